This design comes from an exercise in tuning for small area and a short achievable clock period on the open sky130 flow, not from production work.
Function was checked by simulation only, so behaviour that the tests miss may differ from the original.
The runs stand in the order in which they began. Some may have run side by side, so a run need not build on the results above it, and the first need not be the original design.
Some runs may be left out. An edit can pass the tests and still lose a function that they never use.
Power is estimated from default activity; no workload was simulated.

`flow/config.mk`:
```
export PLATFORM = sky130hd
export DESIGN_NAME = islemci
export DESIGN_NICKNAME = islemci
export VERILOG_FILES = /design/flow/design.v
export SDC_FILE = /design/flow/constraint.sdc
export NUM_CORES = 4
export LEC_CHECK = 0
export CAP_MARGIN = 20
export CORE_MARGIN = 2
export CORE_UTILIZATION = 40
export SLEW_MARGIN = 20
```
`flow/constraint.sdc`:
```
create_clock -name core_clock -period 25.0 [get_ports {saat}]
set_input_delay 5.0000 -clock core_clock [delete_from_list [all_inputs] [get_ports {saat}]]
set_output_delay 5.0000 -clock core_clock [all_outputs]
set_load 0.01 [all_outputs]
```
`flow/design.v`:
```
`timescale 1ns / 1ps
module islemci(
    input saat,
    input reset,
    input [31:0] buyruk,
    output reg [31:0] program_sayaci,
    output [1023:0] yazmaclar
);
    reg [31:0] yazmaclar_r [31:0];
    genvar i;
    generate 
        for (i = 0; i < 32; i = i + 1) begin
            assign yazmaclar[i*32 +: 32] = yazmaclar_r[i];
        end
    endgenerate
    wire [31:0] buyruk_w;
    assign buyruk_w = {buyruk[7:0], buyruk[15:8], buyruk[23:16], buyruk[31:24]};
    wire [6:0] opcode;
    wire [2:0] funct3;
    wire [6:0] funct7;
    assign opcode = buyruk_w[6:0];
    assign funct3 = buyruk_w[14:12];
    assign funct7 = buyruk_w[31:25];
    wire [4:0] rd_adres;
    wire [4:0] rs1_adres;
    wire [4:0] rs2_adres;
    assign rd_adres = buyruk_w[11:7];
    assign rs1_adres = buyruk_w[19:15];
    assign rs2_adres = buyruk_w[24:20];
    integer j;
    always @(posedge saat) begin
        if(reset) begin   
            program_sayaci <= 32'h00000000;
            for (j=0; j < 32; j = j+1) begin
                yazmaclar_r[j] <= 32'h00000000;
            end
        end
        else begin
            if(opcode == 7'b1110111 && funct3 == 3'b000 && funct7 == 7'b0000000) begin
                yazmaclar_r[rd_adres] <= yazmaclar_r[rs1_adres] * yazmaclar_r[rs1_adres] +
                                         yazmaclar_r[rs2_adres] * yazmaclar_r[rs2_adres];
                program_sayaci <= program_sayaci + 4;
            end
            else if(opcode == 7'b1110111 && funct3 == 3'b001 && funct7 == 7'b1000010) begin
                yazmaclar_r[rd_adres] <= yazmaclar_r[rs1_adres] * yazmaclar_r[rs2_adres] -
                                         yazmaclar_r[rs1_adres];
                program_sayaci <= program_sayaci + 4;
            end
            else if(opcode == 7'b1110111 && funct3 == 3'b100) begin
                yazmaclar_r[rd_adres] <= yazmaclar_r[rs1_adres] ^ {{20{buyruk_w[31]}}, buyruk_w[31:20]};
                program_sayaci <= program_sayaci + 4;
            end
            else if(opcode == 7'b1110111 && funct3 == 3'b101) begin
                yazmaclar_r[rd_adres] <= {{20{1'b0}}, buyruk_w[31:20]};
                program_sayaci <= program_sayaci + 4;
            end
            else if(opcode == 7'b1110111 && funct3 == 3'b010 && buyruk_w[30:20] == 11'b10101010101) begin
                yazmaclar_r[rd_adres] <= bitsay(buyruk_w[31], yazmaclar_r[rs1_adres]);
                program_sayaci <= program_sayaci + 4;
            end
            else if(opcode == 7'b1111111 && funct3 == 3'b111) begin
                case(buyruk_w[31:30])
                    2'b00: begin
                        program_sayaci <= program_sayaci + 4;
                    end
                    2'b01: begin
                        if(yazmaclar_r[rs1_adres] == yazmaclar_r[rs2_adres])
                            program_sayaci <= {{21{buyruk_w[7]}}, buyruk_w[7], buyruk_w[29:25], buyruk_w[11:8], 1'b0};
                        else
                            program_sayaci <= program_sayaci + 4;
                    end
                    2'b10: begin
                        if($signed(yazmaclar_r[rs1_adres]) < $signed(yazmaclar_r[rs2_adres]))
                            program_sayaci <= {{21{buyruk_w[7]}}, buyruk_w[7], buyruk_w[29:25], buyruk_w[11:8], 1'b0};
                        else
                            program_sayaci <= program_sayaci + 4;
                    end
                    2'b11: begin
                        if($signed(yazmaclar_r[rs1_adres]) >= $signed(yazmaclar_r[rs2_adres]))
                            program_sayaci <= {{21{buyruk_w[7]}}, buyruk_w[7], buyruk_w[29:25], buyruk_w[11:8], 1'b0};
                        else
                            program_sayaci <= program_sayaci + 4;
                    end
                endcase
            end
            else if(opcode == 7'b1111111) begin
                yazmaclar_r[rd_adres] <= program_sayaci + 4;
                program_sayaci <= {{10{buyruk_w[31]}}, buyruk_w[31], buyruk_w[19:12], buyruk_w[20], buyruk_w[30:21], 1'b0, 1'b0};
            end
        end
        yazmaclar_r[0] <= 0;
    end
    function [31:0] bitsay;
        input s1;
        input [31:0] deger;
        integer k;
        reg [31:0] bir_sayisi;
        begin
            bir_sayisi = 0;
            for(k = 0; k < 32; k = k+1) begin
                if(deger[k])begin
                    bir_sayisi = bir_sayisi + 1;
                end
            end
            if (s1)
                bitsay = bir_sayisi;
            else
                bitsay = 32 - bir_sayisi;
        end
    endfunction
endmodule
```
`flow/run.sh`:
```
#!/bin/bash
# synth_recipe.tcl (not shown) runs the flow's synth.tcl, then flattens the netlist and writes it again
# the make line also repeats each setting of config.mk as NAME=value (left out here)
make -C /OpenROAD-flow-scripts/flow DESIGN_CONFIG=/design/flow/config.mk WORK_HOME=/design/flow/orfs CLKGATE_MAP_FILE= SYNTH_SCRIPT=/design/flow/synth_recipe.tcl finish
```
==> results of run 1 <==
final cells by class:
type	instances	area [sq um]	share of cell area, %
clock buffer	136	2850	2.27
clock inverter	59	593	0.473
tap	3496	4370	3.49
timing repair buffer	1487	14300	11.4
antenna	26	65.1	0.0519
multi-input combinational	6337	66400	53.0
inverter	1521	5720	4.56
sequential	1055	31000	24.8
how the worst min path moves through the flow:
| stage | cells after the start | endpoint | from | slack, ns |
|---|---|---|---|---|
| after floorplan | 2 | program_sayaci[1]$_SDFFE_PP0P_ | program_sayaci[1]$_SDFFE_PP0P_ | 0.51 |
| after global placement | 2 | program_sayaci[31]$_SDFFE_PP0N_ | program_sayaci[31]$_SDFFE_PP0N_ | 0.52 |
| after detailed placement | 2 | program_sayaci[31]$_SDFFE_PP0N_ | program_sayaci[31]$_SDFFE_PP0N_ | 0.54 |
| after CTS | 2 | program_sayaci[3]$_SDFFE_PP0N_ | program_sayaci[3]$_SDFFE_PP0N_ | 0.55 |
| after global routing | 2 | program_sayaci[3]$_SDFFE_PP0N_ | program_sayaci[3]$_SDFFE_PP0N_ | 0.59 |
| final | 2 | program_sayaci[31]$_SDFFE_PP0N_ | program_sayaci[31]$_SDFFE_PP0N_ | 0.55 |
stage by stage:
stage	hold WS, ns	instances	setup TNS, ns
2_1_floorplan	0.507	9539	-1116.61
3_3_place_gp	0.519	13900	0
3_5_place_dp	0.538	13900	0
4_1_cts	0.554	14100	0
5_1_grt	0.587	14100	0
6_report	0.552	14100	0
sequential cells by signal, indices dropped and copies added (netlist names):
name            count
yazmaclar_r      1024
program_sayaci     31
synth_stat cells, drive strengths merged (7+ instances only):
master	count	area, sq um
a22oi	39	293
ha	466	5830
a211o	9	78.8
a211oi	34	265
nand3b	10	78.8
and3	29	181
or2	16	100
buf	252	1290
o21ai	131	659
nor3b	12	95.1
or3	14	92.6
fa	1235	24700
and2	26	164
a21o	25	188
o22ai	28	195
nor2	1570	5900
and4	12	105
clkbuf	375	1410
a21oi	211	1060
o31ai	9	67.6
o21a	7	52.6
o211ai	19	143
a21boi	19	146
nand2	830	3120
edfxtp	992	29800
xnor2	279	2590
nor4	14	87.6
a221oi	14	190
o21bai	27	203
xor2	66	661
o221ai	8	70.1
nor2b	29	181
nand4	33	206
xnor3	16	364
a31oi	22	153
dfxtp	63	1260
nand2b	18	113
mux2	44	499
a2111oi	13	120
mux2i	150	1550
clkinv	12	50.1
nor3	70	380
inv	1509	5660
nand3	87	435
mux4	578	13000
worst reg2reg max path: cells and delay by family, from the launching register on:
kind / cells / cell delay [ns]
xor gates and xnor gates: 2 / 0.24
and+or+nand+nor: 32 / 3.73
buffers and inverters: 9 / 0.93
DFF: 1 / 0.67
adders and majority gates: 28 / 7.08
muxes: 10 / 3.03
AOI/OAI and AO/OA: 27 / 4.23
metal layers:
layer	wire length (um)	track usage, %
met2	221000	56.7
met5	186	0.0731
met3	77400	15.1
met4	50500	29.6
met1	178000	47.7
cells by family (layout without fill, tap and decap cells):
family,after synthesis,after routing
compound gates,677,677
xor+xnor,364,364
fa+ha+maj,1701,1701
buf+inv,2148,3203
flops,1055,1055
mux,772,772
other cells,1,59
simple gates,2789,2790
==> metrics.md, run 1 <==
| Metric | Value |
|---|---|
| Vias per cell | 6.18 |
| Die height | 516 um |
| Mapped Area | 0.105 sq mm |
| Setup violators final | 0 |
| Critical Path RT | 25.49 ns |
| Drt first pass iters | 8 |
| Yosys warnings | 1 |
| Critical path's top delay family | adder cells |
| CP max-delay cell | nor2_2 |
| Critical setup path kind | primary input to register |
| Slew HR | 14.5% |
| CP startpoint | buyruk[23] |
| Total gr overflow | 0 |
| I/O pins | 1090 |
| Critical Path AT | 24.51 ns |
| Post-synth EDFFs | 992 |
| Startpoint Class | primary input |
| Final Critical Period | 24.03 ns |
| Final Hold Viols | 0 |
| Yosys reg bits | 1055 |
| Worst r2r src | yazmaclar_r[3][1]$_SDFFCE_PN0P_ |
| Overall Global Routing Usage | 39.4% |
| FILL cells | 23500 |
| Clock Path Buffers | 3 |
| Skew final | 0.0807 ns |
| # rows | 187 |
| Root Driver | clkbuf_16 |
| Final HPWL DP | 390000 um |
| Synth Instances | 9507 |
| H-tree lvl count | 3 |
| Worst Slack Setup Final | 0.975 ns |
| Port Buffers | 1088 |
| Max_cap viols | 0 |
| CTS tree | built |
| Post-synthesis sequential area ratio | 29.7% |
| Drc violations | 0 |
| Avg Cell Area, Syn | 11.0 sq um |
| Critical path destination | yazmaclar_r[7][24]$_SDFFCE_PN0P_ |
| Initial antenna violation count | 41 |
| Postcts setup bufs | 0 |
| Worst-Margin Slew | 1.28 ns |
| Tcrit/Tclk final | 96.1% |
| Reg2Reg Depth | 108 |
| Distinct cells, synth | 121 |
| Register-to-Register Setup Slack | 4.77 ns |
| Fin nets | 12200 |
| Initial Util | 40.3% |
| Critical-path maximum fanout | 20 |
| Worst-skew pair later-pin latency | 0.78 ns |
| CTS clk-pin slew, worst paths | 0.07 ns |
| Hold buffers post-CTS | 0 |
| Share of cells above drive strength 1 | 13.8% |
| Chip width | 516 um |
| First-pass GRT wire length | 719000 um |
| WP buf/inv | 10 |
| Delay of the slowest critical-path stage | 0.65 ns |
| WL final | 528000 um |
| Crit-path most repeated cell | ha_1 |
| Worst hold path type | register to register |
| Simple-gate portion of the synthesized area | 10.9% |
| Synth async-reset ratio | 0% |
| RSZ-0062 raised after global routing | false |
| Post-Place Cell Area | 0.122 sq mm |
| Core area | 0.260 sq mm |
| Top FF cell, synth | edfxtp_1 |
| Vias in the first global route | 88400 |
| Crit. End Element | register |
| Most common cell after layout, fill and taps aside | nor2_1 |
| Main combinational cell family by area after synthesis | adder cells |
| Peak Freq | 0.0416 GHz |
| ANT nets after route | 0 |
| Final Max Tran Viols | 0 |
| Layout area overhead | 19.7% |
| Post-Synth Adder-Cell Area | 29.2% |
| Inserted Clock Buffers | 104 |
| Worst reg2reg path endpoint | yazmaclar_r[7][24]$_SDFFCE_PN0P_ |
| Compound-Gate Fraction of Synth Area | 4.31% |
| GP Congestion | 1.02 |
| Design area | 0.125 sq mm |
| Die ar. | 0.266 sq mm |
| Sink Count | 1055 |
| Status | finished clean |
| XOR/XNOR share of the synthesized area | 3.52% |
| Post-CTS resize count | 0 |
| Vias | 87200 |
| Multiplexer area fraction after synthesis | 14.4% |
| Pre-CTS WS | 0.280 ns |
| Final core utilization | 48.2% |
| Most frequent cells in the layout | nor2_1, inv_1, fa_1 |
| Largest net degree at the start of global routing | 81 |
| Starting DRC count in detailed routing | 12600 |
| Critical path depth in cells | 109 |
| WL/cell | 37.4 um |
Power of run 1 is left out: the tool's default activity adds up to more than one toggle a clock period on the data nets, which glitch-free logic cannot reach.
==> inputs of run 2 (changes only) <==
==> flow/design.v (replaced) <==
`timescale 1ns / 1ps
module islemci(
    input saat,
    input reset,
    input [31:0] buyruk,
    output [31:0] program_sayaci,
    output [1023:0] yazmaclar
);
    wire [31:0] w = {buyruk[7:0], buyruk[15:8], buyruk[23:16], buyruk[31:24]};
    wire [6:0] opcode = w[6:0];
    wire [4:0] rd = w[11:7];
    wire [2:0] f3 = w[14:12];
    wire [4:0] rs1 = w[19:15];
    wire [4:0] rs2 = w[24:20];
    wire [6:0] f7 = w[31:25];
    wire op77 = opcode == 7'b1110111;
    wire op7f = opcode == 7'b1111111;
    wire kt = op77 && f3 == 3'b000 && f7 == 7'b0000000;
    wire cc = op77 && f3 == 3'b001 && f7 == 7'b1000010;
    wire sf = op77 && f3 == 3'b100;
    wire ta = op77 && f3 == 3'b101;
    wire bs = op77 && f3 == 3'b010 && w[30:20] == 11'b10101010101;
    wire br = op7f && f3 == 3'b111;
    wire jl = op7f && f3 != 3'b111;
    wire wr = kt | cc | sf | ta | bs | jl;
    wire valid = wr | br;
    wire [31:0] x [0:31];
    assign x[0] = 32'd0;
    genvar gi;
    generate
        for (gi = 0; gi < 32; gi = gi + 1) begin : g_out
            assign yazmaclar[gi*32 +: 32] = x[gi];
        end
    endgenerate
    reg [31:1] pc;
    assign program_sayaci = {pc, 1'b0};
    reg [31:0] A, B;
    integer ri;
    always @* begin
        A = 32'd0;
        B = 32'd0;
        for (ri = 1; ri < 32; ri = ri + 1) begin
            A = A | (x[ri] & {32{rs1 == ri}});
            B = B | (x[ri] & {32{rs2 == ri}});
        end
    end
    wire [31:0] U = kt ? A : {1'b0, B[31:1]};
    wire [31:0] V = kt ? B : {1'b0, A[31:1]};
    wire mp1 = (A[0] & (B[0] | kt));
    wire mp2 = (B[0] & kt);
    wire mp3 = (~A[0] & ~kt);
    wire mp4 = ~kt;
    wire mp5 = (A[0] & B[1] & ~kt);
    wire mp6 = (A[1] & B[0] & ~kt);
    wire mp7 = (~A[1] & ~kt);
    wire mp8 = (A[0] & U[1]);
    wire mp9 = (A[1] & (B[1] | kt));
    wire mp10 = (B[1] & kt);
    wire mp11 = (B[0] & V[1]);
    wire mp12 = (~A[2] & ~kt);
    wire mp13 = (A[0] & U[2]);
    wire mp14 = (A[1] & B[2] & ~kt);
    wire mp15 = (A[2] & B[1] & ~kt);
    wire mp16 = (B[0] & V[2]);
    wire mp17 = (~A[3] & ~kt);
    wire mp18 = (A[0] & U[3]);
    wire mp19 = (A[1] & U[2]);
    wire mp20 = (A[2] & (B[2] | kt));
    wire mp21 = (B[2] & kt);
    wire mp22 = (B[1] & V[2]);
    wire mp23 = (B[0] & V[3]);
    wire mp24 = (~A[4] & ~kt);
    wire mp25 = (A[0] & U[4]);
    wire mp26 = (A[1] & U[3]);
    wire mp27 = (A[2] & B[3] & ~kt);
    wire mp28 = (A[3] & B[2] & ~kt);
    wire mp29 = (B[1] & V[3]);
    wire mp30 = (B[0] & V[4]);
    wire mp31 = (~A[5] & ~kt);
    wire mp32 = (A[0] & U[5]);
    wire mp33 = (A[1] & U[4]);
    wire mp34 = (A[2] & U[3]);
    wire mp35 = (A[3] & (B[3] | kt));
    wire mp36 = (B[3] & kt);
    wire mp37 = (B[2] & V[3]);
    wire mp38 = (B[1] & V[4]);
    wire mp39 = (B[0] & V[5]);
    wire mp40 = (~A[6] & ~kt);
    wire mp41 = (A[0] & U[6]);
    wire mp42 = (A[1] & U[5]);
    wire mp43 = (A[2] & U[4]);
    wire mp44 = (A[3] & B[4] & ~kt);
    wire mp45 = (A[4] & B[3] & ~kt);
    wire mp46 = (B[2] & V[4]);
    wire mp47 = (B[1] & V[5]);
    wire mp48 = (B[0] & V[6]);
    wire mp49 = (~A[7] & ~kt);
    wire mp50 = (A[0] & U[7]);
    wire mp51 = (A[1] & U[6]);
    wire mp52 = (A[2] & U[5]);
    wire mp53 = (A[3] & U[4]);
    wire mp54 = (A[4] & (B[4] | kt));
    wire mp55 = (B[4] & kt);
    wire mp56 = (B[3] & V[4]);
    wire mp57 = (B[2] & V[5]);
    wire mp58 = (B[1] & V[6]);
    wire mp59 = (B[0] & V[7]);
    wire mp60 = (~A[8] & ~kt);
    wire mp61 = (A[0] & U[8]);
    wire mp62 = (A[1] & U[7]);
    wire mp63 = (A[2] & U[6]);
    wire mp64 = (A[3] & U[5]);
    wire mp65 = (A[4] & B[5] & ~kt);
    wire mp66 = (A[5] & B[4] & ~kt);
    wire mp67 = (B[3] & V[5]);
    wire mp68 = (B[2] & V[6]);
    wire mp69 = (B[1] & V[7]);
    wire mp70 = (B[0] & V[8]);
    wire mp71 = (~A[9] & ~kt);
    wire mp72 = (A[0] & U[9]);
    wire mp73 = (A[1] & U[8]);
    wire mp74 = (A[2] & U[7]);
    wire mp75 = (A[3] & U[6]);
    wire mp76 = (A[4] & U[5]);
    wire mp77 = (A[5] & (B[5] | kt));
    wire mp78 = (B[5] & kt);
    wire mp79 = (B[4] & V[5]);
    wire mp80 = (B[3] & V[6]);
    wire mp81 = (B[2] & V[7]);
    wire mp82 = (B[1] & V[8]);
    wire mp83 = (B[0] & V[9]);
    wire mp84 = (~A[10] & ~kt);
    wire mp85 = (A[0] & U[10]);
    wire mp86 = (A[1] & U[9]);
    wire mp87 = (A[2] & U[8]);
    wire mp88 = (A[3] & U[7]);
    wire mp89 = (A[4] & U[6]);
    wire mp90 = (A[5] & B[6] & ~kt);
    wire mp91 = (A[6] & B[5] & ~kt);
    wire mp92 = (B[4] & V[6]);
    wire mp93 = (B[3] & V[7]);
    wire mp94 = (B[2] & V[8]);
    wire mp95 = (B[1] & V[9]);
    wire mp96 = (B[0] & V[10]);
    wire mp97 = (~A[11] & ~kt);
    wire mp98 = (A[0] & U[11]);
    wire mp99 = (A[1] & U[10]);
    wire mp100 = (A[2] & U[9]);
    wire mp101 = (A[3] & U[8]);
    wire mp102 = (A[4] & U[7]);
    wire mp103 = (A[5] & U[6]);
    wire mp104 = (A[6] & (B[6] | kt));
    wire mp105 = (B[6] & kt);
    wire mp106 = (B[5] & V[6]);
    wire mp107 = (B[4] & V[7]);
    wire mp108 = (B[3] & V[8]);
    wire mp109 = (B[2] & V[9]);
    wire mp110 = (B[1] & V[10]);
    wire mp111 = (B[0] & V[11]);
    wire mp112 = (~A[12] & ~kt);
    wire mp113 = (A[0] & U[12]);
    wire mp114 = (A[1] & U[11]);
    wire mp115 = (A[2] & U[10]);
    wire mp116 = (A[3] & U[9]);
    wire mp117 = (A[4] & U[8]);
    wire mp118 = (A[5] & U[7]);
    wire mp119 = (A[6] & B[7] & ~kt);
    wire mp120 = (A[7] & B[6] & ~kt);
    wire mp121 = (B[5] & V[7]);
    wire mp122 = (B[4] & V[8]);
    wire mp123 = (B[3] & V[9]);
    wire mp124 = (B[2] & V[10]);
    wire mp125 = (B[1] & V[11]);
    wire mp126 = (B[0] & V[12]);
    wire mp127 = (~A[13] & ~kt);
    wire mp128 = (A[0] & U[13]);
    wire mp129 = (A[1] & U[12]);
    wire mp130 = (A[2] & U[11]);
    wire mp131 = (A[3] & U[10]);
    wire mp132 = (A[4] & U[9]);
    wire mp133 = (A[5] & U[8]);
    wire mp134 = (A[6] & U[7]);
    wire mp135 = (A[7] & (B[7] | kt));
    wire mp136 = (B[7] & kt);
    wire mp137 = (B[6] & V[7]);
    wire mp138 = (B[5] & V[8]);
    wire mp139 = (B[4] & V[9]);
    wire mp140 = (B[3] & V[10]);
    wire mp141 = (B[2] & V[11]);
    wire mp142 = (B[1] & V[12]);
    wire mp143 = (B[0] & V[13]);
    wire mp144 = (~A[14] & ~kt);
    wire mp145 = (A[0] & U[14]);
    wire mp146 = (A[1] & U[13]);
    wire mp147 = (A[2] & U[12]);
    wire mp148 = (A[3] & U[11]);
    wire mp149 = (A[4] & U[10]);
    wire mp150 = (A[5] & U[9]);
    wire mp151 = (A[6] & U[8]);
    wire mp152 = (A[7] & B[8] & ~kt);
    wire mp153 = (A[8] & B[7] & ~kt);
    wire mp154 = (B[6] & V[8]);
    wire mp155 = (B[5] & V[9]);
    wire mp156 = (B[4] & V[10]);
    wire mp157 = (B[3] & V[11]);
    wire mp158 = (B[2] & V[12]);
    wire mp159 = (B[1] & V[13]);
    wire mp160 = (B[0] & V[14]);
    wire mp161 = (~A[15] & ~kt);
    wire mp162 = (A[0] & U[15]);
    wire mp163 = (A[1] & U[14]);
    wire mp164 = (A[2] & U[13]);
    wire mp165 = (A[3] & U[12]);
    wire mp166 = (A[4] & U[11]);
    wire mp167 = (A[5] & U[10]);
    wire mp168 = (A[6] & U[9]);
    wire mp169 = (A[7] & U[8]);
    wire mp170 = (A[8] & (B[8] | kt));
    wire mp171 = (B[8] & kt);
    wire mp172 = (B[7] & V[8]);
    wire mp173 = (B[6] & V[9]);
    wire mp174 = (B[5] & V[10]);
    wire mp175 = (B[4] & V[11]);
    wire mp176 = (B[3] & V[12]);
    wire mp177 = (B[2] & V[13]);
    wire mp178 = (B[1] & V[14]);
    wire mp179 = (B[0] & V[15]);
    wire mp180 = (~A[16] & ~kt);
    wire mp181 = (A[0] & U[16]);
    wire mp182 = (A[1] & U[15]);
    wire mp183 = (A[2] & U[14]);
    wire mp184 = (A[3] & U[13]);
    wire mp185 = (A[4] & U[12]);
    wire mp186 = (A[5] & U[11]);
    wire mp187 = (A[6] & U[10]);
    wire mp188 = (A[7] & U[9]);
    wire mp189 = (A[8] & B[9] & ~kt);
    wire mp190 = (A[9] & B[8] & ~kt);
    wire mp191 = (B[7] & V[9]);
    wire mp192 = (B[6] & V[10]);
    wire mp193 = (B[5] & V[11]);
    wire mp194 = (B[4] & V[12]);
    wire mp195 = (B[3] & V[13]);
    wire mp196 = (B[2] & V[14]);
    wire mp197 = (B[1] & V[15]);
    wire mp198 = (B[0] & V[16]);
    wire mp199 = (~A[17] & ~kt);
    wire mp200 = (A[0] & U[17]);
    wire mp201 = (A[1] & U[16]);
    wire mp202 = (A[2] & U[15]);
    wire mp203 = (A[3] & U[14]);
    wire mp204 = (A[4] & U[13]);
    wire mp205 = (A[5] & U[12]);
    wire mp206 = (A[6] & U[11]);
    wire mp207 = (A[7] & U[10]);
    wire mp208 = (A[8] & U[9]);
    wire mp209 = (A[9] & (B[9] | kt));
    wire mp210 = (B[9] & kt);
    wire mp211 = (B[8] & V[9]);
    wire mp212 = (B[7] & V[10]);
    wire mp213 = (B[6] & V[11]);
    wire mp214 = (B[5] & V[12]);
    wire mp215 = (B[4] & V[13]);
    wire mp216 = (B[3] & V[14]);
    wire mp217 = (B[2] & V[15]);
    wire mp218 = (B[1] & V[16]);
    wire mp219 = (B[0] & V[17]);
    wire mp220 = (~A[18] & ~kt);
    wire mp221 = (A[0] & U[18]);
    wire mp222 = (A[1] & U[17]);
    wire mp223 = (A[2] & U[16]);
    wire mp224 = (A[3] & U[15]);
    wire mp225 = (A[4] & U[14]);
    wire mp226 = (A[5] & U[13]);
    wire mp227 = (A[6] & U[12]);
    wire mp228 = (A[7] & U[11]);
    wire mp229 = (A[8] & U[10]);
    wire mp230 = (A[9] & B[10] & ~kt);
    wire mp231 = (A[10] & B[9] & ~kt);
    wire mp232 = (B[8] & V[10]);
    wire mp233 = (B[7] & V[11]);
    wire mp234 = (B[6] & V[12]);
    wire mp235 = (B[5] & V[13]);
    wire mp236 = (B[4] & V[14]);
    wire mp237 = (B[3] & V[15]);
    wire mp238 = (B[2] & V[16]);
    wire mp239 = (B[1] & V[17]);
    wire mp240 = (B[0] & V[18]);
    wire mp241 = (~A[19] & ~kt);
    wire mp242 = (A[0] & U[19]);
    wire mp243 = (A[1] & U[18]);
    wire mp244 = (A[2] & U[17]);
    wire mp245 = (A[3] & U[16]);
    wire mp246 = (A[4] & U[15]);
    wire mp247 = (A[5] & U[14]);
    wire mp248 = (A[6] & U[13]);
    wire mp249 = (A[7] & U[12]);
    wire mp250 = (A[8] & U[11]);
    wire mp251 = (A[9] & U[10]);
    wire mp252 = (A[10] & (B[10] | kt));
    wire mp253 = (B[10] & kt);
    wire mp254 = (B[9] & V[10]);
    wire mp255 = (B[8] & V[11]);
    wire mp256 = (B[7] & V[12]);
    wire mp257 = (B[6] & V[13]);
    wire mp258 = (B[5] & V[14]);
    wire mp259 = (B[4] & V[15]);
    wire mp260 = (B[3] & V[16]);
    wire mp261 = (B[2] & V[17]);
    wire mp262 = (B[1] & V[18]);
    wire mp263 = (B[0] & V[19]);
    wire mp264 = (~A[20] & ~kt);
    wire mp265 = (A[0] & U[20]);
    wire mp266 = (A[1] & U[19]);
    wire mp267 = (A[2] & U[18]);
    wire mp268 = (A[3] & U[17]);
    wire mp269 = (A[4] & U[16]);
    wire mp270 = (A[5] & U[15]);
    wire mp271 = (A[6] & U[14]);
    wire mp272 = (A[7] & U[13]);
    wire mp273 = (A[8] & U[12]);
    wire mp274 = (A[9] & U[11]);
    wire mp275 = (A[10] & B[11] & ~kt);
    wire mp276 = (A[11] & B[10] & ~kt);
    wire mp277 = (B[9] & V[11]);
    wire mp278 = (B[8] & V[12]);
    wire mp279 = (B[7] & V[13]);
    wire mp280 = (B[6] & V[14]);
    wire mp281 = (B[5] & V[15]);
    wire mp282 = (B[4] & V[16]);
    wire mp283 = (B[3] & V[17]);
    wire mp284 = (B[2] & V[18]);
    wire mp285 = (B[1] & V[19]);
    wire mp286 = (B[0] & V[20]);
    wire mp287 = (~A[21] & ~kt);
    wire mp288 = (A[0] & U[21]);
    wire mp289 = (A[1] & U[20]);
    wire mp290 = (A[2] & U[19]);
    wire mp291 = (A[3] & U[18]);
    wire mp292 = (A[4] & U[17]);
    wire mp293 = (A[5] & U[16]);
    wire mp294 = (A[6] & U[15]);
    wire mp295 = (A[7] & U[14]);
    wire mp296 = (A[8] & U[13]);
    wire mp297 = (A[9] & U[12]);
    wire mp298 = (A[10] & U[11]);
    wire mp299 = (A[11] & (B[11] | kt));
    wire mp300 = (B[11] & kt);
    wire mp301 = (B[10] & V[11]);
    wire mp302 = (B[9] & V[12]);
    wire mp303 = (B[8] & V[13]);
    wire mp304 = (B[7] & V[14]);
    wire mp305 = (B[6] & V[15]);
    wire mp306 = (B[5] & V[16]);
    wire mp307 = (B[4] & V[17]);
    wire mp308 = (B[3] & V[18]);
    wire mp309 = (B[2] & V[19]);
    wire mp310 = (B[1] & V[20]);
    wire mp311 = (B[0] & V[21]);
    wire mp312 = (~A[22] & ~kt);
    wire mp313 = (A[0] & U[22]);
    wire mp314 = (A[1] & U[21]);
    wire mp315 = (A[2] & U[20]);
    wire mp316 = (A[3] & U[19]);
    wire mp317 = (A[4] & U[18]);
    wire mp318 = (A[5] & U[17]);
    wire mp319 = (A[6] & U[16]);
    wire mp320 = (A[7] & U[15]);
    wire mp321 = (A[8] & U[14]);
    wire mp322 = (A[9] & U[13]);
    wire mp323 = (A[10] & U[12]);
    wire mp324 = (A[11] & B[12] & ~kt);
    wire mp325 = (A[12] & B[11] & ~kt);
    wire mp326 = (B[10] & V[12]);
    wire mp327 = (B[9] & V[13]);
    wire mp328 = (B[8] & V[14]);
    wire mp329 = (B[7] & V[15]);
    wire mp330 = (B[6] & V[16]);
    wire mp331 = (B[5] & V[17]);
    wire mp332 = (B[4] & V[18]);
    wire mp333 = (B[3] & V[19]);
    wire mp334 = (B[2] & V[20]);
    wire mp335 = (B[1] & V[21]);
    wire mp336 = (B[0] & V[22]);
    wire mp337 = (~A[23] & ~kt);
    wire mp338 = (A[0] & U[23]);
    wire mp339 = (A[1] & U[22]);
    wire mp340 = (A[2] & U[21]);
    wire mp341 = (A[3] & U[20]);
    wire mp342 = (A[4] & U[19]);
    wire mp343 = (A[5] & U[18]);
    wire mp344 = (A[6] & U[17]);
    wire mp345 = (A[7] & U[16]);
    wire mp346 = (A[8] & U[15]);
    wire mp347 = (A[9] & U[14]);
    wire mp348 = (A[10] & U[13]);
    wire mp349 = (A[11] & U[12]);
    wire mp350 = (A[12] & (B[12] | kt));
    wire mp351 = (B[12] & kt);
    wire mp352 = (B[11] & V[12]);
    wire mp353 = (B[10] & V[13]);
    wire mp354 = (B[9] & V[14]);
    wire mp355 = (B[8] & V[15]);
    wire mp356 = (B[7] & V[16]);
    wire mp357 = (B[6] & V[17]);
    wire mp358 = (B[5] & V[18]);
    wire mp359 = (B[4] & V[19]);
    wire mp360 = (B[3] & V[20]);
    wire mp361 = (B[2] & V[21]);
    wire mp362 = (B[1] & V[22]);
    wire mp363 = (B[0] & V[23]);
    wire mp364 = (~A[24] & ~kt);
    wire mp365 = (A[0] & U[24]);
    wire mp366 = (A[1] & U[23]);
    wire mp367 = (A[2] & U[22]);
    wire mp368 = (A[3] & U[21]);
    wire mp369 = (A[4] & U[20]);
    wire mp370 = (A[5] & U[19]);
    wire mp371 = (A[6] & U[18]);
    wire mp372 = (A[7] & U[17]);
    wire mp373 = (A[8] & U[16]);
    wire mp374 = (A[9] & U[15]);
    wire mp375 = (A[10] & U[14]);
    wire mp376 = (A[11] & U[13]);
    wire mp377 = (A[12] & B[13] & ~kt);
    wire mp378 = (A[13] & B[12] & ~kt);
    wire mp379 = (B[11] & V[13]);
    wire mp380 = (B[10] & V[14]);
    wire mp381 = (B[9] & V[15]);
    wire mp382 = (B[8] & V[16]);
    wire mp383 = (B[7] & V[17]);
    wire mp384 = (B[6] & V[18]);
    wire mp385 = (B[5] & V[19]);
    wire mp386 = (B[4] & V[20]);
    wire mp387 = (B[3] & V[21]);
    wire mp388 = (B[2] & V[22]);
    wire mp389 = (B[1] & V[23]);
    wire mp390 = (B[0] & V[24]);
    wire mp391 = (~A[25] & ~kt);
    wire mp392 = (A[0] & U[25]);
    wire mp393 = (A[1] & U[24]);
    wire mp394 = (A[2] & U[23]);
    wire mp395 = (A[3] & U[22]);
    wire mp396 = (A[4] & U[21]);
    wire mp397 = (A[5] & U[20]);
    wire mp398 = (A[6] & U[19]);
    wire mp399 = (A[7] & U[18]);
    wire mp400 = (A[8] & U[17]);
    wire mp401 = (A[9] & U[16]);
    wire mp402 = (A[10] & U[15]);
    wire mp403 = (A[11] & U[14]);
    wire mp404 = (A[12] & U[13]);
    wire mp405 = (A[13] & (B[13] | kt));
    wire mp406 = (B[13] & kt);
    wire mp407 = (B[12] & V[13]);
    wire mp408 = (B[11] & V[14]);
    wire mp409 = (B[10] & V[15]);
    wire mp410 = (B[9] & V[16]);
    wire mp411 = (B[8] & V[17]);
    wire mp412 = (B[7] & V[18]);
    wire mp413 = (B[6] & V[19]);
    wire mp414 = (B[5] & V[20]);
    wire mp415 = (B[4] & V[21]);
    wire mp416 = (B[3] & V[22]);
    wire mp417 = (B[2] & V[23]);
    wire mp418 = (B[1] & V[24]);
    wire mp419 = (B[0] & V[25]);
    wire mp420 = (~A[26] & ~kt);
    wire mp421 = (A[0] & U[26]);
    wire mp422 = (A[1] & U[25]);
    wire mp423 = (A[2] & U[24]);
    wire mp424 = (A[3] & U[23]);
    wire mp425 = (A[4] & U[22]);
    wire mp426 = (A[5] & U[21]);
    wire mp427 = (A[6] & U[20]);
    wire mp428 = (A[7] & U[19]);
    wire mp429 = (A[8] & U[18]);
    wire mp430 = (A[9] & U[17]);
    wire mp431 = (A[10] & U[16]);
    wire mp432 = (A[11] & U[15]);
    wire mp433 = (A[12] & U[14]);
    wire mp434 = (A[13] & B[14] & ~kt);
    wire mp435 = (A[14] & B[13] & ~kt);
    wire mp436 = (B[12] & V[14]);
    wire mp437 = (B[11] & V[15]);
    wire mp438 = (B[10] & V[16]);
    wire mp439 = (B[9] & V[17]);
    wire mp440 = (B[8] & V[18]);
    wire mp441 = (B[7] & V[19]);
    wire mp442 = (B[6] & V[20]);
    wire mp443 = (B[5] & V[21]);
    wire mp444 = (B[4] & V[22]);
    wire mp445 = (B[3] & V[23]);
    wire mp446 = (B[2] & V[24]);
    wire mp447 = (B[1] & V[25]);
    wire mp448 = (B[0] & V[26]);
    wire mp449 = (~A[27] & ~kt);
    wire mp450 = (A[0] & U[27]);
    wire mp451 = (A[1] & U[26]);
    wire mp452 = (A[2] & U[25]);
    wire mp453 = (A[3] & U[24]);
    wire mp454 = (A[4] & U[23]);
    wire mp455 = (A[5] & U[22]);
    wire mp456 = (A[6] & U[21]);
    wire mp457 = (A[7] & U[20]);
    wire mp458 = (A[8] & U[19]);
    wire mp459 = (A[9] & U[18]);
    wire mp460 = (A[10] & U[17]);
    wire mp461 = (A[11] & U[16]);
    wire mp462 = (A[12] & U[15]);
    wire mp463 = (A[13] & U[14]);
    wire mp464 = (A[14] & (B[14] | kt));
    wire mp465 = (B[14] & kt);
    wire mp466 = (B[13] & V[14]);
    wire mp467 = (B[12] & V[15]);
    wire mp468 = (B[11] & V[16]);
    wire mp469 = (B[10] & V[17]);
    wire mp470 = (B[9] & V[18]);
    wire mp471 = (B[8] & V[19]);
    wire mp472 = (B[7] & V[20]);
    wire mp473 = (B[6] & V[21]);
    wire mp474 = (B[5] & V[22]);
    wire mp475 = (B[4] & V[23]);
    wire mp476 = (B[3] & V[24]);
    wire mp477 = (B[2] & V[25]);
    wire mp478 = (B[1] & V[26]);
    wire mp479 = (B[0] & V[27]);
    wire mp480 = (~A[28] & ~kt);
    wire mp481 = (A[0] & U[28]);
    wire mp482 = (A[1] & U[27]);
    wire mp483 = (A[2] & U[26]);
    wire mp484 = (A[3] & U[25]);
    wire mp485 = (A[4] & U[24]);
    wire mp486 = (A[5] & U[23]);
    wire mp487 = (A[6] & U[22]);
    wire mp488 = (A[7] & U[21]);
    wire mp489 = (A[8] & U[20]);
    wire mp490 = (A[9] & U[19]);
    wire mp491 = (A[10] & U[18]);
    wire mp492 = (A[11] & U[17]);
    wire mp493 = (A[12] & U[16]);
    wire mp494 = (A[13] & U[15]);
    wire mp495 = (A[14] & B[15] & ~kt);
    wire mp496 = (A[15] & B[14] & ~kt);
    wire mp497 = (B[13] & V[15]);
    wire mp498 = (B[12] & V[16]);
    wire mp499 = (B[11] & V[17]);
    wire mp500 = (B[10] & V[18]);
    wire mp501 = (B[9] & V[19]);
    wire mp502 = (B[8] & V[20]);
    wire mp503 = (B[7] & V[21]);
    wire mp504 = (B[6] & V[22]);
    wire mp505 = (B[5] & V[23]);
    wire mp506 = (B[4] & V[24]);
    wire mp507 = (B[3] & V[25]);
    wire mp508 = (B[2] & V[26]);
    wire mp509 = (B[1] & V[27]);
    wire mp510 = (B[0] & V[28]);
    wire mp511 = (~A[29] & ~kt);
    wire mp512 = (A[0] & U[29]);
    wire mp513 = (A[1] & U[28]);
    wire mp514 = (A[2] & U[27]);
    wire mp515 = (A[3] & U[26]);
    wire mp516 = (A[4] & U[25]);
    wire mp517 = (A[5] & U[24]);
    wire mp518 = (A[6] & U[23]);
    wire mp519 = (A[7] & U[22]);
    wire mp520 = (A[8] & U[21]);
    wire mp521 = (A[9] & U[20]);
    wire mp522 = (A[10] & U[19]);
    wire mp523 = (A[11] & U[18]);
    wire mp524 = (A[12] & U[17]);
    wire mp525 = (A[13] & U[16]);
    wire mp526 = (A[14] & U[15]);
    wire mp527 = (A[15] & (B[15] | kt));
    wire mp528 = (B[15] & kt);
    wire mp529 = (B[14] & V[15]);
    wire mp530 = (B[13] & V[16]);
    wire mp531 = (B[12] & V[17]);
    wire mp532 = (B[11] & V[18]);
    wire mp533 = (B[10] & V[19]);
    wire mp534 = (B[9] & V[20]);
    wire mp535 = (B[8] & V[21]);
    wire mp536 = (B[7] & V[22]);
    wire mp537 = (B[6] & V[23]);
    wire mp538 = (B[5] & V[24]);
    wire mp539 = (B[4] & V[25]);
    wire mp540 = (B[3] & V[26]);
    wire mp541 = (B[2] & V[27]);
    wire mp542 = (B[1] & V[28]);
    wire mp543 = (B[0] & V[29]);
    wire mp544 = (~A[30] & ~kt);
    wire mp545 = (A[0] & U[30]);
    wire mp546 = (A[1] & U[29]);
    wire mp547 = (A[2] & U[28]);
    wire mp548 = (A[3] & U[27]);
    wire mp549 = (A[4] & U[26]);
    wire mp550 = (A[5] & U[25]);
    wire mp551 = (A[6] & U[24]);
    wire mp552 = (A[7] & U[23]);
    wire mp553 = (A[8] & U[22]);
    wire mp554 = (A[9] & U[21]);
    wire mp555 = (A[10] & U[20]);
    wire mp556 = (A[11] & U[19]);
    wire mp557 = (A[12] & U[18]);
    wire mp558 = (A[13] & U[17]);
    wire mp559 = (A[14] & U[16]);
    wire mp560 = (A[15] & B[16] & ~kt);
    wire mp561 = (A[16] & B[15] & ~kt);
    wire mp562 = (B[14] & V[16]);
    wire mp563 = (B[13] & V[17]);
    wire mp564 = (B[12] & V[18]);
    wire mp565 = (B[11] & V[19]);
    wire mp566 = (B[10] & V[20]);
    wire mp567 = (B[9] & V[21]);
    wire mp568 = (B[8] & V[22]);
    wire mp569 = (B[7] & V[23]);
    wire mp570 = (B[6] & V[24]);
    wire mp571 = (B[5] & V[25]);
    wire mp572 = (B[4] & V[26]);
    wire mp573 = (B[3] & V[27]);
    wire mp574 = (B[2] & V[28]);
    wire mp575 = (B[1] & V[29]);
    wire mp576 = (B[0] & V[30]);
    wire mp577 = (~A[31] & ~kt);
    wire ms578;
    wire mc579;
    wire ms580;
    wire mc581;
    wire ms582;
    wire mc583;
    wire ms584;
    wire mc585;
    wire ms586;
    wire mc587;
    wire ms588;
    wire mc589;
    wire ms590;
    wire mc591;
    wire ms592;
    wire mc593;
    wire ms594;
    wire mc595;
    wire ms596;
    wire mc597;
    wire ms598;
    wire mc599;
    wire ms600;
    wire ms601;
    wire ms602;
    wire ms603;
    wire ms604;
    wire ms605;
    wire mc606;
    wire ms607;
    wire mc608;
    wire ms609;
    wire mc610;
    wire ms611;
    wire mc612;
    wire ms613;
    wire mc614;
    wire ms615;
    wire mc616;
    wire ms617;
    wire mc618;
    wire ms619;
    wire mc620;
    wire ms621;
    wire mc622;
    wire ms623;
    wire mc624;
    wire ms625;
    wire mc626;
    wire ms627;
    wire mc628;
    wire ms629;
    wire mc630;
    wire ms631;
    wire mc632;
    wire ms633;
    wire mc634;
    wire ms635;
    wire mc636;
    wire ms637;
    wire mc638;
    wire ms639;
    wire mc640;
    wire ms641;
    wire mc642;
    wire ms643;
    wire mc644;
    wire ms645;
    wire mc646;
    wire ms647;
    wire mc648;
    wire ms649;
    wire mc650;
    wire ms651;
    wire mc652;
    wire ms653;
    wire mc654;
    wire ms655;
    wire mc656;
    wire ms657;
    wire mc658;
    wire ms659;
    wire mc660;
    wire ms661;
    wire mc662;
    wire ms663;
    wire mc664;
    wire ms665;
    wire mc666;
    wire ms667;
    wire mc668;
    wire ms669;
    wire mc670;
    wire ms671;
    wire mc672;
    wire ms673;
    wire mc674;
    wire ms675;
    wire mc676;
    wire ms677;
    wire mc678;
    wire ms679;
    wire mc680;
    wire ms681;
    wire mc682;
    wire ms683;
    wire mc684;
    wire ms685;
    wire mc686;
    wire ms687;
    wire mc688;
    wire ms689;
    wire mc690;
    wire ms691;
    wire mc692;
    wire ms693;
    wire mc694;
    wire ms695;
    wire mc696;
    wire ms697;
    wire mc698;
    wire ms699;
    wire mc700;
    wire ms701;
    wire mc702;
    wire ms703;
    wire mc704;
    wire ms705;
    wire mc706;
    wire ms707;
    wire mc708;
    wire ms709;
    wire mc710;
    wire ms711;
    wire mc712;
    wire ms713;
    wire mc714;
    wire ms715;
    wire mc716;
    wire ms717;
    wire mc718;
    wire ms719;
    wire mc720;
    wire ms721;
    wire mc722;
    wire ms723;
    wire mc724;
    wire ms725;
    wire mc726;
    wire ms727;
    wire mc728;
    wire ms729;
    wire mc730;
    wire ms731;
    wire mc732;
    wire ms733;
    wire mc734;
    wire ms735;
    wire mc736;
    wire ms737;
    wire mc738;
    wire ms739;
    wire mc740;
    wire ms741;
    wire mc742;
    wire ms743;
    wire mc744;
    wire ms745;
    wire mc746;
    wire ms747;
    wire mc748;
    wire ms749;
    wire mc750;
    wire ms751;
    wire mc752;
    wire ms753;
    wire mc754;
    wire ms755;
    wire mc756;
    wire ms757;
    wire mc758;
    wire ms759;
    wire mc760;
    wire ms761;
    wire mc762;
    wire ms763;
    wire mc764;
    wire ms765;
    wire mc766;
    wire ms767;
    wire ms768;
    wire ms769;
    wire ms770;
    wire ms771;
    wire ms772;
    wire ms773;
    wire ms774;
    wire ms775;
    wire ms776;
    wire mc777;
    wire ms778;
    wire mc779;
    wire ms780;
    wire mc781;
    wire ms782;
    wire mc783;
    wire ms784;
    wire mc785;
    wire ms786;
    wire mc787;
    wire ms788;
    wire mc789;
    wire ms790;
    wire mc791;
    wire ms792;
    wire mc793;
    wire ms794;
    wire mc795;
    wire ms796;
    wire mc797;
    wire ms798;
    wire mc799;
    wire ms800;
    wire mc801;
    wire ms802;
    wire mc803;
    wire ms804;
    wire mc805;
    wire ms806;
    wire mc807;
    wire ms808;
    wire mc809;
    wire ms810;
    wire mc811;
    wire ms812;
    wire mc813;
    wire ms814;
    wire mc815;
    wire ms816;
    wire mc817;
    wire ms818;
    wire mc819;
    wire ms820;
    wire mc821;
    wire ms822;
    wire mc823;
    wire ms824;
    wire mc825;
    wire ms826;
    wire mc827;
    wire ms828;
    wire mc829;
    wire ms830;
    wire mc831;
    wire ms832;
    wire mc833;
    wire ms834;
    wire mc835;
    wire ms836;
    wire mc837;
    wire ms838;
    wire mc839;
    wire ms840;
    wire mc841;
    wire ms842;
    wire mc843;
    wire ms844;
    wire mc845;
    wire ms846;
    wire mc847;
    wire ms848;
    wire mc849;
    wire ms850;
    wire mc851;
    wire ms852;
    wire mc853;
    wire ms854;
    wire mc855;
    wire ms856;
    wire mc857;
    wire ms858;
    wire mc859;
    wire ms860;
    wire mc861;
    wire ms862;
    wire mc863;
    wire ms864;
    wire mc865;
    wire ms866;
    wire mc867;
    wire ms868;
    wire mc869;
    wire ms870;
    wire mc871;
    wire ms872;
    wire mc873;
    wire ms874;
    wire mc875;
    wire ms876;
    wire mc877;
    wire ms878;
    wire mc879;
    wire ms880;
    wire mc881;
    wire ms882;
    wire mc883;
    wire ms884;
    wire mc885;
    wire ms886;
    wire mc887;
    wire ms888;
    wire mc889;
    wire ms890;
    wire mc891;
    wire ms892;
    wire mc893;
    wire ms894;
    wire mc895;
    wire ms896;
    wire mc897;
    wire ms898;
    wire mc899;
    wire ms900;
    wire mc901;
    wire ms902;
    wire mc903;
    wire ms904;
    wire mc905;
    wire ms906;
    wire mc907;
    wire ms908;
    wire mc909;
    wire ms910;
    wire mc911;
    wire ms912;
    wire mc913;
    wire ms914;
    wire mc915;
    wire ms916;
    wire mc917;
    wire ms918;
    wire mc919;
    wire ms920;
    wire mc921;
    wire ms922;
    wire mc923;
    wire ms924;
    wire mc925;
    wire ms926;
    wire mc927;
    wire ms928;
    wire mc929;
    wire ms930;
    wire mc931;
    wire ms932;
    wire mc933;
    wire ms934;
    wire mc935;
    wire ms936;
    wire mc937;
    wire ms938;
    wire mc939;
    wire ms940;
    wire mc941;
    wire ms942;
    wire mc943;
    wire ms944;
    wire mc945;
    wire ms946;
    wire mc947;
    wire ms948;
    wire mc949;
    wire ms950;
    wire mc951;
    wire ms952;
    wire mc953;
    wire ms954;
    wire mc955;
    wire ms956;
    wire mc957;
    wire ms958;
    wire mc959;
    wire ms960;
    wire mc961;
    wire ms962;
    wire mc963;
    wire ms964;
    wire mc965;
    wire ms966;
    wire mc967;
    wire ms968;
    wire mc969;
    wire ms970;
    wire mc971;
    wire ms972;
    wire mc973;
    wire ms974;
    wire ms975;
    wire ms976;
    wire ms977;
    wire ms978;
    wire ms979;
    wire ms980;
    wire mc981;
    wire ms982;
    wire mc983;
    wire ms984;
    wire mc985;
    wire ms986;
    wire mc987;
    wire ms988;
    wire mc989;
    wire ms990;
    wire mc991;
    wire ms992;
    wire mc993;
    wire ms994;
    wire mc995;
    wire ms996;
    wire mc997;
    wire ms998;
    wire mc999;
    wire ms1000;
    wire mc1001;
    wire ms1002;
    wire mc1003;
    wire ms1004;
    wire mc1005;
    wire ms1006;
    wire mc1007;
    wire ms1008;
    wire mc1009;
    wire ms1010;
    wire mc1011;
    wire ms1012;
    wire mc1013;
    wire ms1014;
    wire mc1015;
    wire ms1016;
    wire mc1017;
    wire ms1018;
    wire mc1019;
    wire ms1020;
    wire mc1021;
    wire ms1022;
    wire mc1023;
    wire ms1024;
    wire mc1025;
    wire ms1026;
    wire mc1027;
    wire ms1028;
    wire mc1029;
    wire ms1030;
    wire mc1031;
    wire ms1032;
    wire mc1033;
    wire ms1034;
    wire mc1035;
    wire ms1036;
    wire mc1037;
    wire ms1038;
    wire mc1039;
    wire ms1040;
    wire mc1041;
    wire ms1042;
    wire mc1043;
    wire ms1044;
    wire mc1045;
    wire ms1046;
    wire mc1047;
    wire ms1048;
    wire mc1049;
    wire ms1050;
    wire mc1051;
    wire ms1052;
    wire mc1053;
    wire ms1054;
    wire mc1055;
    wire ms1056;
    wire mc1057;
    wire ms1058;
    wire mc1059;
    wire ms1060;
    wire mc1061;
    wire ms1062;
    wire mc1063;
    wire ms1064;
    wire mc1065;
    wire ms1066;
    wire mc1067;
    wire ms1068;
    wire mc1069;
    wire ms1070;
    wire mc1071;
    wire ms1072;
    wire mc1073;
    wire ms1074;
    wire mc1075;
    wire ms1076;
    wire mc1077;
    wire ms1078;
    wire mc1079;
    wire ms1080;
    wire mc1081;
    wire ms1082;
    wire mc1083;
    wire ms1084;
    wire mc1085;
    wire ms1086;
    wire mc1087;
    wire ms1088;
    wire mc1089;
    wire ms1090;
    wire mc1091;
    wire ms1092;
    wire mc1093;
    wire ms1094;
    wire mc1095;
    wire ms1096;
    wire mc1097;
    wire ms1098;
    wire mc1099;
    wire ms1100;
    wire mc1101;
    wire ms1102;
    wire mc1103;
    wire ms1104;
    wire mc1105;
    wire ms1106;
    wire mc1107;
    wire ms1108;
    wire mc1109;
    wire ms1110;
    wire mc1111;
    wire ms1112;
    wire mc1113;
    wire ms1114;
    wire mc1115;
    wire ms1116;
    wire mc1117;
    wire ms1118;
    wire mc1119;
    wire ms1120;
    wire mc1121;
    wire ms1122;
    wire mc1123;
    wire ms1124;
    wire mc1125;
    wire ms1126;
    wire mc1127;
    wire ms1128;
    wire mc1129;
    wire ms1130;
    wire mc1131;
    wire ms1132;
    wire mc1133;
    wire ms1134;
    wire mc1135;
    wire ms1136;
    wire mc1137;
    wire ms1138;
    wire mc1139;
    wire ms1140;
    wire mc1141;
    wire ms1142;
    wire mc1143;
    wire ms1144;
    wire mc1145;
    wire ms1146;
    wire mc1147;
    wire ms1148;
    wire mc1149;
    wire ms1150;
    wire mc1151;
    wire ms1152;
    wire ms1153;
    wire ms1154;
    wire ms1155;
    wire ms1156;
    wire mc1157;
    wire ms1158;
    wire mc1159;
    wire ms1160;
    wire mc1161;
    wire ms1162;
    wire mc1163;
    wire ms1164;
    wire mc1165;
    wire ms1166;
    wire mc1167;
    wire ms1168;
    wire mc1169;
    wire ms1170;
    wire mc1171;
    wire ms1172;
    wire mc1173;
    wire ms1174;
    wire mc1175;
    wire ms1176;
    wire mc1177;
    wire ms1178;
    wire mc1179;
    wire ms1180;
    wire mc1181;
    wire ms1182;
    wire mc1183;
    wire ms1184;
    wire mc1185;
    wire ms1186;
    wire mc1187;
    wire ms1188;
    wire mc1189;
    wire ms1190;
    wire mc1191;
    wire ms1192;
    wire mc1193;
    wire ms1194;
    wire mc1195;
    wire ms1196;
    wire mc1197;
    wire ms1198;
    wire mc1199;
    wire ms1200;
    wire mc1201;
    wire ms1202;
    wire mc1203;
    wire ms1204;
    wire mc1205;
    wire ms1206;
    wire mc1207;
    wire ms1208;
    wire mc1209;
    wire ms1210;
    wire mc1211;
    wire ms1212;
    wire mc1213;
    wire ms1214;
    wire mc1215;
    wire ms1216;
    wire mc1217;
    wire ms1218;
    wire mc1219;
    wire ms1220;
    wire mc1221;
    wire ms1222;
    wire mc1223;
    wire ms1224;
    wire mc1225;
    wire ms1226;
    wire mc1227;
    wire ms1228;
    wire mc1229;
    wire ms1230;
    wire mc1231;
    wire ms1232;
    wire mc1233;
    wire ms1234;
    wire mc1235;
    wire ms1236;
    wire mc1237;
    wire ms1238;
    wire mc1239;
    wire ms1240;
    wire mc1241;
    wire ms1242;
    wire mc1243;
    wire ms1244;
    wire mc1245;
    wire ms1246;
    wire mc1247;
    wire ms1248;
    wire mc1249;
    wire ms1250;
    wire mc1251;
    wire ms1252;
    wire mc1253;
    wire ms1254;
    wire mc1255;
    wire ms1256;
    wire mc1257;
    wire ms1258;
    wire mc1259;
    wire ms1260;
    wire mc1261;
    wire ms1262;
    wire mc1263;
    wire ms1264;
    wire mc1265;
    wire ms1266;
    wire mc1267;
    wire ms1268;
    wire mc1269;
    wire ms1270;
    wire mc1271;
    wire ms1272;
    wire mc1273;
    wire ms1274;
    wire mc1275;
    wire ms1276;
    wire mc1277;
    wire ms1278;
    wire mc1279;
    wire ms1280;
    wire mc1281;
    wire ms1282;
    wire mc1283;
    wire ms1284;
    wire mc1285;
    wire ms1286;
    wire mc1287;
    wire ms1288;
    wire mc1289;
    wire ms1290;
    wire mc1291;
    wire ms1292;
    wire mc1293;
    wire ms1294;
    wire mc1295;
    wire ms1296;
    wire mc1297;
    wire ms1298;
    wire mc1299;
    wire ms1300;
    wire mc1301;
    wire ms1302;
    wire mc1303;
    wire ms1304;
    wire mc1305;
    wire ms1306;
    wire mc1307;
    wire ms1308;
    wire ms1309;
    wire ms1310;
    wire ms1311;
    wire mc1312;
    wire ms1313;
    wire mc1314;
    wire ms1315;
    wire mc1316;
    wire ms1317;
    wire mc1318;
    wire ms1319;
    wire mc1320;
    wire ms1321;
    wire mc1322;
    wire ms1323;
    wire mc1324;
    wire ms1325;
    wire mc1326;
    wire ms1327;
    wire mc1328;
    wire ms1329;
    wire mc1330;
    wire ms1331;
    wire mc1332;
    wire ms1333;
    wire mc1334;
    wire ms1335;
    wire mc1336;
    wire ms1337;
    wire mc1338;
    wire ms1339;
    wire mc1340;
    wire ms1341;
    wire mc1342;
    wire ms1343;
    wire mc1344;
    wire ms1345;
    wire mc1346;
    wire ms1347;
    wire mc1348;
    wire ms1349;
    wire mc1350;
    wire ms1351;
    wire mc1352;
    wire ms1353;
    wire mc1354;
    wire ms1355;
    wire mc1356;
    wire ms1357;
    wire mc1358;
    wire ms1359;
    wire mc1360;
    wire ms1361;
    wire mc1362;
    wire ms1363;
    wire mc1364;
    wire ms1365;
    wire mc1366;
    wire ms1367;
    wire mc1368;
    wire ms1369;
    wire mc1370;
    wire ms1371;
    wire mc1372;
    wire ms1373;
    wire mc1374;
    wire ms1375;
    wire mc1376;
    wire ms1377;
    wire mc1378;
    wire ms1379;
    wire mc1380;
    wire ms1381;
    wire mc1382;
    wire ms1383;
    wire mc1384;
    wire ms1385;
    wire mc1386;
    wire ms1387;
    wire mc1388;
    wire ms1389;
    wire mc1390;
    wire ms1391;
    wire mc1392;
    wire ms1393;
    wire mc1394;
    wire ms1395;
    wire mc1396;
    wire ms1397;
    wire mc1398;
    wire ms1399;
    wire mc1400;
    wire ms1401;
    wire mc1402;
    wire ms1403;
    wire mc1404;
    wire ms1405;
    wire mc1406;
    wire ms1407;
    wire mc1408;
    wire ms1409;
    wire mc1410;
    wire ms1411;
    wire mc1412;
    wire ms1413;
    wire mc1414;
    wire ms1415;
    wire mc1416;
    wire ms1417;
    wire mc1418;
    wire ms1419;
    wire mc1420;
    wire ms1421;
    wire mc1422;
    wire ms1423;
    wire ms1424;
    wire ms1425;
    wire mc1426;
    wire ms1427;
    wire mc1428;
    wire ms1429;
    wire mc1430;
    wire ms1431;
    wire mc1432;
    wire ms1433;
    wire mc1434;
    wire ms1435;
    wire mc1436;
    wire ms1437;
    wire mc1438;
    wire ms1439;
    wire mc1440;
    wire ms1441;
    wire mc1442;
    wire ms1443;
    wire mc1444;
    wire ms1445;
    wire mc1446;
    wire ms1447;
    wire mc1448;
    wire ms1449;
    wire mc1450;
    wire ms1451;
    wire mc1452;
    wire ms1453;
    wire mc1454;
    wire ms1455;
    wire mc1456;
    wire ms1457;
    wire mc1458;
    wire ms1459;
    wire mc1460;
    wire ms1461;
    wire mc1462;
    wire ms1463;
    wire mc1464;
    wire ms1465;
    wire mc1466;
    wire ms1467;
    wire mc1468;
    wire ms1469;
    wire mc1470;
    wire ms1471;
    wire mc1472;
    wire ms1473;
    wire mc1474;
    wire ms1475;
    wire mc1476;
    wire ms1477;
    wire mc1478;
    wire ms1479;
    wire mc1480;
    wire ms1481;
    wire mc1482;
    wire ms1483;
    wire mc1484;
    wire ms1485;
    wire mc1486;
    wire ms1487;
    wire ms1488;
    wire mc1489;
    wire ms1490;
    wire mc1491;
    wire ms1492;
    wire mc1493;
    wire ms1494;
    wire mc1495;
    wire ms1496;
    wire mc1497;
    wire ms1498;
    wire mc1499;
    wire ms1500;
    wire mc1501;
    wire ms1502;
    wire mc1503;
    wire ms1504;
    wire mc1505;
    wire ms1506;
    wire mc1507;
    wire ms1508;
    wire mc1509;
    wire ms1510;
    wire mc1511;
    wire ms1512;
    wire mc1513;
    wire ms1514;
    wire mc1515;
    wire ms1516;
    wire mc1517;
    wire ms1518;
    wire mc1519;
    wire ms1520;
    wire mc1521;
    wire ms1522;
    wire mc1523;
    wire ms1524;
    wire mc1525;
    wire ms1526;
    wire mc1527;
    wire ms1528;
    wire mc1529;
    wire ms1530;
    wire mc1531;
    wire ms1532;
    wire mc1533;
    wire ms1534;
    wire mc1535;
    wire ms1536;
    wire mc1537;
    wire ms1538;
    wire mc1539;
    wire ms1540;
    wire mc1541;
    wire ms1542;
    wire mc1543;
    wire ms1544;
    wire mc1545;
    wire ms1546;
    wire mc1547;
    wire ms1548;
    wire mc1549;
    wire ms1550;
    wire ps1551;
    wire pc1552;
    wire ps1553;
    wire pc1554;
    wire ps1555;
    wire pc1556;
    wire ps1557;
    wire pc1558;
    wire ps1559;
    wire pc1560;
    wire ps1561;
    wire pc1562;
    wire ps1563;
    wire pc1564;
    wire ps1565;
    wire pc1566;
    wire ps1567;
    wire pc1568;
    wire ps1569;
    wire pc1570;
    wire ps1571;
    wire pc1572;
    wire ps1573;
    wire pc1574;
    wire ps1575;
    wire pc1576;
    wire ps1577;
    wire pc1578;
    wire ps1579;
    wire pc1580;
    wire ps1581;
    wire pc1582;
    wire ps1583;
    wire pc1584;
    wire ps1585;
    wire pc1586;
    wire ps1587;
    wire pc1588;
    wire ps1589;
    wire pc1590;
    wire ps1591;
    wire pc1592;
    wire ps1593;
    wire pc1594;
    wire ps1595;
    wire pc1596;
    wire ps1597;
    wire pc1598;
    wire ps1599;
    wire pc1600;
    wire ps1601;
    wire pc1602;
    wire ps1603;
    wire pc1604;
    wire ps1605;
    wire pc1606;
    wire ps1607;
    wire pc1608;
    wire ps1609;
    wire pc1610;
    wire ps1611;
    wire pc1612;
    assign {mc579,ms578} = mp392 + mp393;
    assign {mc581,ms580} = mp421 + mp422 + mp423;
    assign {mc583,ms582} = mp450 + mp451 + mp452;
    assign {mc585,ms584} = mp453 + mp454 + mp455;
    assign {mc587,ms586} = mp481 + mp482 + mp483;
    assign {mc589,ms588} = mp484 + mp485 + mp486;
    assign {mc591,ms590} = mp487 + mp488;
    assign {mc593,ms592} = mp512 + mp513 + mp514;
    assign {mc595,ms594} = mp515 + mp516 + mp517;
    assign {mc597,ms596} = mp518 + mp519 + mp520;
    assign {mc599,ms598} = mp521 + mp522 + mp523;
    assign ms600 = mp545 ^ mp546 ^ mp547;
    assign ms601 = mp548 ^ mp549 ^ mp550;
    assign ms602 = mp551 ^ mp552 ^ mp553;
    assign ms603 = mp554 ^ mp555 ^ mp556;
    assign ms604 = mp557 ^ mp558;
    assign {mc606,ms605} = mp200 + mp201 + mp202;
    assign {mc608,ms607} = mp221 + mp222 + mp223;
    assign {mc610,ms609} = mp224 + mp225;
    assign {mc612,ms611} = mp242 + mp243 + mp244;
    assign {mc614,ms613} = mp245 + mp246 + mp247;
    assign {mc616,ms615} = mp248 + mp249 + mp250;
    assign {mc618,ms617} = mp265 + mp266 + mp267;
    assign {mc620,ms619} = mp268 + mp269 + mp270;
    assign {mc622,ms621} = mp271 + mp272 + mp273;
    assign {mc624,ms623} = mp274 + mp275;
    assign {mc626,ms625} = mp288 + mp289 + mp290;
    assign {mc628,ms627} = mp291 + mp292 + mp293;
    assign {mc630,ms629} = mp294 + mp295 + mp296;
    assign {mc632,ms631} = mp297 + mp298 + mp299;
    assign {mc634,ms633} = mp300 + mp301 + mp302;
    assign {mc636,ms635} = mp313 + mp314 + mp315;
    assign {mc638,ms637} = mp316 + mp317 + mp318;
    assign {mc640,ms639} = mp319 + mp320 + mp321;
    assign {mc642,ms641} = mp322 + mp323 + mp324;
    assign {mc644,ms643} = mp325 + mp326 + mp327;
    assign {mc646,ms645} = mp328 + mp329;
    assign {mc648,ms647} = mp338 + mp339 + mp340;
    assign {mc650,ms649} = mp341 + mp342 + mp343;
    assign {mc652,ms651} = mp344 + mp345 + mp346;
    assign {mc654,ms653} = mp347 + mp348 + mp349;
    assign {mc656,ms655} = mp350 + mp351 + mp352;
    assign {mc658,ms657} = mp353 + mp354 + mp355;
    assign {mc660,ms659} = mp356 + mp357 + mp358;
    assign {mc662,ms661} = mp365 + mp366 + mp367;
    assign {mc664,ms663} = mp368 + mp369 + mp370;
    assign {mc666,ms665} = mp371 + mp372 + mp373;
    assign {mc668,ms667} = mp374 + mp375 + mp376;
    assign {mc670,ms669} = mp377 + mp378 + mp379;
    assign {mc672,ms671} = mp380 + mp381 + mp382;
    assign {mc674,ms673} = mp383 + mp384 + mp385;
    assign {mc676,ms675} = mp386 + mp387;
    assign {mc678,ms677} = mp394 + mp395 + mp396;
    assign {mc680,ms679} = mp397 + mp398 + mp399;
    assign {mc682,ms681} = mp400 + mp401 + mp402;
    assign {mc684,ms683} = mp403 + mp404 + mp405;
    assign {mc686,ms685} = mp406 + mp407 + mp408;
    assign {mc688,ms687} = mp409 + mp410 + mp411;
    assign {mc690,ms689} = mp412 + mp413 + mp414;
    assign {mc692,ms691} = mp415 + mp416 + mp417;
    assign {mc694,ms693} = mp418 + mp419;
    assign {mc696,ms695} = mp424 + mp425 + mp426;
    assign {mc698,ms697} = mp427 + mp428 + mp429;
    assign {mc700,ms699} = mp430 + mp431 + mp432;
    assign {mc702,ms701} = mp433 + mp434 + mp435;
    assign {mc704,ms703} = mp436 + mp437 + mp438;
    assign {mc706,ms705} = mp439 + mp440 + mp441;
    assign {mc708,ms707} = mp442 + mp443 + mp444;
    assign {mc710,ms709} = mp445 + mp446 + mp447;
    assign {mc712,ms711} = mp448 + mp449 + mc579;
    assign {mc714,ms713} = mp456 + mp457 + mp458;
    assign {mc716,ms715} = mp459 + mp460 + mp461;
    assign {mc718,ms717} = mp462 + mp463 + mp464;
    assign {mc720,ms719} = mp465 + mp466 + mp467;
    assign {mc722,ms721} = mp468 + mp469 + mp470;
    assign {mc724,ms723} = mp471 + mp472 + mp473;
    assign {mc726,ms725} = mp474 + mp475 + mp476;
    assign {mc728,ms727} = mp477 + mp478 + mp479;
    assign {mc730,ms729} = mp480 + mc581 + ms582;
    assign {mc732,ms731} = mp489 + mp490 + mp491;
    assign {mc734,ms733} = mp492 + mp493 + mp494;
    assign {mc736,ms735} = mp495 + mp496 + mp497;
    assign {mc738,ms737} = mp498 + mp499 + mp500;
    assign {mc740,ms739} = mp501 + mp502 + mp503;
    assign {mc742,ms741} = mp504 + mp505 + mp506;
    assign {mc744,ms743} = mp507 + mp508 + mp509;
    assign {mc746,ms745} = mp510 + mp511 + mc583;
    assign {mc748,ms747} = mc585 + ms586 + ms588;
    assign {mc750,ms749} = mp524 + mp525 + mp526;
    assign {mc752,ms751} = mp527 + mp528 + mp529;
    assign {mc754,ms753} = mp530 + mp531 + mp532;
    assign {mc756,ms755} = mp533 + mp534 + mp535;
    assign {mc758,ms757} = mp536 + mp537 + mp538;
    assign {mc760,ms759} = mp539 + mp540 + mp541;
    assign {mc762,ms761} = mp542 + mp543 + mp544;
    assign {mc764,ms763} = mc587 + mc589 + mc591;
    assign {mc766,ms765} = ms592 + ms594 + ms596;
    assign ms767 = mp559 ^ mp560 ^ mp561;
    assign ms768 = mp562 ^ mp563 ^ mp564;
    assign ms769 = mp565 ^ mp566 ^ mp567;
    assign ms770 = mp568 ^ mp569 ^ mp570;
    assign ms771 = mp571 ^ mp572 ^ mp573;
    assign ms772 = mp574 ^ mp575 ^ mp576;
    assign ms773 = mp577 ^ mc593 ^ mc595;
    assign ms774 = mc597 ^ mc599 ^ ms600;
    assign ms775 = ms601 ^ ms602 ^ ms603;
    assign {mc777,ms776} = mp98 + mp99 + mp100;
    assign {mc779,ms778} = mp113 + mp114 + mp115;
    assign {mc781,ms780} = mp116 + mp117;
    assign {mc783,ms782} = mp128 + mp129 + mp130;
    assign {mc785,ms784} = mp131 + mp132 + mp133;
    assign {mc787,ms786} = mp134 + mp135 + mp136;
    assign {mc789,ms788} = mp145 + mp146 + mp147;
    assign {mc791,ms790} = mp148 + mp149 + mp150;
    assign {mc793,ms792} = mp151 + mp152 + mp153;
    assign {mc795,ms794} = mp154 + mp155;
    assign {mc797,ms796} = mp162 + mp163 + mp164;
    assign {mc799,ms798} = mp165 + mp166 + mp167;
    assign {mc801,ms800} = mp168 + mp169 + mp170;
    assign {mc803,ms802} = mp171 + mp172 + mp173;
    assign {mc805,ms804} = mp174 + mp175 + mp176;
    assign {mc807,ms806} = mp181 + mp182 + mp183;
    assign {mc809,ms808} = mp184 + mp185 + mp186;
    assign {mc811,ms810} = mp187 + mp188 + mp189;
    assign {mc813,ms812} = mp190 + mp191 + mp192;
    assign {mc815,ms814} = mp193 + mp194 + mp195;
    assign {mc817,ms816} = mp196 + mp197;
    assign {mc819,ms818} = mp203 + mp204 + mp205;
    assign {mc821,ms820} = mp206 + mp207 + mp208;
    assign {mc823,ms822} = mp209 + mp210 + mp211;
    assign {mc825,ms824} = mp212 + mp213 + mp214;
    assign {mc827,ms826} = mp215 + mp216 + mp217;
    assign {mc829,ms828} = mp218 + mp219 + mp220;
    assign {mc831,ms830} = mp226 + mp227 + mp228;
    assign {mc833,ms832} = mp229 + mp230 + mp231;
    assign {mc835,ms834} = mp232 + mp233 + mp234;
    assign {mc837,ms836} = mp235 + mp236 + mp237;
    assign {mc839,ms838} = mp238 + mp239 + mp240;
    assign {mc841,ms840} = mp241 + mc606 + ms607;
    assign {mc843,ms842} = mp251 + mp252 + mp253;
    assign {mc845,ms844} = mp254 + mp255 + mp256;
    assign {mc847,ms846} = mp257 + mp258 + mp259;
    assign {mc849,ms848} = mp260 + mp261 + mp262;
    assign {mc851,ms850} = mp263 + mp264 + mc608;
    assign {mc853,ms852} = mc610 + ms611 + ms613;
    assign {mc855,ms854} = mp276 + mp277 + mp278;
    assign {mc857,ms856} = mp279 + mp280 + mp281;
    assign {mc859,ms858} = mp282 + mp283 + mp284;
    assign {mc861,ms860} = mp285 + mp286 + mp287;
    assign {mc863,ms862} = mc612 + mc614 + mc616;
    assign {mc865,ms864} = ms617 + ms619 + ms621;
    assign {mc867,ms866} = mp303 + mp304 + mp305;
    assign {mc869,ms868} = mp306 + mp307 + mp308;
    assign {mc871,ms870} = mp309 + mp310 + mp311;
    assign {mc873,ms872} = mp312 + mc618 + mc620;
    assign {mc875,ms874} = mc622 + mc624 + ms625;
    assign {mc877,ms876} = ms627 + ms629 + ms631;
    assign {mc879,ms878} = mp330 + mp331 + mp332;
    assign {mc881,ms880} = mp333 + mp334 + mp335;
    assign {mc883,ms882} = mp336 + mp337 + mc626;
    assign {mc885,ms884} = mc628 + mc630 + mc632;
    assign {mc887,ms886} = mc634 + ms635 + ms637;
    assign {mc889,ms888} = ms639 + ms641 + ms643;
    assign {mc891,ms890} = mp359 + mp360 + mp361;
    assign {mc893,ms892} = mp362 + mp363 + mp364;
    assign {mc895,ms894} = mc636 + mc638 + mc640;
    assign {mc897,ms896} = mc642 + mc644 + mc646;
    assign {mc899,ms898} = ms647 + ms649 + ms651;
    assign {mc901,ms900} = ms653 + ms655 + ms657;
    assign {mc903,ms902} = mp388 + mp389 + mp390;
    assign {mc905,ms904} = mp391 + mc648 + mc650;
    assign {mc907,ms906} = mc652 + mc654 + mc656;
    assign {mc909,ms908} = mc658 + mc660 + ms661;
    assign {mc911,ms910} = ms663 + ms665 + ms667;
    assign {mc913,ms912} = ms669 + ms671 + ms673;
    assign {mc915,ms914} = mp420 + ms578 + mc662;
    assign {mc917,ms916} = mc664 + mc666 + mc668;
    assign {mc919,ms918} = mc670 + mc672 + mc674;
    assign {mc921,ms920} = mc676 + ms677 + ms679;
    assign {mc923,ms922} = ms681 + ms683 + ms685;
    assign {mc925,ms924} = ms687 + ms689 + ms691;
    assign {mc927,ms926} = ms580 + mc678 + mc680;
    assign {mc929,ms928} = mc682 + mc684 + mc686;
    assign {mc931,ms930} = mc688 + mc690 + mc692;
    assign {mc933,ms932} = mc694 + ms695 + ms697;
    assign {mc935,ms934} = ms699 + ms701 + ms703;
    assign {mc937,ms936} = ms705 + ms707 + ms709;
    assign {mc939,ms938} = ms584 + mc696 + mc698;
    assign {mc941,ms940} = mc700 + mc702 + mc704;
    assign {mc943,ms942} = mc706 + mc708 + mc710;
    assign {mc945,ms944} = mc712 + ms713 + ms715;
    assign {mc947,ms946} = ms717 + ms719 + ms721;
    assign {mc949,ms948} = ms723 + ms725 + ms727;
    assign {mc951,ms950} = ms590 + mc714 + mc716;
    assign {mc953,ms952} = mc718 + mc720 + mc722;
    assign {mc955,ms954} = mc724 + mc726 + mc728;
    assign {mc957,ms956} = mc730 + ms731 + ms733;
    assign {mc959,ms958} = ms735 + ms737 + ms739;
    assign {mc961,ms960} = ms741 + ms743 + ms745;
    assign {mc963,ms962} = ms598 + mc732 + mc734;
    assign {mc965,ms964} = mc736 + mc738 + mc740;
    assign {mc967,ms966} = mc742 + mc744 + mc746;
    assign {mc969,ms968} = mc748 + ms749 + ms751;
    assign {mc971,ms970} = ms753 + ms755 + ms757;
    assign {mc973,ms972} = ms759 + ms761 + ms763;
    assign ms974 = ms604 ^ mc750 ^ mc752;
    assign ms975 = mc754 ^ mc756 ^ mc758;
    assign ms976 = mc760 ^ mc762 ^ mc764;
    assign ms977 = mc766 ^ ms767 ^ ms768;
    assign ms978 = ms769 ^ ms770 ^ ms771;
    assign ms979 = ms772 ^ ms773 ^ ms774;
    assign {mc981,ms980} = mp50 + mp51 + mp52;
    assign {mc983,ms982} = mp61 + mp62 + mp63;
    assign {mc985,ms984} = mp64 + mp65;
    assign {mc987,ms986} = mp72 + mp73 + mp74;
    assign {mc989,ms988} = mp75 + mp76 + mp77;
    assign {mc991,ms990} = mp78 + mp79 + mp80;
    assign {mc993,ms992} = mp85 + mp86 + mp87;
    assign {mc995,ms994} = mp88 + mp89 + mp90;
    assign {mc997,ms996} = mp91 + mp92 + mp93;
    assign {mc999,ms998} = mp94 + mp95;
    assign {mc1001,ms1000} = mp101 + mp102 + mp103;
    assign {mc1003,ms1002} = mp104 + mp105 + mp106;
    assign {mc1005,ms1004} = mp107 + mp108 + mp109;
    assign {mc1007,ms1006} = mp110 + mp111 + mp112;
    assign {mc1009,ms1008} = mp118 + mp119 + mp120;
    assign {mc1011,ms1010} = mp121 + mp122 + mp123;
    assign {mc1013,ms1012} = mp124 + mp125 + mp126;
    assign {mc1015,ms1014} = mp127 + mc777 + ms778;
    assign {mc1017,ms1016} = mp137 + mp138 + mp139;
    assign {mc1019,ms1018} = mp140 + mp141 + mp142;
    assign {mc1021,ms1020} = mp143 + mp144 + mc779;
    assign {mc1023,ms1022} = mc781 + ms782 + ms784;
    assign {mc1025,ms1024} = mp156 + mp157 + mp158;
    assign {mc1027,ms1026} = mp159 + mp160 + mp161;
    assign {mc1029,ms1028} = mc783 + mc785 + mc787;
    assign {mc1031,ms1030} = ms788 + ms790 + ms792;
    assign {mc1033,ms1032} = mp177 + mp178 + mp179;
    assign {mc1035,ms1034} = mp180 + mc789 + mc791;
    assign {mc1037,ms1036} = mc793 + mc795 + ms796;
    assign {mc1039,ms1038} = ms798 + ms800 + ms802;
    assign {mc1041,ms1040} = mp198 + mp199 + mc797;
    assign {mc1043,ms1042} = mc799 + mc801 + mc803;
    assign {mc1045,ms1044} = mc805 + ms806 + ms808;
    assign {mc1047,ms1046} = ms810 + ms812 + ms814;
    assign {mc1049,ms1048} = ms605 + mc807 + mc809;
    assign {mc1051,ms1050} = mc811 + mc813 + mc815;
    assign {mc1053,ms1052} = mc817 + ms818 + ms820;
    assign {mc1055,ms1054} = ms822 + ms824 + ms826;
    assign {mc1057,ms1056} = ms609 + mc819 + mc821;
    assign {mc1059,ms1058} = mc823 + mc825 + mc827;
    assign {mc1061,ms1060} = mc829 + ms830 + ms832;
    assign {mc1063,ms1062} = ms834 + ms836 + ms838;
    assign {mc1065,ms1064} = ms615 + mc831 + mc833;
    assign {mc1067,ms1066} = mc835 + mc837 + mc839;
    assign {mc1069,ms1068} = mc841 + ms842 + ms844;
    assign {mc1071,ms1070} = ms846 + ms848 + ms850;
    assign {mc1073,ms1072} = ms623 + mc843 + mc845;
    assign {mc1075,ms1074} = mc847 + mc849 + mc851;
    assign {mc1077,ms1076} = mc853 + ms854 + ms856;
    assign {mc1079,ms1078} = ms858 + ms860 + ms862;
    assign {mc1081,ms1080} = ms633 + mc855 + mc857;
    assign {mc1083,ms1082} = mc859 + mc861 + mc863;
    assign {mc1085,ms1084} = mc865 + ms866 + ms868;
    assign {mc1087,ms1086} = ms870 + ms872 + ms874;
    assign {mc1089,ms1088} = ms645 + mc867 + mc869;
    assign {mc1091,ms1090} = mc871 + mc873 + mc875;
    assign {mc1093,ms1092} = mc877 + ms878 + ms880;
    assign {mc1095,ms1094} = ms882 + ms884 + ms886;
    assign {mc1097,ms1096} = ms659 + mc879 + mc881;
    assign {mc1099,ms1098} = mc883 + mc885 + mc887;
    assign {mc1101,ms1100} = mc889 + ms890 + ms892;
    assign {mc1103,ms1102} = ms894 + ms896 + ms898;
    assign {mc1105,ms1104} = ms675 + mc891 + mc893;
    assign {mc1107,ms1106} = mc895 + mc897 + mc899;
    assign {mc1109,ms1108} = mc901 + ms902 + ms904;
    assign {mc1111,ms1110} = ms906 + ms908 + ms910;
    assign {mc1113,ms1112} = ms693 + mc903 + mc905;
    assign {mc1115,ms1114} = mc907 + mc909 + mc911;
    assign {mc1117,ms1116} = mc913 + ms914 + ms916;
    assign {mc1119,ms1118} = ms918 + ms920 + ms922;
    assign {mc1121,ms1120} = ms711 + mc915 + mc917;
    assign {mc1123,ms1122} = mc919 + mc921 + mc923;
    assign {mc1125,ms1124} = mc925 + ms926 + ms928;
    assign {mc1127,ms1126} = ms930 + ms932 + ms934;
    assign {mc1129,ms1128} = ms729 + mc927 + mc929;
    assign {mc1131,ms1130} = mc931 + mc933 + mc935;
    assign {mc1133,ms1132} = mc937 + ms938 + ms940;
    assign {mc1135,ms1134} = ms942 + ms944 + ms946;
    assign {mc1137,ms1136} = ms747 + mc939 + mc941;
    assign {mc1139,ms1138} = mc943 + mc945 + mc947;
    assign {mc1141,ms1140} = mc949 + ms950 + ms952;
    assign {mc1143,ms1142} = ms954 + ms956 + ms958;
    assign {mc1145,ms1144} = ms765 + mc951 + mc953;
    assign {mc1147,ms1146} = mc955 + mc957 + mc959;
    assign {mc1149,ms1148} = mc961 + ms962 + ms964;
    assign {mc1151,ms1150} = ms966 + ms968 + ms970;
    assign ms1152 = ms775 ^ mc963 ^ mc965;
    assign ms1153 = mc967 ^ mc969 ^ mc971;
    assign ms1154 = mc973 ^ ms974 ^ ms975;
    assign ms1155 = ms976 ^ ms977 ^ ms978;
    assign {mc1157,ms1156} = mp18 + mp19;
    assign {mc1159,ms1158} = mp25 + mp26 + mp27;
    assign {mc1161,ms1160} = mp32 + mp33 + mp34;
    assign {mc1163,ms1162} = mp35 + mp36 + mp37;
    assign {mc1165,ms1164} = mp41 + mp42 + mp43;
    assign {mc1167,ms1166} = mp44 + mp45 + mp46;
    assign {mc1169,ms1168} = mp47 + mp48;
    assign {mc1171,ms1170} = mp53 + mp54 + mp55;
    assign {mc1173,ms1172} = mp56 + mp57 + mp58;
    assign {mc1175,ms1174} = mp59 + mp60 + ms980;
    assign {mc1177,ms1176} = mp66 + mp67 + mp68;
    assign {mc1179,ms1178} = mp69 + mp70 + mp71;
    assign {mc1181,ms1180} = mc981 + ms982 + ms984;
    assign {mc1183,ms1182} = mp81 + mp82 + mp83;
    assign {mc1185,ms1184} = mp84 + mc983 + mc985;
    assign {mc1187,ms1186} = ms986 + ms988 + ms990;
    assign {mc1189,ms1188} = mp96 + mp97 + mc987;
    assign {mc1191,ms1190} = mc989 + mc991 + ms992;
    assign {mc1193,ms1192} = ms994 + ms996 + ms998;
    assign {mc1195,ms1194} = ms776 + mc993 + mc995;
    assign {mc1197,ms1196} = mc997 + mc999 + ms1000;
    assign {mc1199,ms1198} = ms1002 + ms1004 + ms1006;
    assign {mc1201,ms1200} = ms780 + mc1001 + mc1003;
    assign {mc1203,ms1202} = mc1005 + mc1007 + ms1008;
    assign {mc1205,ms1204} = ms1010 + ms1012 + ms1014;
    assign {mc1207,ms1206} = ms786 + mc1009 + mc1011;
    assign {mc1209,ms1208} = mc1013 + mc1015 + ms1016;
    assign {mc1211,ms1210} = ms1018 + ms1020 + ms1022;
    assign {mc1213,ms1212} = ms794 + mc1017 + mc1019;
    assign {mc1215,ms1214} = mc1021 + mc1023 + ms1024;
    assign {mc1217,ms1216} = ms1026 + ms1028 + ms1030;
    assign {mc1219,ms1218} = ms804 + mc1025 + mc1027;
    assign {mc1221,ms1220} = mc1029 + mc1031 + ms1032;
    assign {mc1223,ms1222} = ms1034 + ms1036 + ms1038;
    assign {mc1225,ms1224} = ms816 + mc1033 + mc1035;
    assign {mc1227,ms1226} = mc1037 + mc1039 + ms1040;
    assign {mc1229,ms1228} = ms1042 + ms1044 + ms1046;
    assign {mc1231,ms1230} = ms828 + mc1041 + mc1043;
    assign {mc1233,ms1232} = mc1045 + mc1047 + ms1048;
    assign {mc1235,ms1234} = ms1050 + ms1052 + ms1054;
    assign {mc1237,ms1236} = ms840 + mc1049 + mc1051;
    assign {mc1239,ms1238} = mc1053 + mc1055 + ms1056;
    assign {mc1241,ms1240} = ms1058 + ms1060 + ms1062;
    assign {mc1243,ms1242} = ms852 + mc1057 + mc1059;
    assign {mc1245,ms1244} = mc1061 + mc1063 + ms1064;
    assign {mc1247,ms1246} = ms1066 + ms1068 + ms1070;
    assign {mc1249,ms1248} = ms864 + mc1065 + mc1067;
    assign {mc1251,ms1250} = mc1069 + mc1071 + ms1072;
    assign {mc1253,ms1252} = ms1074 + ms1076 + ms1078;
    assign {mc1255,ms1254} = ms876 + mc1073 + mc1075;
    assign {mc1257,ms1256} = mc1077 + mc1079 + ms1080;
    assign {mc1259,ms1258} = ms1082 + ms1084 + ms1086;
    assign {mc1261,ms1260} = ms888 + mc1081 + mc1083;
    assign {mc1263,ms1262} = mc1085 + mc1087 + ms1088;
    assign {mc1265,ms1264} = ms1090 + ms1092 + ms1094;
    assign {mc1267,ms1266} = ms900 + mc1089 + mc1091;
    assign {mc1269,ms1268} = mc1093 + mc1095 + ms1096;
    assign {mc1271,ms1270} = ms1098 + ms1100 + ms1102;
    assign {mc1273,ms1272} = ms912 + mc1097 + mc1099;
    assign {mc1275,ms1274} = mc1101 + mc1103 + ms1104;
    assign {mc1277,ms1276} = ms1106 + ms1108 + ms1110;
    assign {mc1279,ms1278} = ms924 + mc1105 + mc1107;
    assign {mc1281,ms1280} = mc1109 + mc1111 + ms1112;
    assign {mc1283,ms1282} = ms1114 + ms1116 + ms1118;
    assign {mc1285,ms1284} = ms936 + mc1113 + mc1115;
    assign {mc1287,ms1286} = mc1117 + mc1119 + ms1120;
    assign {mc1289,ms1288} = ms1122 + ms1124 + ms1126;
    assign {mc1291,ms1290} = ms948 + mc1121 + mc1123;
    assign {mc1293,ms1292} = mc1125 + mc1127 + ms1128;
    assign {mc1295,ms1294} = ms1130 + ms1132 + ms1134;
    assign {mc1297,ms1296} = ms960 + mc1129 + mc1131;
    assign {mc1299,ms1298} = mc1133 + mc1135 + ms1136;
    assign {mc1301,ms1300} = ms1138 + ms1140 + ms1142;
    assign {mc1303,ms1302} = ms972 + mc1137 + mc1139;
    assign {mc1305,ms1304} = mc1141 + mc1143 + ms1144;
    assign {mc1307,ms1306} = ms1146 + ms1148 + ms1150;
    assign ms1308 = ms979 ^ mc1145 ^ mc1147;
    assign ms1309 = mc1149 ^ mc1151 ^ ms1152;
    assign ms1310 = ms1153 ^ ms1154 ^ ms1155;
    assign {mc1312,ms1311} = mp8 + mp9;
    assign {mc1314,ms1313} = mp13 + mp14 + mp15;
    assign {mc1316,ms1315} = mp20 + mp21 + mp22;
    assign {mc1318,ms1317} = mp23 + mp24;
    assign {mc1320,ms1319} = mp28 + mp29 + mp30;
    assign {mc1322,ms1321} = mp31 + mc1157 + ms1158;
    assign {mc1324,ms1323} = mp38 + mp39 + mp40;
    assign {mc1326,ms1325} = mc1159 + ms1160 + ms1162;
    assign {mc1328,ms1327} = mp49 + mc1161 + mc1163;
    assign {mc1330,ms1329} = ms1164 + ms1166 + ms1168;
    assign {mc1332,ms1331} = mc1165 + mc1167 + mc1169;
    assign {mc1334,ms1333} = ms1170 + ms1172 + ms1174;
    assign {mc1336,ms1335} = mc1171 + mc1173 + mc1175;
    assign {mc1338,ms1337} = ms1176 + ms1178 + ms1180;
    assign {mc1340,ms1339} = mc1177 + mc1179 + mc1181;
    assign {mc1342,ms1341} = ms1182 + ms1184 + ms1186;
    assign {mc1344,ms1343} = mc1183 + mc1185 + mc1187;
    assign {mc1346,ms1345} = ms1188 + ms1190 + ms1192;
    assign {mc1348,ms1347} = mc1189 + mc1191 + mc1193;
    assign {mc1350,ms1349} = ms1194 + ms1196 + ms1198;
    assign {mc1352,ms1351} = mc1195 + mc1197 + mc1199;
    assign {mc1354,ms1353} = ms1200 + ms1202 + ms1204;
    assign {mc1356,ms1355} = mc1201 + mc1203 + mc1205;
    assign {mc1358,ms1357} = ms1206 + ms1208 + ms1210;
    assign {mc1360,ms1359} = mc1207 + mc1209 + mc1211;
    assign {mc1362,ms1361} = ms1212 + ms1214 + ms1216;
    assign {mc1364,ms1363} = mc1213 + mc1215 + mc1217;
    assign {mc1366,ms1365} = ms1218 + ms1220 + ms1222;
    assign {mc1368,ms1367} = mc1219 + mc1221 + mc1223;
    assign {mc1370,ms1369} = ms1224 + ms1226 + ms1228;
    assign {mc1372,ms1371} = mc1225 + mc1227 + mc1229;
    assign {mc1374,ms1373} = ms1230 + ms1232 + ms1234;
    assign {mc1376,ms1375} = mc1231 + mc1233 + mc1235;
    assign {mc1378,ms1377} = ms1236 + ms1238 + ms1240;
    assign {mc1380,ms1379} = mc1237 + mc1239 + mc1241;
    assign {mc1382,ms1381} = ms1242 + ms1244 + ms1246;
    assign {mc1384,ms1383} = mc1243 + mc1245 + mc1247;
    assign {mc1386,ms1385} = ms1248 + ms1250 + ms1252;
    assign {mc1388,ms1387} = mc1249 + mc1251 + mc1253;
    assign {mc1390,ms1389} = ms1254 + ms1256 + ms1258;
    assign {mc1392,ms1391} = mc1255 + mc1257 + mc1259;
    assign {mc1394,ms1393} = ms1260 + ms1262 + ms1264;
    assign {mc1396,ms1395} = mc1261 + mc1263 + mc1265;
    assign {mc1398,ms1397} = ms1266 + ms1268 + ms1270;
    assign {mc1400,ms1399} = mc1267 + mc1269 + mc1271;
    assign {mc1402,ms1401} = ms1272 + ms1274 + ms1276;
    assign {mc1404,ms1403} = mc1273 + mc1275 + mc1277;
    assign {mc1406,ms1405} = ms1278 + ms1280 + ms1282;
    assign {mc1408,ms1407} = mc1279 + mc1281 + mc1283;
    assign {mc1410,ms1409} = ms1284 + ms1286 + ms1288;
    assign {mc1412,ms1411} = mc1285 + mc1287 + mc1289;
    assign {mc1414,ms1413} = ms1290 + ms1292 + ms1294;
    assign {mc1416,ms1415} = mc1291 + mc1293 + mc1295;
    assign {mc1418,ms1417} = ms1296 + ms1298 + ms1300;
    assign {mc1420,ms1419} = mc1297 + mc1299 + mc1301;
    assign {mc1422,ms1421} = ms1302 + ms1304 + ms1306;
    assign ms1423 = mc1303 ^ mc1305 ^ mc1307;
    assign ms1424 = ms1308 ^ ms1309 ^ ms1310;
    assign {mc1426,ms1425} = mp1 + mp2;
    assign {mc1428,ms1427} = mp5 + mp6;
    assign {mc1430,ms1429} = mp10 + mp11 + mp12;
    assign {mc1432,ms1431} = mp16 + mp17 + mc1312;
    assign {mc1434,ms1433} = ms1156 + mc1314 + ms1315;
    assign {mc1436,ms1435} = mc1316 + mc1318 + ms1319;
    assign {mc1438,ms1437} = mc1320 + mc1322 + ms1323;
    assign {mc1440,ms1439} = mc1324 + mc1326 + ms1327;
    assign {mc1442,ms1441} = mc1328 + mc1330 + ms1331;
    assign {mc1444,ms1443} = mc1332 + mc1334 + ms1335;
    assign {mc1446,ms1445} = mc1336 + mc1338 + ms1339;
    assign {mc1448,ms1447} = mc1340 + mc1342 + ms1343;
    assign {mc1450,ms1449} = mc1344 + mc1346 + ms1347;
    assign {mc1452,ms1451} = mc1348 + mc1350 + ms1351;
    assign {mc1454,ms1453} = mc1352 + mc1354 + ms1355;
    assign {mc1456,ms1455} = mc1356 + mc1358 + ms1359;
    assign {mc1458,ms1457} = mc1360 + mc1362 + ms1363;
    assign {mc1460,ms1459} = mc1364 + mc1366 + ms1367;
    assign {mc1462,ms1461} = mc1368 + mc1370 + ms1371;
    assign {mc1464,ms1463} = mc1372 + mc1374 + ms1375;
    assign {mc1466,ms1465} = mc1376 + mc1378 + ms1379;
    assign {mc1468,ms1467} = mc1380 + mc1382 + ms1383;
    assign {mc1470,ms1469} = mc1384 + mc1386 + ms1387;
    assign {mc1472,ms1471} = mc1388 + mc1390 + ms1391;
    assign {mc1474,ms1473} = mc1392 + mc1394 + ms1395;
    assign {mc1476,ms1475} = mc1396 + mc1398 + ms1399;
    assign {mc1478,ms1477} = mc1400 + mc1402 + ms1403;
    assign {mc1480,ms1479} = mc1404 + mc1406 + ms1407;
    assign {mc1482,ms1481} = mc1408 + mc1410 + ms1411;
    assign {mc1484,ms1483} = mc1412 + mc1414 + ms1415;
    assign {mc1486,ms1485} = mc1416 + mc1418 + ms1419;
    assign ms1487 = mc1420 ^ mc1422 ^ ms1423;
    assign {mc1489,ms1488} = mp3 + mp4;
    assign {mc1491,ms1490} = mp7 + mc1426 + ms1427;
    assign {mc1493,ms1492} = ms1311 + mc1428 + ms1429;
    assign {mc1495,ms1494} = ms1313 + mc1430 + ms1431;
    assign {mc1497,ms1496} = ms1317 + mc1432 + ms1433;
    assign {mc1499,ms1498} = ms1321 + mc1434 + ms1435;
    assign {mc1501,ms1500} = ms1325 + mc1436 + ms1437;
    assign {mc1503,ms1502} = ms1329 + mc1438 + ms1439;
    assign {mc1505,ms1504} = ms1333 + mc1440 + ms1441;
    assign {mc1507,ms1506} = ms1337 + mc1442 + ms1443;
    assign {mc1509,ms1508} = ms1341 + mc1444 + ms1445;
    assign {mc1511,ms1510} = ms1345 + mc1446 + ms1447;
    assign {mc1513,ms1512} = ms1349 + mc1448 + ms1449;
    assign {mc1515,ms1514} = ms1353 + mc1450 + ms1451;
    assign {mc1517,ms1516} = ms1357 + mc1452 + ms1453;
    assign {mc1519,ms1518} = ms1361 + mc1454 + ms1455;
    assign {mc1521,ms1520} = ms1365 + mc1456 + ms1457;
    assign {mc1523,ms1522} = ms1369 + mc1458 + ms1459;
    assign {mc1525,ms1524} = ms1373 + mc1460 + ms1461;
    assign {mc1527,ms1526} = ms1377 + mc1462 + ms1463;
    assign {mc1529,ms1528} = ms1381 + mc1464 + ms1465;
    assign {mc1531,ms1530} = ms1385 + mc1466 + ms1467;
    assign {mc1533,ms1532} = ms1389 + mc1468 + ms1469;
    assign {mc1535,ms1534} = ms1393 + mc1470 + ms1471;
    assign {mc1537,ms1536} = ms1397 + mc1472 + ms1473;
    assign {mc1539,ms1538} = ms1401 + mc1474 + ms1475;
    assign {mc1541,ms1540} = ms1405 + mc1476 + ms1477;
    assign {mc1543,ms1542} = ms1409 + mc1478 + ms1479;
    assign {mc1545,ms1544} = ms1413 + mc1480 + ms1481;
    assign {mc1547,ms1546} = ms1417 + mc1482 + ms1483;
    assign {mc1549,ms1548} = ms1421 + mc1484 + ms1485;
    assign ms1550 = ms1424 ^ mc1486 ^ ms1487;
    assign {pc1552,ps1551} = P[0] + P[1] + P[2];
    assign {pc1554,ps1553} = P[3] + P[4] + P[5];
    assign {pc1556,ps1555} = P[6] + P[7] + P[8];
    assign {pc1558,ps1557} = P[9] + P[10] + P[11];
    assign {pc1560,ps1559} = P[12] + P[13] + P[14];
    assign {pc1562,ps1561} = P[15] + P[16] + P[17];
    assign {pc1564,ps1563} = P[18] + P[19];
    assign {pc1566,ps1565} = P[20] + P[21] + P[22];
    assign {pc1568,ps1567} = P[23] + P[24] + P[25];
    assign {pc1570,ps1569} = P[26] + P[27] + P[28];
    assign {pc1572,ps1571} = P[29] + P[30] + P[31];
    assign {pc1574,ps1573} = ps1551 + ps1553 + ps1555;
    assign {pc1576,ps1575} = pc1552 + pc1554 + pc1556;
    assign {pc1578,ps1577} = pc1558 + pc1560;
    assign {pc1580,ps1579} = ps1557 + ps1559 + ps1561;
    assign {pc1582,ps1581} = ps1563 + ps1565;
    assign {pc1584,ps1583} = pc1562 + pc1564 + pc1566;
    assign {pc1586,ps1585} = pc1568 + pc1570 + pc1572;
    assign {pc1588,ps1587} = pc1574 + ps1575;
    assign {pc1590,ps1589} = ps1567 + ps1569 + ps1571;
    assign {pc1592,ps1591} = ps1577 + pc1580 + pc1582;
    assign {pc1594,ps1593} = ps1583 + ps1585;
    assign {pc1596,ps1595} = pc1576 + pc1578 + pc1584;
    assign {pc1598,ps1597} = pc1586 + pc1588;
    assign {pc1600,ps1599} = ps1573 + ps1579;
    assign {pc1602,ps1601} = ps1587 + pc1590 + ps1591;
    assign {pc1604,ps1603} = pc1592 + pc1594 + ps1595;
    assign {pc1606,ps1605} = ps1581 + ps1589;
    assign {pc1608,ps1607} = ps1593 + pc1600 + ps1601;
    assign {pc1610,ps1609} = ps1597 + pc1602 + ps1603;
    assign {pc1612,ps1611} = pc1596 + pc1598 + pc1604;
    wire [31:0] mr0 = {mc1549, mc1547, mc1545, mc1543, mc1541, mc1539, mc1537, mc1535, mc1533, mc1531, mc1529, mc1527, mc1525, mc1523, mc1521, mc1519, mc1517, mc1515, mc1513, mc1511, mc1509, mc1507, mc1505, mc1503, mc1501, mc1499, mc1497, mc1495, mc1493, mc1491, mc1489, ms1425};
    wire [31:0] mr1 = {ms1550, ms1548, ms1546, ms1544, ms1542, ms1540, ms1538, ms1536, ms1534, ms1532, ms1530, ms1528, ms1526, ms1524, ms1522, ms1520, ms1518, ms1516, ms1514, ms1512, ms1510, ms1508, ms1506, ms1504, ms1502, ms1500, ms1498, ms1496, ms1494, ms1492, ms1490, ms1488};
    wire [31:0] mul = mr0 + mr1;
    wire [5:0] pr0 = {1'b0, pc1612, pc1610, pc1608, pc1606, ps1599};
    wire [5:0] pr1 = {1'b0, 1'b0, ps1611, ps1609, ps1607, ps1605};
    wire [31:0] P = w[31] ? A : ~A;
    wire [5:0] cnt = pr0 + pr1;
    wire [31:0] imm = {{20{w[31] & sf}}, w[31:20]};
    wire [31:0] xr = (A & {32{sf}}) ^ imm;
    wire [31:1] pc4 = {pc[31:2] + 30'd1, pc[1]};
    wire nr = ~reset;
    wire s_mul = (kt | cc) & nr;
    wire s_xr = (sf | ta) & nr;
    wire s_bs = bs & nr;
    wire s_jl = jl & nr;
    wire [31:0] wd = (mul & {32{s_mul}}) | (xr & {32{s_xr}}) |
                     ({26'd0, cnt} & {32{s_bs}}) | ({pc4, 1'b0} & {32{s_jl}});
    generate
        for (gi = 1; gi < 32; gi = gi + 1) begin : g_reg
            reg [31:0] q;
            always @(posedge saat)
                if (reset || (wr && rd == gi))
                    q <= wd;
            assign x[gi] = q;
        end
    endgenerate
    wire eq = A == B;
    wire lt = $signed(A) < $signed(B);
    wire taken = (w[31:30] == 2'b01 && eq) || (w[31:30] == 2'b10 && lt) ||
                 (w[31:30] == 2'b11 && !lt);
    wire [31:1] T = {{21{w[7]}}, w[7], w[29:25], w[11:8]};
    wire [31:1] J = {{10{w[31]}}, w[31], w[19:12], w[20], w[30:21], 1'b0};
    wire s_t = br & taken & nr;
    wire s_j = jl & nr;
    wire s_4 = ((valid & ~(br & taken)) & ~jl) & nr;
    wire [31:1] pcd = (pc4 & {31{s_4}}) | (T & {31{s_t}}) | (J & {31{s_j}});
    always @(posedge saat) begin
        if (reset || valid)
            pc <= pcd;
    end
endmodule
==> run 2 against run 1 <==
- still clean
- synthesized cell count is 43% lower
- setup slack better by 6.6 ns
- clock-buffer cell count is 14 lower
- core utilization is 3.7 points higher
- critical path depth is 76 lower
- sequential cell count is 32 lower
- register-to-register slack better by 8.8 ns
- final cell count is 38% lower
- global-route usage is 21 points higher
- hold slack better by 0.14 ns
- highest routed layer unchanged
==> metrics.md, run 2 <==
| Metric | Value |
|---|---|
| Net Sw Frac | 48.2% |
| FILL cells | 13800 |
| Crit-path most repeated cell | fa_1 |
| Overall Global Routing Usage | 60.3% |
| Status | finished clean |
| Post-CTS resize count | 0 |
| Top FF cell, synth | edfxtp_1 |
| Vias in the first global route | 63200 |
| Slew HR | 10.7% |
| Port Buffers | 1056 |
| Delay of the slowest critical-path stage | 1.06 ns |
| Post-synth top area cell | edfxtp_1 |
| Pre-CTS WS | 7.33 ns |
| Hold buffers post-CTS | 0 |
| Most frequent cells after synthesis | edfxtp_1, a22oi_1, nand2_1 |
| Static leakage | 29.7 nW |
| Core area | 0.159 sq mm |
| Postcts setup bufs | 0 |
| Cell with the most instances after synthesis | edfxtp_1 |
| WL/cell | 58.0 um |
| Peak Freq | 0.0575 GHz |
| Starting DRC count in detailed routing | 15500 |
| CTS tree | built |
| Largest cells by area after synthesis | edfxtp_1, fa_1, a22oi_1 |
| Initial Util | 40.3% |
| Largest net degree at the start of global routing | 59 |
| Part of the power in registers | 22.2% |
| Final Hold Slack | 0.692 ns |
| Inserted Clock Buffers | 109 |
| Final Non-Filler Cells | 8706 |
| Chip width | 404 um |
| Worst Slack Setup Final | 7.61 ns |
| Top cell type's share of synthesized area | 48.1% |
| Most common cell after layout, fill and taps aside | clkdlybuf4s50_1 |
| Worst hold path type | register to register |
| Final Power | 9.51 mW |
| ANT nets after route | 0 |
| Area of the multi-input gates | 0.0317 sq mm |
| Worst-Margin Slew | 1.34 ns |
| # rows | 146 |
| Worst-skew pair later-pin latency | 0.81 ns |
| H-tree lvl count | 3 |
| Vias | 69000 |
| Clk pwr share | 18.6% |
| Die height | 404 um |
| Final setup TNS | 0 ns |
| Critical Path AT | 17.95 ns |
| Critical setup path kind | primary input to register |
| Max_cap viols | 0 |
| Tcrit/Tclk final | 69.6% |
| Vias per cell | 7.92 |
| Critical Path RT | 25.56 ns |
| Final Hold Viols | 0 |
| Total gr overflow | 0 |
| Post-synth EDFFs | 1023 |
| Clock Path Buffers | 3 |
| Final Max Tran Viols | 0 |
| Skew final | 0.0576 ns |
| Die ar. | 0.163 sq mm |
| CTS clk-pin slew, worst paths | 0.07 ns |
| Yosys warnings | 1 |
| WL final | 505000 um |
| First-pass GRT wire length | 641000 um |
| Fin nets | 7090 |
| Startpoint Class | primary input |
| Post-Place Cell Area | 0.0784 sq mm |
| PD cells | 115 mW/mm^2 |
| Share of cells above drive strength 1 | 9.97% |
| Register Area | 0.0307 sq mm |
| Final HPWL DP | 362000 um |
| Crit. End Element | register |
| Synth Instances | 5432 |
| Switch Pwr | 4.59 mW |
| Most frequent cells in the layout | clkdlybuf4s50_1, edfxtp_1, a22oi_1 |
| Biggest regs | g.q (992), pc (31) |
| GP Congestion | 1.13 |
| I/O pins | 1090 |
| Drt first pass iters | 14 |
| Yosys reg bits | 1023 |
| Avg Cell Area, Syn | 11.8 sq um |
| Design area | 0.0824 sq mm |
| Mapped Area | 0.0639 sq mm |
| Peak VDD IR | 0.426 mV |
| Initial antenna violation count | 99 |
| CP max-delay cell | nand2_1 |
| Distinct cells, synth | 82 |
| Internal power | 4.92 mW |
| Critical-path maximum fanout | 31 |
| Max reg flops | 992 |
| Post-synthesis sequential area ratio | 48.1% |
| Largest reg by FF count | g.q |
| Setup violators final | 0 |
| Layout area overhead | 29.0% |
| Drc violations | 0 |
| Root Driver | clkbuf_16 |
| Final Critical Period | 17.39 ns |
| Sink Count | 1023 |
| Logic pwr share | 59.2% |
| Synth async-reset ratio | 0% |
| RSZ-0062 raised after global routing | false |
| Final core utilization | 52.0% |
| Inst Count DP | 8441 |
## run 2: cell types whose count changed in the layout (fill, tap and decap cells not counted), moves of 95 or more
cell / change
nor2_1: -1434
nand3_1: +130
mux4_2: -578
buf_4: -128
inv_1: -1206
fa_1: -758
mux2i_1: -95
xnor2_1: -178
a22oi_1: +596
ha_1: -358
nand2_1: -176
nand4_1: +110
and3_1: +234
## run 2: final cells by class
class / count / area share (%)
antenna: 56 / 0.170
clock buffer: 122 / 3.42
clock inverter: 82 / 1.13
inverter: 284 / 1.29
multi-input combinational: 3764 / 38.5
sequential: 1023 / 37.3
tap: 2072 / 3.15
timing repair buffer: 1303 / 15.1
## run 2: worst paths after layout
check	from	end	slack, ns	cells after the start
max	buyruk[10]	g_reg[25].q[31]$_DFFE_PP_	7.61	33
min	pc[1]$_DFFE_PP_	pc[1]$_DFFE_PP_	0.69	2
min reg2reg	pc[1]$_DFFE_PP_	pc[1]$_DFFE_PP_	0.69	2
max reg2reg	g_reg[6].q[10]$_DFFE_PP_	g_reg[25].q[31]$_DFFE_PP_	13.54	28
## run 2: power groups by stage
stage / Combinational [mW] / Clock, mW / Sequential, mW
finish: 5.63 / 1.77 / 2.11
global route: 5.85 / 1.80 / 2.09
CTS: 5.50 / 1.74 / 2.08
detailed placement: 5.47 / 0 / 2.12
global placement: 5.41 / 0 / 2.12
floorplan: 3.07 / 0 / 2.05
## run 2: logic make-up (layout without fill, tap and decap cells)
group	Yosys count	count (layout)	synth area share [%]
and+or+nand+nor	1819	1819	14.5
AOI/OAI and AO/OA	1150	1150	13.4
DFF	1023	1023	48.1
buffers and inverters	677	1791	4.31
adders and majority gates	571	571	16.8
xor gates and xnor gates	149	149	2.24
muxes	42	42	0.682
other	1	89	0.00587
## run 2: worst max-delay path: cells and delay by family
kind | cells | cell delay [ns]
xor+xnor | 1 | 0.19
simple gates | 9 | 4.70
fa+ha+maj | 7 | 3.21
buf+inv | 5 | 1.33
compound gates | 11 | 3.36
## run 2: layer usage
layer  track usage [%]  vias up  part of all wire (%)
li1                  -    22500                     -
met1              68.7    34300                    32
met2              79.3     9205                    38
met3              35.7     2869                    18
met4              51.0       79                    11
met5              4.10        -                  0.27

-- what the ideal ports hide --
How much do the figures lean on ideal ports? The routed layouts below were timed once more, with nothing changed but the port constraints. Step 1: set_driving_cell puts a clkbuf_16 on saat and a buf_2 on each other input, an assumption about the parent block. Step 2, shift: input delay + t, output delay - t, t = (earliest + latest rising clock arrival at the registers) / 2. This alone moves slack from input paths to output paths. a / b / c = no drivers / after step 1 / after step 2; a / b = the first two.
| run | shift t [ns] | setup slack, ns | worst setup path after step 2 | clock arrival spread, ns |
|---|---|---|---|---|
| run 1 | 0.845 | 0.975 / 1.026 / 0.181 | input to register | 0.081 / 0.080 |
| run 2 | 0.889 | 7.608 / 7.686 / 6.797 | input to register | 0.057 / 0.058 |
After both steps setup and hold are still met in every run listed. For run 2, which loses most, drivers alone change the setup slack by +0.078 ns; drivers and shift together by -0.811 ns.
